From an optimization exercise on the open Yosys and OpenROAD flow, aimed at small area; shortcuts taken in it are not production practice. RTL that was checked went through simulation tests only; none was proved equivalent to the original. The runs stand in the order in which they began. Some may have run side by side, so a run need not build on the results above it, and the first need not be the original design. Some runs may be left out. An edit can pass the tests and still lose a function that they never use. For runs 1 to 6, only the layout was checked, not whether the RTL still works. The clock cells of run 7 come from the design's own scripts or RTL, not from TritonCTS. No driver is modelled on the clock port, so clock power and skew are understated where the tree is cut down; a real chip needs a root buffer or a tree.

<file path="design/flow/run.sh">
#!/bin/bash
# synth_recipe.tcl (not shown) runs the flow's synth.tcl, then flattens the netlist and writes it again
# the make line also repeats each setting of config.mk as NAME=value (left out here)
make -C /OpenROAD-flow-scripts/flow DESIGN_CONFIG=/design/flow/config.mk WORK_HOME=/design/flow/orfs CLKGATE_MAP_FILE= SYNTH_SCRIPT=/design/flow/synth_recipe.tcl finish
</file>
<file path="design/flow/design.v">
module motor_driver_wrapper (  
input PCLK,  
input PRESERN,  
input PSEL,  
input PENABLE,  
output wire PREADY,  
output wire PSLVERR,  
input PWRITE,  
input [31:0] PADDR,  
input wire [31:0] PWDATA,  
output wire [31:0] PRDATA,  
output wire [3:0] pulseX,
output wire [3:0] pulseY,
output reg [3:0] LED,
output wire [1:0] motionstateY
);
reg [1:0] DIRX;
reg [1:0] DIRY;
assign PREADY = 1;
assign PSLVERR = 0;
assign PRDATA = 32'b0;
wire WRITE_EN;
assign WRITE_EN = (PSEL && PENABLE && PWRITE);
always@(posedge PCLK) begin
if(~PRESERN) begin
	DIRX = 2'b11;
	DIRY = 2'b11;
	LED = 4'b1111;
end
if (WRITE_EN && PADDR[3:2] == 2'b00) begin
	DIRX = PWDATA[1:0];
	if (PWDATA[1:0] == 2'b01)
		LED[1:0] = 2'b10;
	else if (PWDATA[1:0] == 2'b10)
		LED[1:0] = 2'b01;
	else if (PWDATA[1:0] == 2'b11)
		LED[1:0] = 2'b11;
	else
		LED[1:0] = 2'b00;
end
if (WRITE_EN && PADDR[3:2] == 2'b01) begin
	DIRY = PWDATA[1:0];
	if (PWDATA[1:0] == 2'b01)
		LED[3:2] = 2'b10;
	else if (PWDATA[1:0] == 2'b10)
		LED[3:2] = 2'b01;
	else if (PWDATA[1:0] == 2'b11)
		LED[3:2] = 2'b11;
	else
		LED[3:2] = 2'b00;
end
end
motors_driver d1(.clock(PCLK), .reset(PRESERN), .dirX(DIRX), .dirY(DIRY), .pulseX(pulseX), .pulseY(pulseY), .motionstateY(motionstateY));
endmodule
module motors_driver(clock, reset, dirX, dirY, pulseX, pulseY,motionstateY);
input clock, reset;
input [1:0] dirX, dirY;
wire [1:0] dirXtest;
assign dirXtest = dirX;
parameter STOP = 2'b00;
parameter ACCEL = 2'b01;
parameter RUN = 2'b10;
parameter DECEL = 2'b11;
output reg[3:0] pulseX;
output reg [3:0] pulseY;
reg pulseEnX;
reg pulseEnY;
reg pulseClkX;
reg pulseClkY;
reg [1:0] motionstateX;
output reg [1:0] motionstateY;
reg [1:0] nextmotionstateX, nextmotionstateY;
reg [1:0] prevdirX, prevdirY;
reg [25:0] speedX;
reg [25:0] speedY;
parameter OFF = 3'b000;			 
parameter STEP1 = 3'b001;		 
parameter STEP2 = 3'b010;		 
parameter STEP3 = 3'b011;		 
parameter STEP4 = 3'b100;		 
reg [28:0] countX, countY;
wire riseX = (countX >= speedX) && ~pulseClkX;
wire riseY = (countY >= speedY) && ~pulseClkY;
always @(posedge clock)
begin
	if(~reset) begin
		pulseClkX <= 0;
		countX <= 0;
	end
	else if(countX >= speedX) begin
		pulseClkX <= ~pulseClkX;
		countX <= 0;
	end
	else begin
		countX <= countX + 2;
	end		
end
always @(posedge clock)
begin
	if(~reset) begin
		pulseClkY <= 0;
		countY <= 0;
	end
	else if(countY >= speedY) begin
		pulseClkY <= ~pulseClkY;
		countY <= 0;
	end
	else begin
		countY <= countY + 2;
	end
end
reg [2:0] stateX;
reg [2:0] stateY;
reg [2:0] nextstateX, nextstateY;
always@ *
begin
	nextstateX = stateX;
	nextstateY = stateY;
	case (stateX)
	OFF:	begin
			nextstateX = STEP1;
			end
	STEP1: 	begin
			if(dirX == 2'b10 || ((dirX == 2'b01 || dirX == 2'b00) && motionstateX == DECEL)) begin
			nextstateX = STEP2;
			end
			if(dirX == 2'b01 || ((dirX == 2'b10 || dirX == 2'b00) && motionstateX == DECEL)) begin
			nextstateX = STEP4;
			end
		end
	STEP2: 	begin
			if(dirX == 2'b10 || ((dirX == 2'b01 || dirX == 2'b00) && motionstateX == DECEL)) begin
			nextstateX = STEP3;
			end
			if(dirX == 2'b01 || ((dirX == 2'b10 || dirX == 2'b00) && motionstateX == DECEL)) begin
			nextstateX = STEP1;
			end
		end
	STEP3: 	begin
			if(dirX == 2'b10 || ((dirX == 2'b01 || dirX == 2'b00) && motionstateX == DECEL)) begin
			nextstateX = STEP4;
			end
			if(dirX == 2'b01 || ((dirX == 2'b10 || dirX == 2'b00) && motionstateX == DECEL))begin
			nextstateX = STEP2;
			end
		end
	STEP4: 	begin
			if(dirX == 2'b10 || ((dirX == 2'b01 || dirX == 2'b00) && motionstateX == DECEL)) begin
			nextstateX = STEP1;
			end
			if(dirX == 2'b01 || ((dirX == 2'b10 || dirX == 2'b00) && motionstateX == DECEL)) begin
			nextstateX = STEP3;
			end
		end
	default: nextstateX = OFF;
	endcase
	case (stateY)
	OFF:	begin
			nextstateY = STEP1;
			end
	STEP1: 	begin
			if(dirY == 2'b10 || ((dirY == 2'b01 || dirY == 2'b00) && motionstateY == DECEL)) begin
			nextstateY = STEP2;
			end
			if(dirY == 2'b01 || ((dirY == 2'b10 || dirY == 2'b00) && motionstateY == DECEL)) begin
			nextstateY = STEP4;
			end
		end
	STEP2: 	begin
			if(dirY == 2'b10 || ((dirY == 2'b01 || dirY == 2'b00) && motionstateY == DECEL)) begin
			nextstateY = STEP3;
			end
			if(dirY == 2'b01 || ((dirY == 2'b10 || dirY == 2'b00) && motionstateY == DECEL)) begin
			nextstateY = STEP1;
			end
		end
	STEP3: 	begin
			if(dirY == 2'b10 || ((dirY == 2'b01 || dirY == 2'b00) && motionstateY == DECEL)) begin
			nextstateY = STEP4;
			end
			if(dirY == 2'b01 || ((dirY == 2'b10 || dirY == 2'b00) && motionstateY == DECEL)) begin
			nextstateY = STEP2;
			end
		end
	STEP4: 	begin
			if(dirY == 2'b10 || ((dirY == 2'b01 || dirY == 2'b00) && motionstateY == DECEL)) begin
			nextstateY = STEP1;
			end
			if(dirY == 2'b01 || ((dirY == 2'b10 || dirY == 2'b00) && motionstateY == DECEL)) begin
			nextstateY = STEP3;
			end
		end
	default: nextstateY = OFF;
	endcase
end
always@ (posedge clock)
begin
	if(~reset) begin
		stateX <= OFF;
	end
	else if(~riseX) begin
	end
	else if(~pulseEnX) begin			 
		stateX <= OFF;
	end
	else begin
		stateX <= nextstateX;
	end
end
always@ (posedge clock)
begin
	if(~reset) begin
		stateY <= OFF;
	end
	else if(~riseY) begin
	end
	else if(~pulseEnY) begin			 
		stateY <= OFF;
	end
	else begin
		stateY <= nextstateY;
	end
end
always@ *
begin
	case(stateX)
	OFF: 	begin
			pulseX = 4'b0000;
			end
	STEP1:	begin
			pulseX = 4'b1001;
			end
	STEP2:	begin
			pulseX = 4'b0101;
			end
	STEP3:	begin
			pulseX = 4'b0110;
			end
	STEP4:	begin
			pulseX = 4'b1010;
			end
	default: pulseX = 4'b0000;
	endcase
	case(stateY)
	OFF: 	begin
			pulseY = 4'b0000;
			end
	STEP1:	begin
			pulseY = 4'b1001;
			end
	STEP2:	begin
			pulseY = 4'b0101;
			end
	STEP3:	begin
			pulseY = 4'b0110;
			end
	STEP4:	begin
			pulseY = 4'b1010;
			end
	default: pulseY = 4'b0000;
	endcase
end
always @*
begin
	case(motionstateX)
	STOP:	if(dirX == 2'b10 || dirX == 2'b01) begin
				nextmotionstateX = ACCEL;
			end
			else begin
				nextmotionstateX = STOP;
			end
	ACCEL:	if(speedX <= 15'b101110111000000 ) begin
				nextmotionstateX = RUN;
			end
			else if(prevdirX != dirX) begin
				nextmotionstateX = DECEL;
			end
			else begin
				nextmotionstateX = ACCEL;
			end
	RUN:	if(prevdirX != dirX) begin
				nextmotionstateX = DECEL;
			end
			else begin
				nextmotionstateX = RUN;
			end
	DECEL:	if((speedX >= 17'b11000011010100000) ) begin
				nextmotionstateX = STOP;
			end
			else begin
				nextmotionstateX = DECEL;
			end
	default: nextmotionstateX = STOP;
	endcase
	case(motionstateY)
	STOP:	if(dirY == 2'b10 || dirY == 2'b01) begin
				nextmotionstateY = ACCEL;
			end
			else begin
				nextmotionstateY = STOP;
			end
	ACCEL:	if(speedY <= 16'b1000010011010000) begin
				nextmotionstateY = RUN;
			end
			else if(prevdirY != dirY) begin
				nextmotionstateY = DECEL;
			end
			else begin
				nextmotionstateY = ACCEL;
			end
	RUN:	if(prevdirY != dirY) begin
				nextmotionstateY = DECEL;
			end
			else begin
				nextmotionstateY = RUN;
			end
	DECEL:	if((speedY >= 17'b11000011010100000) ) begin
				nextmotionstateY = STOP;
			end
			else begin
				nextmotionstateY = DECEL;
			end
	default: nextmotionstateY = STOP;
	endcase
end
always @(posedge clock)
begin
	if(~reset) begin
		motionstateX <= STOP;
		speedX <= 17'b11000011010100000;
		prevdirX <= 2'b11;
	end
	else if(riseX) begin
	motionstateX <= nextmotionstateX;
	case(motionstateX)
	STOP: 	speedX <= 17'b11000011010100000;
	ACCEL: 	speedX <= speedX - 9'b111110100;
	DECEL: 	speedX <= speedX + 9'b111110100;
	RUN:	speedX <= 15'b101110111000000;
	endcase
	prevdirX <= dirX;
	end
end
always @(posedge clock)
begin
	if(~reset) begin
		motionstateY <= STOP;
		speedY <= 17'b11000011010100000;
		prevdirY <= 2'b11;
	end
	else if(riseY) begin
	motionstateY <= nextmotionstateY;
	case(motionstateY)
	STOP: 	speedY <= 17'b11000011010100000;
	ACCEL: 	speedY <= speedY - 8'b11111010;
	DECEL: 	speedY <= speedY + 8'b11111010;
	RUN:	speedY <= 16'b1000010011010000;
	endcase
	prevdirY <= dirY;
	end
end
always @ (posedge clock)
begin
	if(~reset) begin
		pulseEnX <= 0;
		pulseEnY <= 0;
	end
	else begin
	case(motionstateX)
	STOP:	begin
			pulseEnX <= 0;
			end
	ACCEL:	begin
			pulseEnX <= 1;
			end
	RUN:	begin
			pulseEnX <= 1;
			end
	DECEL:	begin
			pulseEnX <= 1;
			end
	endcase
	case(motionstateY)
	STOP:	begin
			pulseEnY <= 0;
			end
	ACCEL:	begin
			pulseEnY <= 1;
			end
	RUN:	begin
			pulseEnY <= 1;
			end
	DECEL:	begin
			pulseEnY <= 1;
			end
	endcase
	end
end
endmodule
</file>
<file path="design/flow/config.mk">
export PLATFORM = sky130hd
export DESIGN_NAME = motor_driver_wrapper
export DESIGN_NICKNAME = motor_driver_wrapper
export VERILOG_FILES = /design/flow/design.v
export SDC_FILE = /design/flow/constraint.sdc
export NUM_CORES = 4
export LEC_CHECK = 0
export CAP_MARGIN = 20
export CORE_MARGIN = 2
export CORE_UTILIZATION = 40
export SLEW_MARGIN = 20
</file>
<file path="design/flow/constraint.sdc">
create_clock -name core_clock -period 10.0 [get_ports {PCLK}]
set_input_delay 2.0000 -clock core_clock [delete_from_list [all_inputs] [get_ports {PCLK}]]
set_output_delay 2.0000 -clock core_clock [all_outputs]
set_load 0.01 [all_outputs]
</file>
==> results.toml, run 1 <==
[yosys]
yosys.area_share.simple_pct = 22.5
synth_warnings = 2
synth_compound_area_share_pct = 21.7
synth_cell_type_count = 77
synth_edf_count = 8
netlist_top_cells_area = "dfxtp_1, ha_1, a21oi_1"
synth_xor_xnor_area_share_pct = 7.36
ys_seq_elements = 131
synth_top_cell_area_share_pct = 25.9
synth_cells = 1227
synth-seq-area-share_pct = 28.4
synth_top_cell_by_area = "dfxtp_1"
syn_area_per_cell_um2 = 7.76
synth_fa_ha_area_share_pct = 11.7
ys.flop_type = "dfxtp_1"
synth_area_mm2 = 0.00952
muxShareOfSynthArea_pct = 0.736
async_reset_ff_share_pct = 0
synth_top_family_by_area = "simple AND/OR/NAND/NOR gates"

[sta]
slew_violations = 0
min_period_over_period_pct = 41.1
slew_headroom_pct = 30.7
worst_pin_slew_ns = 1.04
rsz0062_at_grt = "false"
setup_viol = 0
fin_skew_ns = 0.0113
period_needed_ns = 4.11
finalSetupTns_ns = 0
hold_viol = 0
fmax_ghz = 0.243

[global_routing]
gr-total-overflow = 0
antenna_found_initial = 1
grt_pass1_wl_um = 39300
grt_max_degree = 40
grt_pass1_vias = 7908
gr-usage-all-layers_pct = 19.4

[clock_tree]
worst_skew_pair.late_latency_ns = 0.43
cts_tree = "yes"
cts-root-buf = "clkbuf_16"
clk_path_buf_depth = 2
cts.htree.levels = 4
cts_hold_buf = 0
post_cts_buffers = 0
ctsResizeCount = 0
cts_sinks = 131
clk_pin_slew_ns = 0.06
cts_buffers = 17

[min_path]
hold_end = "d1.countX[1]"
hp-class = "reg -> reg"
worstHoldStart = "d1.countX[1]"
hold_path_depth = 1

[layout]
final_nets = 1379
diodes = 0
fillers = 2366
syn2layout_area_growth_pct = 10.2
drive_above_1_share_pct = 4.21

[critical_path]
required_ns = 10.33
cp-start-kind = "primary input"
r2r_end = "d1.speedX[22]"
critPathMaxStageDelay_ns = 0.50
cp_slowest_cell = "clkinv_1"
crit_fanout = 38
criticalPathCategory = "in -> reg"
crit_path_cell_trace = "clkdlybuf4s50_1 -> buf_4 -> clkinv_1 -> buf_4 -> or3_1 -> o311ai_1"
cp_common_cell = "buf_4"
reg2reg_from = "d1.motionstateX[1]"
crit_arrival_ns = 4.44
r2r_cells = 11
crit_path_end_kind = "flop"
r2r_slack_ns = 6.38

[die]
io_pins = 117
die_w_um = 158
start_util_pct = 40.7
rows = 56
die_area_mm2 = 0.0251
fp.dieH_um = 158
core_mm2 = 0.0234

[detailed_routing]
postRouteAntennaNets = 0
drt_pass1_iterations = 5
drtIter0Drc = 494
drc = 0
num_vias = 8420
wl_per_cell_um = 14.9
wl_um = 23100
avgViaCountPerCell = 5.42

[place]
gp_congestion = 0.897
port_buffers = 22
hpwl_um = 16400

[flow_run]
drv_cap = 0

[status]
status = "timing/DRC/antenna clean"
[registers in the layout (all words and copies together), names as in the netlist, 2 cells and up]
register         cells
d1.stateY            3
d1.countY           28
d1.stateX            3
d1.speedX           24
d1.prevdirY          2
DIRY                 2
DIRX                 2
LED                  4
d1.motionstateX      2
d1.speedY           25
d1.countX           28
d1.prevdirX          2
d1.motionstateY      2
[layer usage]
layer,up-vias,wire length (um),track usage (%)
met5,-,8,0
met4,2,427,7.04
met3,31,823,3.27
met2,138,10100,30.4
met1,3921,11700,26.9
li1,4328,-,-
[final cells by class]
| class | instances | area, um^2 | area share [%] |
|---|---|---|---|
| Multi-Input combinational cell | 976 | 6230 | 59.4 |
| Sequential cell | 131 | 2700 | 25.7 |
| Clock buffer | 20 | 457 | 4.35 |
| Tap cell | 319 | 399 | 3.80 |
| Timing Repair Buffer | 29 | 273 | 2.60 |
| Inverter | 67 | 256 | 2.44 |
| Clock inverter | 12 | 178 | 1.69 |
[kinds of logic (layout without fill, tap and decap cells)]
family / after synthesis / in the layout
and+or+nand+nor: 448 / 448
DFF: 131 / 131
buffers and inverters: 156 / 128
AOI/OAI and AO/OA: 314 / 314
adders and majority gates: 89 / 89
muxes: 7 / 7
xor gates and xnor gates: 80 / 80
other: 2 / 38
[cells in the final DEF, fill, tap and decap left out, types with 20 or more instances in the layout]
master and n:
a21o_1 39, a21oi_1 90, and3_1 22, clkdlybuf4s50_1 22
conb_1 38, dfxtp_1 123, ha_1 88, inv_1 64
nand2_1 118, nand3_1 68, nand4_1 24, nor2_1 117
nor3_1 25, o21ai_0 37, o21ai_1 20, xnor2_1 33
xor2_1 47
[worst max-delay path, delay by kind of cell]
kind | cells | cell delay (ns)
and+or+nand+nor | 1 | 0.35
AOI/OAI and AO/OA | 1 | 0.23
buffers and inverters | 4 | 1.80
[through the flow]
| step | hold slack (ns) | instance area (um^2) | instances | util [%] | worst slack, ns |
|---|---|---|---|---|---|
| after CTS | 0.472 | 10500 | 1554 | 44.9 | 5.91 |
| after global placement | 0.448 | 9860 | 1522 | 42.1 | 5.51 |
| final | 0.470 | 10500 | 1554 | 44.9 | 5.89 |
| after detailed placement | 0.457 | 9860 | 1522 | 42.1 | 5.48 |
| after global routing | 0.502 | 10500 | 1554 | 44.9 | 5.79 |
| after floorplan | 0.430 | 9660 | 1263 | - | 6.70 |
[synth_stat cells (10+ instances only)]
cell	n
o21ai_0	37
nand4_1	24
a21oi_1	90
buf_4	34
dfxtp_1	123
inv_1	64
xor2_1	47
a21o_1	39
o211ai_1	10
o21a_1	14
or3_1	13
and3_1	22
o21ai_1	21
clkbuf_1	50
nor3_1	25
nand3_1	68
nand2_1	119
ha_1	88
a31oi_1	15
xnor2_1	33
nor2_1	117
a211oi_1	17
[worst max path at each step]
stage | from | endpoint | slack [ns] | depth (start not counted)
after CTS | PRESERN | d1.speedY[22] | 5.91 | 6
after detailed placement | PRESERN | d1.speedY[22] | 5.48 | 6
after global placement | PRESERN | d1.speedY[23] | 5.51 | 6
after global routing | PRESERN | d1.speedY[22] | 5.79 | 6
final | PRESERN | d1.speedY[22] | 5.89 | 6
after floorplan | d1.motionstateY[0] | d1.speedY[25] | 6.70 | 13
Power of run 1 is not shown: the default activity estimate is doubtful for this run.
==> inputs of run 2 (changes only) <==
==> design/flow/design.v (replaced) <==
module motor_driver_wrapper (
input PCLK,
input PRESERN,
input PSEL,
input PENABLE,
output wire PREADY,
output wire PSLVERR,
input PWRITE,
input [31:0] PADDR,
input wire [31:0] PWDATA,
output wire [31:0] PRDATA,
output wire [3:0] pulseX,
output wire [3:0] pulseY,
output wire [3:0] LED,
output wire [1:0] motionstateY
);
reg [1:0] DIRX;
reg [1:0] DIRY;
assign PREADY = 1'b1;
assign PSLVERR = 1'b0;
assign PRDATA = 32'b0;
wire WRITE_EN = PSEL & PENABLE & PWRITE;
always @(posedge PCLK) begin
	if (WRITE_EN && PADDR[3:2] == 2'b00) DIRX <= PWDATA[1:0];
	else if (~PRESERN) DIRX <= 2'b11;
	if (WRITE_EN && PADDR[3:2] == 2'b01) DIRY <= PWDATA[1:0];
	else if (~PRESERN) DIRY <= 2'b11;
end
assign LED = {DIRY[0], DIRY[1], DIRX[0], DIRX[1]};
wire [1:0] msX;
motor_axis #(.PW(8), .PRE(250), .KW(8), .KSTART(200), .KMAX(48)) ax (
	.clock(PCLK), .reset(PRESERN), .dir(DIRX), .pulse(pulseX), .ms(msX));
motor_axis #(.PW(7), .PRE(125), .KW(9), .KSTART(400), .KMAX(136)) ay (
	.clock(PCLK), .reset(PRESERN), .dir(DIRY), .pulse(pulseY), .ms(motionstateY));
endmodule
module motor_axis #(parameter PW = 8, PRE = 250, KW = 8, KSTART = 200, KMAX = 48) (
	input clock,
	input reset,
	input [1:0] dir,
	output wire [3:0] pulse,
	output reg [1:0] ms
);
localparam STOP = 2'b00, ACCEL = 2'b01, RUN = 2'b10, DECEL = 2'b11;
reg [PW-1:0] b;
reg [KW-1:0] a;
reg [KW-1:0] k;
reg pclk;
reg [1:0] prevdir;
reg on, x, y;
wire bz = (b == 0);
wire bw = (b == PRE-1);
wire trig = bz && (a == k);
wire rise = trig && ~pclk;
wire clr = trig | ~reset;
always @(posedge clock) begin
	if (clr) begin
		b <= 0;
		a <= 0;
	end else if (bw) begin
		b <= 0;
		a <= a + 1'b1;
	end else begin
		b <= b + 1'b1;
	end
	if (~reset) pclk <= 1'b0;
	else if (trig) pclk <= ~pclk;
end
reg [1:0] nms;
always @* begin
	case (ms)
	STOP:  nms = (dir[0] ^ dir[1]) ? ACCEL : STOP;
	ACCEL: nms = (k == KMAX) ? RUN : (prevdir != dir) ? DECEL : ACCEL;
	RUN:   nms = (prevdir != dir) ? DECEL : RUN;
	default: nms = (k == KSTART) ? STOP : DECEL;
	endcase
end
wire decel = (ms == DECEL);
wire back = (dir == 2'b01) | (decel & (dir != 2'b11));
wire fwd = (dir == 2'b10) & ~decel;
always @(posedge clock) begin
	if (~reset) begin
		ms <= STOP;
		k <= KSTART;
		prevdir <= 2'b11;
		on <= 1'b0;
	end else if (rise) begin
		ms <= nms;
		case (ms)
		STOP:  k <= KSTART;
		ACCEL: k <= k - 1'b1;
		RUN:   k <= KMAX;
		default: k <= k + 1'b1;
		endcase
		prevdir <= dir;
		on <= (ms != STOP);
	end
end
always @(posedge clock) begin
	if (reset && rise) begin
		if (~on) begin
			x <= 1'b1;
			y <= 1'b1;
		end else if (back) begin
			x <= y;
			y <= ~x;
		end else if (fwd) begin
			x <= ~y;
			y <= x;
		end
	end
end
assign pulse = on ? {x, ~x, ~y, y} : 4'b0000;
endmodule
==> run 2 against run 1 <==
Die area decreased by 53%. Still clean. Synthesized cell count is 56% lower. Sequential share of layout area rose by 5.2 points. Via count decreased by 57%.
==> results.toml, run 2 <==
[status]
status = "timing/DRC/antenna clean"

[critical_path]
critPathBufInv = 1
cp-start-kind = "flop"
crit_fanout = 19
crit_family = "flip-flops"
crit_path_end_kind = "output pin"
criticalPathCategory = "reg -> out"
cp_slowest_cell = "dfxtp_1"
critPathMaxStageDelay_ns = 0.72
crit_path_cell_trace = "clkdlybuf4s50_1"
reg2reg_from = "ay.ms[1]"
crit_path_start = "ay.ms[1]"
required_ns = 8.00
crit_arrival_ns = 1.72

[clock_tree]
worst_skew_pair.late_latency_ns = 0.35
cts_buffers = 9
cts_tree = "yes"
cts.htree.levels = 3
clk_path_buf_depth = 2
clk_pin_slew_ns = 0.07
cts-root-buf = "clkbuf_8"
ctsResizeCount = 0
cts_hold_buf = 0
post_cts_buffers = 0
cts_sinks = 69

[place]
hpwl_um = 6350
gp_congestion = 0.835
port_buffers = 22
dp.cells = 673
place_ws_ns = 6.04

[layout]
top_regs = "ay.a: 9 flops, ay.k: 9 flops"
fin_cells = 689
diodes = 0
final_cell_mix = "nor2_1, dfxtp_1, nand2_1, xnor2_1, conb_1"
syn2layout_area_growth_pct = 7.54
drive_above_1_share_pct = 6.92
final_nets = 626
fillers = 1065

[detailed_routing]
wl_um = 8820
drtIter0Drc = 182
num_vias = 3599
avgViaCountPerCell = 5.22
postRouteAntennaNets = 0
drc = 0
wl_per_cell_um = 12.8
drt_pass1_iterations = 4

[yosys]
synth_top_cell_by_area = "dfxtp_1"
synth_compound_area_share_pct = 13.3
yosys.area_share.simple_pct = 25.3
synth_warnings = 3
synth_top_cell_area_share_pct = 27.8
synth_edf_count = 8
synth_area_mm2 = 0.00440
ys.flop_type = "dfxtp_1"
netlist_top_cells_area = "dfxtp_1, xnor2_1, buf_4"
muxShareOfSynthArea_pct = 2.13
synth-seq-area-share_pct = 33.2
synth_fa_ha_area_share_pct = 3.70
synth_xor_xnor_area_share_pct = 11.2
async_reset_ff_share_pct = 0
ys_seq_elements = 69
synth_common_cells = "dfxtp_1, nor2_1, nand2_1"
synth_top_family_by_area = "simple AND/OR/NAND/NOR gates"
syn_area_per_cell_um2 = 8.11
synth_cell_type_count = 64
synth_cells = 542

[sta]
fin_skew_ns = 0.00959
hold_viol = 0
slew_headroom_pct = 57.9
min_period_over_period_pct = 37.2
finalSetupTns_ns = 0
slew_violations = 0
setup_ws_ns = 6.28
setup_viol = 0
fmax_ghz = 0.269
period_needed_ns = 3.72
worst_pin_slew_ns = 0.626
rsz0062_at_grt = "false"

[global_routing]
gr-usage-all-layers_pct = 16.0
antenna_found_initial = 0
gr-total-overflow = 0
grt_max_degree = 24
grt_pass1_wl_um = 15100
grt_pass1_vias = 3270

[die]
die_w_um = 109
rows = 38
core_mm2 = 0.0108
start_util_pct = 40.7
die_area_mm2 = 0.0118
fp.dieH_um = 109
io_pins = 117

[min_path]
hp-class = "reg -> reg"
worstHoldStart = "ay.b[0]"

[flow_run]
drv_cap = 0
run 2: changes by cell type after synthesis, moves of 48 or more:
cell | before | now
ha_1 | 88 | 13
nand2_1 | 119 | 54
dfxtp_1 | 123 | 61
a21oi_1 | 90 | 29
nor2_1 | 117 | 61
inv_1 | 64 | 14
nand3_1 | 68 | 20
run 2: cell type report:
cell class | count | area, um^2 | area share [%]
clock buffers | 12 | 145 | 3.07
clock inverters | 4 | 71.3 | 1.51
inverters | 16 | 60.1 | 1.27
multi-input cells | 423 | 2570 | 54.4
flip-flops and latches | 69 | 1460 | 30.9
well taps | 140 | 175 | 3.70
repair buffers | 25 | 243 | 5.13
run 2: worst paths after layout:
kind                endpoint  slack (ns)  depth (start not counted)
max          motionstateY[1]        6.28                          1
min                  ay.b[0]        0.47                          1
max reg2reg          ay.k[6]        7.35                          9
min reg2reg          ay.b[0]        0.47                          1
run 2: metrics by stage:
stage,hold slack (ns),instance area (um^2),utilization [%]
6_report,0.467,4730,43.8
5_1_grt,0.520,4730,43.8
4_1_cts,0.468,4730,43.8
3_5_place_dp,0.450,4510,41.8
3_3_place_gp,0.439,4510,41.8
2_1_floorplan,0.426,4520,-
run 2: kinds of logic after synthesis:
logic type | Yosys count
adder cells (fa/ha/maj) | 13
XOR/XNOR | 53
AND/OR/NAND/NOR | 221
multiplexers | 9
buffers and inverters | 82
flip-flops | 69
other | 2
AO/OA/AOI/OAI | 93
run 2: layer usage:
layer,up-vias,routed length [um],track usage [%]
met5,-,0,0
met4,0,134,7.42
met3,10,630,3.95
met2,122,3880,24.8
met1,1651,4180,20.9
li1,1816,-,-
Power of run 2 is not shown: the default activity estimate is doubtful for this run.
==> inputs of run 3 (changes only) <==
==> design/flow/design.v (replaced) <==
module motor_driver_wrapper (
input PCLK,
input PRESERN,
input PSEL,
input PENABLE,
output wire PREADY,
output wire PSLVERR,
input PWRITE,
input [31:0] PADDR,
input wire [31:0] PWDATA,
output wire [31:0] PRDATA,
output wire [3:0] pulseX,
output wire [3:0] pulseY,
output wire [3:0] LED,
output wire [1:0] motionstateY
);
reg [1:0] DIRX;
reg [1:0] DIRY;
assign PREADY = 1'b1;
assign PSLVERR = 1'b0;
assign PRDATA = 32'b0;
wire WRITE_EN = PSEL & PENABLE & PWRITE;
always @(posedge PCLK) begin
	if (WRITE_EN && PADDR[3:2] == 2'b00) DIRX <= PWDATA[1:0];
	else if (~PRESERN) DIRX <= 2'b11;
	if (WRITE_EN && PADDR[3:2] == 2'b01) DIRY <= PWDATA[1:0];
	else if (~PRESERN) DIRY <= 2'b11;
end
assign LED = {DIRY[0], DIRY[1], DIRX[0], DIRX[1]};
wire [1:0] msX;
motor_axis_X ax (.clock(PCLK), .reset(PRESERN), .dir(DIRX), .pulse(pulseX), .ms(msX));
motor_axis_Y ay (.clock(PCLK), .reset(PRESERN), .dir(DIRY), .pulse(pulseY), .ms(motionstateY));
endmodule
module motor_axis_X (
	input clock,
	input reset,
	input [1:0] dir,
	output wire [3:0] pulse,
	output reg [1:0] ms
);
localparam STOP = 2'b00, ACCEL = 2'b01, RUN = 2'b10, DECEL = 2'b11;
localparam [8-1:0] BTAPS = 8'b10001110, S0 = 8'b11001111;
localparam [8-1:0] KTAPS = 8'b10001110, A0 = 8'b11010010, KSTART = 8'b00001101, KRUN = 8'b10010000;
reg [8-1:0] b;
reg [8-1:0] a;
reg [8-1:0] k;
reg pclk;
reg [1:0] prevdir;
reg on, x, y;
wire bz = (b[1] & b[2] & b[3] & ~b[4] & ~b[5] & b[6] & b[7]);           
wire bw = (b[0] & b[1] & b[2] & ~b[3] & ~b[4] & b[5] & b[6]);           
wire az = (~a[0] & a[1] & ~a[2] & a[4] & ~a[5] & a[7]);      
wire trig = bz & az;
wire rise = trig & ~pclk;
wire clr = trig | ~reset;
wire [8-1:0] kup = {k[8-2:0], ^(k & KTAPS)};
wire [8-1:0] kdn = {k[0] ^ ^(k[8-1:1] & KTAPS[8-2:0]), k[8-1:1]};
reg [8-1:0] knext;
always @* begin
	case (ms)
	STOP:  knext = KSTART;
	ACCEL: knext = kdn;
	RUN:   knext = KRUN;
	default: knext = kup;
	endcase
end
always @(posedge clock) begin
	if (clr) b <= S0;
	else b <= {b[8-2:0], ^(b & BTAPS) ^ bw};
	if (~reset) a <= KSTART;
	else if (trig) a <= rise ? knext : k;
	else if (bw) a <= {a[0] ^ ^(a[7:1] & KTAPS[6:0]), a[7:1]};
	if (~reset) pclk <= 1'b0;
	else if (trig) pclk <= ~pclk;
end
reg [1:0] nms;
always @* begin
	case (ms)
	STOP:  nms = (dir[0] ^ dir[1]) ? ACCEL : STOP;
	ACCEL: nms = (~k[0] & ~k[1] & ~k[2] & ~k[3] & ~k[5]) ? RUN : (prevdir != dir) ? DECEL : ACCEL;
	RUN:   nms = (prevdir != dir) ? DECEL : RUN;
	default: nms = (k[0] & ~k[4] & ~k[5] & ~k[6] & ~k[7]) ? STOP : DECEL;
	endcase
end
wire decel = (ms == DECEL);
wire back = (dir == 2'b01) | (decel & (dir != 2'b11));
wire fwd = (dir == 2'b10) & ~decel;
always @(posedge clock) begin
	if (~reset) begin
		ms <= STOP;
		k <= KSTART;
		prevdir <= 2'b11;
		on <= 1'b0;
	end else if (rise) begin
		ms <= nms;
		k <= knext;
		prevdir <= dir;
		on <= (ms != STOP);
	end
end
always @(posedge clock) begin
	if (reset & rise) begin
		if (~on) begin
			x <= 1'b1;
			y <= 1'b1;
		end else if (back) begin
			x <= y;
			y <= ~x;
		end else if (fwd) begin
			x <= ~y;
			y <= x;
		end
	end
end
assign pulse = on ? {x, ~x, ~y, y} : 4'b0000;
endmodule
module motor_axis_Y (
	input clock,
	input reset,
	input [1:0] dir,
	output wire [3:0] pulse,
	output reg [1:0] ms
);
localparam STOP = 2'b00, ACCEL = 2'b01, RUN = 2'b10, DECEL = 2'b11;
localparam [7-1:0] BTAPS = 7'b1000001, S0 = 7'b1010100;
localparam [9-1:0] KTAPS = 9'b100001000, A0 = 9'b000000011, KSTART = 9'b101011010, KRUN = 9'b010001000;
reg [7-1:0] b;
reg [9-1:0] a;
reg [9-1:0] k;
reg pclk;
reg [1:0] prevdir;
reg on, x, y;
wire bz = (~b[1] & b[2] & ~b[3] & b[4] & ~b[5] & b[6]);           
wire bw = (~b[0] & b[1] & ~b[2] & b[3] & ~b[4] & b[5]);           
wire az = (a[0] & a[1] & ~a[2] & ~a[4] & ~a[5] & ~a[6] & ~a[8]);      
wire trig = bz & az;
wire rise = trig & ~pclk;
wire clr = trig | ~reset;
wire [9-1:0] kup = {k[9-2:0], ^(k & KTAPS)};
wire [9-1:0] kdn = {k[0] ^ ^(k[9-1:1] & KTAPS[9-2:0]), k[9-1:1]};
reg [9-1:0] knext;
always @* begin
	case (ms)
	STOP:  knext = KSTART;
	ACCEL: knext = kdn;
	RUN:   knext = KRUN;
	default: knext = kup;
	endcase
end
always @(posedge clock) begin
	if (clr) b <= S0;
	else b <= {b[7-2:0], ^(b & BTAPS) ^ bw};
	if (~reset) a <= KSTART;
	else if (trig) a <= rise ? knext : k;
	else if (bw) a <= {a[0] ^ ^(a[8:1] & KTAPS[7:0]), a[8:1]};
	if (~reset) pclk <= 1'b0;
	else if (trig) pclk <= ~pclk;
end
reg [1:0] nms;
always @* begin
	case (ms)
	STOP:  nms = (dir[0] ^ dir[1]) ? ACCEL : STOP;
	ACCEL: nms = (~k[0] & ~k[1] & ~k[2] & ~k[4] & ~k[5] & ~k[6]) ? RUN : (prevdir != dir) ? DECEL : ACCEL;
	RUN:   nms = (prevdir != dir) ? DECEL : RUN;
	default: nms = (~k[0] & k[1] & ~k[2] & k[3] & k[4] & ~k[5]) ? STOP : DECEL;
	endcase
end
wire decel = (ms == DECEL);
wire back = (dir == 2'b01) | (decel & (dir != 2'b11));
wire fwd = (dir == 2'b10) & ~decel;
always @(posedge clock) begin
	if (~reset) begin
		ms <= STOP;
		k <= KSTART;
		prevdir <= 2'b11;
		on <= 1'b0;
	end else if (rise) begin
		ms <= nms;
		k <= knext;
		prevdir <= dir;
		on <= (ms != STOP);
	end
end
always @(posedge clock) begin
	if (reset & rise) begin
		if (~on) begin
			x <= 1'b1;
			y <= 1'b1;
		end else if (back) begin
			x <= y;
			y <= ~x;
		end else if (fwd) begin
			x <= ~y;
			y <= x;
		end
	end
end
assign pulse = on ? {x, ~x, ~y, y} : 4'b0000;
endmodule
==> run 3 against run 2 <==
Clock-buffer cell count grew 1. Flip-flop and latch count unchanged. Sequential share of layout area up 3.8 points. Still clean on timing, DRC and antenna. Final area is 11% lower. Highest routed layer unchanged. Critical path type unchanged. Synthesized area fell by 13%. Register-to-register slack better by 0.26 ns. Non-clock buffer count grew 1.
==> results.toml, run 3 <==
[sta]
hold_viol = 0
setup_viol = 0
setup_ws_ns = 6.22
fmax_ghz = 0.264
worst_pin_slew_ns = 0.978
min_period_over_period_pct = 37.8
slew_violations = 0
period_needed_ns = 3.78
slew_headroom_pct = 34.8
rsz0062_at_grt = "false"
fin_skew_ns = 0.0106
finalSetupTns_ns = 0
hold_slack_ns = 0.469

[place]
port_buffers = 22
place_ws_ns = 5.91
gp_congestion = 0.763
hpwl_um = 5310

[die]
start_util_pct = 41.3
io_pins = 117
fp.dieH_um = 102
core_mm2 = 0.00928
die_area_mm2 = 0.0104
rows = 35
die_w_um = 102

[flow_run]
drv_cap = 0

[detailed_routing]
drc = 0
postRouteAntennaNets = 0
wl_um = 7890
drtIter0Drc = 151
wl_per_cell_um = 13.6
drt_pass1_iterations = 4
avgViaCountPerCell = 5.14
num_vias = 2991

[critical_path]
crit_family = "flip-flops"
crit_path_end_kind = "output pin"
r2r_cells = 4
r2r_slack_ns = 7.61
cp_slowest_cell = "dfxtp_1"
crit_fanout = 21
crit_path_cell_trace = "clkdlybuf4s50_1"
critPathBufInv = 1
worst-path-stages = 1
required_ns = 8.00
critPathMaxStageDelay_ns = 0.77
crit_arrival_ns = 1.78
cp-start-kind = "flop"
r2r_end = "ay.ms[1]"
reg2reg_from = "ay.a[4]"
criticalPathCategory = "reg -> out"

[min_path]
hold_end = "ax.b[7]"
hold_path_depth = 1
worstHoldStart = "ax.b[6]"
hp-class = "reg -> reg"

[clock_tree]
cts_hold_buf = 0
cts.htree.levels = 3
cts_tree = "yes"
clk_path_buf_depth = 2
cts_buffers = 9
worst_skew_pair.late_latency_ns = 0.34
clk_pin_slew_ns = 0.07
post_cts_buffers = 0
cts-root-buf = "clkbuf_8"
ctsResizeCount = 0
cts_sinks = 69

[status]
status = "timing/DRC/antenna clean"

[layout]
top_regs = "ay.a: 9 flops, ay.k: 9 flops"
syn2layout_area_growth_pct = 10.0
drive_above_1_share_pct = 6.18
utilization_pct = 45.4
final_cell_mix = "dfxtp_1, nand2_1, conb_1, nor2_1, mux2i_1"
final_nets = 520
final_common_cell = "dfxtp_1"
diodes = 0

[yosys]
synth_top_cell_by_area = "dfxtp_1"
ys.flop_type = "dfxtp_1"
syn_area_per_cell_um2 = 8.75
synth_common_cells = "dfxtp_1, nand2_1, buf_4"
yosysMostFrequentCell = "dfxtp_1"
synth_area_mm2 = 0.00383
synth_top_cell_area_share_pct = 31.9
async_reset_ff_share_pct = 0
synth_edf_count = 8
ys_seq_elements = 69
synth_cell_type_count = 60
synth_cells = 438
netlist_top_cells_area = "dfxtp_1, buf_4, mux2i_1"
synth_warnings = 3
synth-seq-area-share_pct = 38.1

[global_routing]
gr-usage-all-layers_pct = 16.1
grt_pass1_vias = 2767
grt_pass1_wl_um = 13400
gr-total-overflow = 0
grt_max_degree = 42
antenna_found_initial = 0
-- run 3: logic make-up (layout without fill, tap and decap cells) --
group | count (synthesis) | in the layout | share of synthesized area, %
adders and majority gates | 2 | 2 | 0.653
AOI/OAI and AO/OA | 84 | 84 | 14.4
other | 2 | 34 | 0.196
buffers and inverters | 72 | 55 | 10.5
and+or+nand+nor | 160 | 160 | 23.4
muxes | 27 | 27 | 7.41
xor gates and xnor gates | 22 | 22 | 5.39
DFF | 69 | 69 | 38.1
-- run 3: how the worst max path moves through the flow --
stage                         from               to  slack (ns)
after floorplan           PADDR[3]          DIRY[0]        7.17
after global placement     PRESERN          ay.b[6]        5.89
after detailed placement   PRESERN          ay.a[3]        5.91
after CTS                 ay.ms[1]  motionstateY[1]        6.21
after global routing       PRESERN          ay.a[3]        6.08
final                     ay.ms[1]  motionstateY[1]        6.22
-- run 3: area by class of cell --
cell class                      count  area, um^2
Timing Repair Buffer               26         250
Inverter                           14        52.6
Clock inverter                      2        35.0
Tap cell                          129         161
Multi-Input combinational cell    329        2100
Sequential cell                    69        1460
Clock buffer                       13         159
Fill cell                         943        5070
-- run 3: per-layer routing --
metal | wire [um] | part of all wire (%) | global-route usage [%] | up-vias
li1 | - | - | - | 1512
met5 | 0 | 0 | 0 | -
met2 | 3580 | 45 | 25.5 | 59
met4 | 108 | 1.4 | 5.33 | 0
met1 | 3910 | 50 | 22.3 | 1409
met3 | 294 | 3.7 | 3.21 | 11
-- run 3: stage by stage --
stage / cell area [um^2] / cells
CTS: 4220 / 582
floorplan: 3950 / 470
global route: 4220 / 582
global placement: 4020 / 567
detailed placement: 4020 / 567
finish: 4220 / 582
Power of run 3 is not shown: the default activity estimate is doubtful for this run.
==> inputs of run 4 (changes only) <==
--- a/design/flow/design.v
+++ b/design/flow/design.v
@@ -41,5 +41,5 @@
 localparam STOP = 2'b00, ACCEL = 2'b01, RUN = 2'b10, DECEL = 2'b11;
 localparam [8-1:0] BTAPS = 8'b10001110, S0 = 8'b11001111;
-localparam [8-1:0] KTAPS = 8'b10001110, A0 = 8'b11010010, KSTART = 8'b00001101, KRUN = 8'b10010000;
+localparam [8-1:0] KTAPS = 8'b10001110, A0 = 8'b00010011, KSTART = 8'b00001000, KRUN = 8'b00000101;
 reg [8-1:0] b;
 reg [8-1:0] a;
@@ -50,6 +50,5 @@
 wire bz = (b[1] & b[2] & b[3] & ~b[4] & ~b[5] & b[6] & b[7]);           
 wire bw = (b[0] & b[1] & b[2] & ~b[3] & ~b[4] & b[5] & b[6]);           
-wire az = (~a[0] & a[1] & ~a[2] & a[4] & ~a[5] & a[7]);      
-wire trig = bz & az;
+wire trig = bz & (a == k);
 wire rise = trig & ~pclk;
 wire clr = trig | ~reset;
@@ -68,7 +67,6 @@
 	if (clr) b <= S0;
 	else b <= {b[8-2:0], ^(b & BTAPS) ^ bw};
-	if (~reset) a <= KSTART;
-	else if (trig) a <= rise ? knext : k;
-	else if (bw) a <= {a[0] ^ ^(a[7:1] & KTAPS[6:0]), a[7:1]};
+	if (clr) a <= A0;
+	else if (bw) a <= {a[6:0], ^(a & KTAPS)};
 	if (~reset) pclk <= 1'b0;
 	else if (trig) pclk <= ~pclk;
@@ -78,7 +76,7 @@
 	case (ms)
 	STOP:  nms = (dir[0] ^ dir[1]) ? ACCEL : STOP;
-	ACCEL: nms = (~k[0] & ~k[1] & ~k[2] & ~k[3] & ~k[5]) ? RUN : (prevdir != dir) ? DECEL : ACCEL;
+	ACCEL: nms = (k[0] & ~k[1] & ~k[4] & ~k[5] & ~k[7]) ? RUN : (prevdir != dir) ? DECEL : ACCEL;
 	RUN:   nms = (prevdir != dir) ? DECEL : RUN;
-	default: nms = (k[0] & ~k[4] & ~k[5] & ~k[6] & ~k[7]) ? STOP : DECEL;
+	default: nms = (~k[1] & ~k[2] & ~k[4] & ~k[5] & ~k[7]) ? STOP : DECEL;
 	endcase
 end
@@ -133,6 +131,5 @@
 wire bz = (~b[1] & b[2] & ~b[3] & b[4] & ~b[5] & b[6]);           
 wire bw = (~b[0] & b[1] & ~b[2] & b[3] & ~b[4] & b[5]);           
-wire az = (a[0] & a[1] & ~a[2] & ~a[4] & ~a[5] & ~a[6] & ~a[8]);      
-wire trig = bz & az;
+wire trig = bz & (a == k);
 wire rise = trig & ~pclk;
 wire clr = trig | ~reset;
@@ -151,7 +148,6 @@
 	if (clr) b <= S0;
 	else b <= {b[7-2:0], ^(b & BTAPS) ^ bw};
-	if (~reset) a <= KSTART;
-	else if (trig) a <= rise ? knext : k;
-	else if (bw) a <= {a[0] ^ ^(a[8:1] & KTAPS[7:0]), a[8:1]};
+	if (clr) a <= A0;
+	else if (bw) a <= {a[7:0], ^(a & KTAPS)};
 	if (~reset) pclk <= 1'b0;
 	else if (trig) pclk <= ~pclk;
==> run 4 against run 3 <==
Global-route usage down 2.2 points. Worst hold slack worse by 0.024 ns. Still clean. Clock-buffer cell count is 1 higher. Worst setup slack worse by 0.014 ns. Non-clock buffer count is 1 lower. Sequential share of layout area grew 1.7 points. Synthesized cell count down 6.6%. Maximum frequency shrank 0.37%. Highest routed layer unchanged. Wire length shrank 18%. Critical path depth unchanged. Flip-flop and latch count unchanged. Critical endpoint unchanged. Core utilization is 1.3 points lower.
==> results.toml, run 4 <==
[clock_tree]
post_cts_buffers = 0
cts_sinks = 69
clk_path_buf_depth = 2
worst_skew_pair.late_latency_ns = 0.34
cts_tree = "yes"
cts.htree.levels = 3
cts_buffers = 9
ctsResizeCount = 0
cts_hold_buf = 0
cts-root-buf = "clkbuf_8"
clk_pin_slew_ns = 0.07

[sta]
setup_ws_ns = 6.20
fmax_ghz = 0.263
period_needed_ns = 3.80
fin_skew_ns = 0.00847
slew_violations = 0
finalSetupTns_ns = 0
slew_headroom_pct = 39.1
hold_viol = 0
min_period_over_period_pct = 38.0
worst_pin_slew_ns = 0.908
setup_viol = 0
rsz0062_at_grt = "false"

[yosys]
synth_cell_type_count = 51
synth_area_mm2 = 0.00370
synth_top_cell_area_share_pct = 33.0
synth_warnings = 3
synth_edf_count = 8
netlist_top_cells_area = "dfxtp_1, mux2i_1, buf_4"
syn_area_per_cell_um2 = 9.05
synth_cells = 409
async_reset_ff_share_pct = 0
ys.flop_type = "dfxtp_1"
synth_top_cell_by_area = "dfxtp_1"
ys_seq_elements = 69
synth_common_cells = "dfxtp_1, nand2_1, buf_4, mux2i_1, xnor2_1"
synth-seq-area-share_pct = 39.5
yosysMostFrequentCell = "dfxtp_1"

[critical_path]
crit_family = "flip-flops"
cp-start-kind = "flop"
critPathMaxStageDelay_ns = 0.79
required_ns = 8.00
crit_path_start = "ay.ms[1]"
r2r_end = "ax.ms[1]"
critPathBufInv = 1
criticalPathCategory = "reg -> out"
crit_path_cell_trace = "clkdlybuf4s50_1"
crit_path_end_kind = "output pin"
r2r_cells = 5
r2r_slack_ns = 7.40
crit_arrival_ns = 1.80
cp_slowest_cell = "dfxtp_1"
reg2reg_from = "ax.k[1]"
crit_fanout = 22

[global_routing]
gr-usage-all-layers_pct = 14.0
antenna_found_initial = 0
grt_pass1_wl_um = 11400
grt_pass1_vias = 2442
gr-total-overflow = 0
grt_max_degree = 45

[die]
start_util_pct = 40.6
die_w_um = 100
core_mm2 = 0.00911
io_pins = 117
fp.dieH_um = 100
rows = 35
die_area_mm2 = 0.0100

[detailed_routing]
avgViaCountPerCell = 4.86
drc = 0
wl_um = 6460
wl_per_cell_um = 12.1
postRouteAntennaNets = 0
num_vias = 2593
drt_pass1_iterations = 4
drtIter0Drc = 70

[layout]
final_cell_mix = "dfxtp_1, nand2_1, mux2i_1, conb_1, xnor2_1"
drive_above_1_share_pct = 5.92
top_regs = "ay.a: 9 flops, ay.k: 9 flops"
fillers = 901
final_nets = 489
utilization_pct = 44.1
final_common_cell = "dfxtp_1"
diodes = 0
syn2layout_area_growth_pct = 8.45

[min_path]
hp-class = "reg -> reg"
hold_path_depth = 1
worstHoldStart = "ax.b[0]"
hold_end = "ax.b[1]"

[place]
gp_congestion = 0.763
port_buffers = 22
hpwl_um = 4430
place_ws_ns = 6.34

[status]
status = "timing/DRC/antenna clean"

[flow_run]
drv_cap = 0
## run 4: cell count changes in the layout (fill, tap and decap cells not counted), sizes merged, moves of 8 or more
cell / delta
o21ai: -9
xnor2: +17
nand2: +18
mux2i: +10
a21oi: -8
## run 4: logic make-up (layout without fill, tap and decap cells)
family	count (synthesis)	count (layout)	share of synthesized area (%)
AO/OA/AOI/OAI	49	49	9.13
XOR/XNOR	41	41	9.91
adder cells (fa/ha/maj)	2	2	0.676
buffers and inverters	66	47	11.0
flip-flops	69	69	39.5
multiplexers	36	36	9.77
other	2	34	0.203
AND/OR/NAND/NOR	144	144	19.8
## run 4: through the flow
step,area (um^2),std cells,hold slack [ns]
4_1_cts,4010,533,0.450
6_report,4010,533,0.445
3_3_place_gp,3820,518,0.425
2_1_floorplan,3820,441,0.411
5_1_grt,4010,533,0.467
3_5_place_dp,3820,518,0.429
## run 4: metal layers
| metal | wire length [um] | share of wire [%] | global-route usage [%] | vias to the layer above |
|---|---|---|---|---|
| met5 | 0 | 0 | 0 | - |
| met4 | 72 | 1.1 | 3.69 | 0 |
| met3 | 217 | 3.4 | 4.39 | 8 |
| met2 | 3020 | 47 | 22.1 | 41 |
| met1 | 3150 | 49 | 18.6 | 1218 |
| li1 | - | - | - | 1326 |
## run 4: final cells by class
class / instances / area (um^2) / share of cell area, %
Multi-Input combinational cell: 306 / 1950 / 48.6
Clock buffer: 14 / 163 / 4.05
Timing Repair Buffer: 25 / 243 / 6.05
Inverter: 7 / 26.3 / 0.655
Clock inverter: 1 / 30.0 / 0.748
Sequential cell: 69 / 1460 / 36.4
Tap cell: 111 / 139 / 3.46
## run 4: worst max path at each step
stage | depth (start not counted) | slack (ns) | to
floorplan | 4 | 6.92 | ax.x
global placement | 4 | 6.32 | ay.b[4]
CTS | 1 | 6.20 | motionstateY[1]
finish | 1 | 6.20 | motionstateY[1]
detailed placement | 4 | 6.34 | ay.b[4]
global route | 1 | 6.10 | motionstateY[1]
Power of run 4 is not shown: the default activity estimate is doubtful for this run.
==> inputs of run 5 (changes only) <==
--- a/design/flow/config.mk
+++ b/design/flow/config.mk
@@ -9,3 +9,6 @@
 export CORE_MARGIN = 2
 export CORE_UTILIZATION = 40
+export CTS_BUF_LIST = sky130_fd_sc_hd__clkbuf_16
+export CTS_CLUSTER_DIAMETER = 500
+export CTS_CLUSTER_SIZE = 100
 export SLEW_MARGIN = 20
==> run 5 against run 4 <==
Worst setup slack improved by 0.015 ns. Register-to-register slack about the same. Synthesized cell count unchanged. Synthesized area unchanged. Worst hold slack about the same. Die area unchanged. Maximum frequency increased by 0.39%. Sequential share of layout area decreased by 0.72 points. Via count increased by 0.15%.
==> results.toml, run 5 <==
[status]
status = "timing/DRC/antenna clean"

[yosys]
yosysMostFrequentCell = "dfxtp_1"
synth_warnings = 3
synth_area_mm2 = 0.00370
netlist_top_cells_area = "dfxtp_1, mux2i_1, buf_4"
synth_top_cell_by_area = "dfxtp_1"
async_reset_ff_share_pct = 0
muxShareOfSynthArea_pct = 9.77
synth_top_cell_area_share_pct = 33.0
synth_compound_area_share_pct = 9.13
syn_area_per_cell_um2 = 9.05
synth_xor_xnor_area_share_pct = 9.91
synth_cells = 409
synth-seq-area-share_pct = 39.5
synth_top_family_by_area = "simple AND/OR/NAND/NOR gates"
synth_cell_type_count = 51
synth_fa_ha_area_share_pct = 0.676
yosys.area_share.simple_pct = 19.8
synth_edf_count = 8
ys.flop_type = "dfxtp_1"
synth_common_cells = "dfxtp_1, nand2_1, buf_4, mux2i_1, xnor2_1"
ys_seq_elements = 69

[die]
fp.dieH_um = 100
start_util_pct = 40.6
rows = 35
io_pins = 117
die_w_um = 100
core_mm2 = 0.00911
die_area_mm2 = 0.0100

[min_path]
worstHoldStart = "ax.b[0]"
hp-class = "reg -> reg"

[critical_path]
reg2reg_from = "ax.k[1]"
critPathBufInv = 1
required_ns = 8.00
crit_arrival_ns = 1.78
criticalPathCategory = "reg -> out"
cp-start-kind = "flop"
crit_path_cell_trace = "clkdlybuf4s50_1"
crit_path_start = "ay.ms[1]"
critPathMaxStageDelay_ns = 0.79
crit_fanout = 22
crit_path_end_kind = "output pin"
crit_family = "flip-flops"
cp_slowest_cell = "dfxtp_1"

[sta]
slew_violations = 0
period_needed_ns = 3.78
min_period_over_period_pct = 37.8
hold_slack_ns = 0.445
slew_headroom_pct = 39.4
finalSetupTns_ns = 0
worst_pin_slew_ns = 0.905
rsz0062_at_grt = "false"
fmax_ghz = 0.264
fin_skew_ns = 0.00533
setup_viol = 0
hold_viol = 0

[clock_tree]
clk_pin_slew_ns = 0.05
worst_skew_pair.late_latency_ns = 0.32
cts_buffers = 9
cts_sinks = 69
cts-root-buf = "clkbuf_16"
ctsResizeCount = 0
cts.htree.levels = 3
cts_tree = "yes"
cts_hold_buf = 0
post_cts_buffers = 0
clk_path_buf_depth = 2

[layout]
drive_above_1_share_pct = 5.45
top_regs = "ay.a: 9 flops, ay.k: 9 flops"
final_common_cell = "dfxtp_1"
final_cell_mix = "dfxtp_1, nand2_1, mux2i_1, conb_1, xnor2_1"
diodes = 0
fillers = 896
syn2layout_area_growth_pct = 10.6
final_nets = 489

[place]
hpwl_um = 4430
port_buffers = 22
gp_congestion = 0.763

[flow_run]
drv_cap = 0

[detailed_routing]
drt_pass1_iterations = 4
postRouteAntennaNets = 0
wl_um = 6420
drc = 0
num_vias = 2597
wl_per_cell_um = 12.0
drtIter0Drc = 74
avgViaCountPerCell = 4.87

[global_routing]
grt_pass1_vias = 2476
grt_max_degree = 45
gr-total-overflow = 0
gr-usage-all-layers_pct = 14.0
grt_pass1_wl_um = 11400
antenna_found_initial = 0
==> run 5: final cells by class <==
type                    count  area [um^2]  share of cell area [%]
flip-flops and latches     69         1460                    35.7
clock buffers               9          225                    5.50
multi-input cells         306         1950                    47.7
clock inverters             6         48.8                    1.19
inverters                   7         26.3                   0.642
well taps                 111          139                    3.39
repair buffers             25          243                    5.93
==> run 5: routing by layer <==
| metal | vias to the layer above | GRT usage, % | part of all wire [%] | wire length [um] |
|---|---|---|---|---|
| li1 | 1328 | - | - | - |
| met1 | 1215 | 18.4 | 49 | 3120 |
| met2 | 48 | 22.3 | 48 | 3050 |
| met3 | 6 | 3.62 | 2.8 | 181 |
| met4 | 0 | 4.95 | 1.0 | 66 |
| met5 | - | 0 | 0 | 0 |
==> run 5: per-stage QoR <==
stage / cell area, um^2 / setup slack, ns / cells / util, %
floorplan: 3820 / 6.92 / 441 / -
global placement: 3820 / 6.32 / 518 / 42.0
detailed placement: 3820 / 6.34 / 518 / 42.0
CTS: 4100 / 6.23 / 533 / 45.0
global route: 4100 / 6.13 / 533 / 45.0
finish: 4100 / 6.22 / 533 / 45.0
==> run 5: path summary, 6_finish.rpt <==
kind	cells after the start	slack, ns	to
max	1	6.22	motionstateY[1]
max reg2reg	5	7.41	ax.ms[1]
min	1	0.44	ax.b[1]
min reg2reg	1	0.44	ax.b[1]
==> run 5: kinds of logic after synthesis <==
group / Yosys count
adder cells (fa/ha/maj): 2
XOR/XNOR: 41
flip-flops: 69
AO/OA/AOI/OAI: 49
multiplexers: 36
buffers and inverters: 66
AND/OR/NAND/NOR: 144
other: 2
Power of run 5 is not shown: the default activity estimate is doubtful for this run.
==> inputs of run 6 (changes only) <==
--- a/design/flow/design.v
+++ b/design/flow/design.v
@@ -55,13 +55,7 @@
 wire [8-1:0] kup = {k[8-2:0], ^(k & KTAPS)};
 wire [8-1:0] kdn = {k[0] ^ ^(k[8-1:1] & KTAPS[8-2:0]), k[8-1:1]};
-reg [8-1:0] knext;
-always @* begin
-	case (ms)
-	STOP:  knext = KSTART;
-	ACCEL: knext = kdn;
-	RUN:   knext = KRUN;
-	default: knext = kup;
-	endcase
-end
+wire k_is_krun = (k[0]);   
+wire kstep = ms[0] | (ms[1] ? ~k_is_krun : on);
+wire [7:0] knext = kstep ? (ms[1] ? kup : kdn) : k;
 always @(posedge clock) begin
 	if (clr) b <= S0;
@@ -136,13 +130,7 @@
 wire [9-1:0] kup = {k[9-2:0], ^(k & KTAPS)};
 wire [9-1:0] kdn = {k[0] ^ ^(k[9-1:1] & KTAPS[9-2:0]), k[9-1:1]};
-reg [9-1:0] knext;
-always @* begin
-	case (ms)
-	STOP:  knext = KSTART;
-	ACCEL: knext = kdn;
-	RUN:   knext = KRUN;
-	default: knext = kup;
-	endcase
-end
+wire k_is_krun = (~k[2]);   
+wire kstep = ms[0] | (ms[1] ? ~k_is_krun : on);
+wire [8:0] knext = kstep ? (ms[1] ? kup : kdn) : k;
 always @(posedge clock) begin
 	if (clr) b <= S0;
--- a/design/flow/config.mk
+++ b/design/flow/config.mk
@@ -9,6 +9,3 @@
 export CORE_MARGIN = 2
 export CORE_UTILIZATION = 40
-export CTS_BUF_LIST = sky130_fd_sc_hd__clkbuf_16
-export CTS_CLUSTER_DIAMETER = 500
-export CTS_CLUSTER_SIZE = 100
 export SLEW_MARGIN = 20
==> run 6 against run 5 <==
Still clean. First-iteration DRC count is 65% higher. Flip-flop and latch count stayed put. Clock skew is 0.0028 ns higher. Register-to-register slack better by 0.21 ns. Die area is 1.3% higher. Worst setup slack better by 0.00095 ns. Clock-buffer cell count is 2 higher. Sequential share of layout area is 0.065 points lower. Synthesized area is 1.4% higher. Final area is 0.18% higher. Core utilization is 0.13 points lower. Maximum frequency hardly changed. Critical path type unchanged. Largest cell class unchanged.
==> results.toml, run 6 <==
[clock_tree]
cts-root-buf = "clkbuf_8"
clk_path_buf_depth = 2
cts.htree.levels = 3
cts_hold_buf = 0
cts_sinks = 69
cts_buffers = 9
ctsResizeCount = 0
clk_pin_slew_ns = 0.08
worst_skew_pair.late_latency_ns = 0.35
cts_tree = "yes"
post_cts_buffers = 0

[sta]
worst_pin_slew_ns = 1.04
hold_viol = 0
slew_violations = 0
min_period_over_period_pct = 37.8
rsz0062_at_grt = "false"
slew_headroom_pct = 30.4
fin_skew_ns = 0.00813
hold_slack_ns = 0.453
setup_viol = 0
fmax_ghz = 0.264
period_needed_ns = 3.78
finalSetupTns_ns = 0

[yosys]
yosysMostFrequentCell = "dfxtp_1"
async_reset_ff_share_pct = 0
synth_xor_xnor_area_share_pct = 9.57
synth_fa_ha_area_share_pct = 0.667
synth_area_mm2 = 0.00375
yosys.area_share.simple_pct = 21.2
synth_top_family_by_area = "simple AND/OR/NAND/NOR gates"
synth_top_cell_area_share_pct = 32.5
ys_seq_elements = 69
netlist_top_cells_area = "dfxtp_1, mux2i_1, buf_4"
synth_common_cells = "dfxtp_1, nand2_1, buf_4"
ys.flop_type = "dfxtp_1"
synth_edf_count = 8
synth-seq-area-share_pct = 38.9
syn_area_per_cell_um2 = 9.02
muxShareOfSynthArea_pct = 7.24
synth_cell_type_count = 57
synth_compound_area_share_pct = 12.0
synth_top_cell_by_area = "dfxtp_1"
synth_cells = 416
synth_warnings = 3

[detailed_routing]
avgViaCountPerCell = 5.08
wl_um = 7170
postRouteAntennaNets = 0
drt_pass1_iterations = 4
wl_per_cell_um = 13.1
num_vias = 2778
drc = 0
drtIter0Drc = 122

[critical_path]
critPathMaxStageDelay_ns = 0.77
crit_fanout = 20
cp-start-kind = "flop"
crit_arrival_ns = 1.78
crit_family = "flip-flops"
crit_path_end_kind = "output pin"
critPathBufInv = 1
required_ns = 8.00
cp_slowest_cell = "dfxtp_1"
criticalPathCategory = "reg -> out"
crit_path_cell_trace = "clkdlybuf4s50_1"

[global_routing]
gr-total-overflow = 0
grt_pass1_wl_um = 12400
gr-usage-all-layers_pct = 15.2
grt_pass1_vias = 2571
antenna_found_initial = 0
grt_max_degree = 26

[place]
gp_congestion = 0.788
dp.cells = 531
port_buffers = 22
detailed_place.area_mm2 = 0.00391
hpwl_um = 5090

[layout]
syn2layout_area_growth_pct = 9.34
top_regs = "ay.a: 9 flops, ay.k: 9 flops"
fin_cells = 547
final_common_cell = "dfxtp_1"
final_cell_mix = "dfxtp_1, nand2_1, conb_1, nor2_1, mux2i_1"
diodes = 0
fillers = 907
drive_above_1_share_pct = 7.80
multi_input_area_mm2 = 0.00203
regArea_mm2 = 0.00146
fin_area_mm2 = 0.00410
final_nets = 502

[flow_run]
drv_cap = 0

[min_path]
hp-class = "reg -> reg"

[die]
start_util_pct = 41.0
die_area_mm2 = 0.0102
io_pins = 117
rows = 35
core_mm2 = 0.00915
fp.dieH_um = 101
die_w_um = 101

[status]
status = "timing/DRC/antenna clean"
-- run 6: changes by cell type after synthesis, moves of 7 or more --
cell / before / now
nand2_1: 54 / 36
xor2_1: 10 / 24
xnor2_1: 30 / 17
a21oi_1: 11 / 21
mux2i_1: 35 / 26
a21boi_1: 8 / 0
nor2b_1: 10 / 2
nor2_1: 23 / 30
o21ai_0: 9 / 16
-- run 6: layout make-up --
cell class | count | share of cell area, %
multi-input combinational | 316 | 49.5
sequential | 69 | 35.6
timing repair buffer | 24 | 5.73
clock buffer | 11 | 3.96
tap | 111 | 3.39
inverter | 11 | 1.01
clock inverter | 5 | 0.793
-- run 6: kinds of logic after synthesis --
logic type | after synthesis
fa+ha+maj | 2
simple gates | 143
mux | 27
compound gates | 69
flops | 69
xor+xnor | 41
buf+inv | 63
other cells | 2
-- run 6: worst paths after layout --
path                 start         endpoint  slack (ns)  cells after the start
setup / recovery  ay.ms[1]  motionstateY[1]        6.22                      1
hold / removal     ax.b[0]          ax.b[1]        0.45                      1
setup reg to reg   ay.k[4]          ay.k[6]        7.62                      5
hold reg to reg    ax.b[0]          ax.b[1]        0.45                      1
-- run 6: per-stage QoR --
stage	utilization [%]	worst slack, ns
floorplan	-	7.17
global placement	42.7	6.20
detailed placement	42.7	6.17
CTS	44.8	6.22
global route	44.8	6.15
finish	44.8	6.22
-- run 6: per-layer routing --
metal	part of all wire (%)	routed length, um	global-route usage, %	vias up
li1	-	-	-	1403
met4	1.5	106	5.69	0
met3	4.4	315	4.02	12
met2	42	3030	22.8	60
met1	52	3720	20.9	1303
met5	0	0	0	-
Power of run 6 is not shown: the default activity estimate is doubtful for this run.
==> inputs of run 7 (changes only) <==
--- a/design/flow/design.v
+++ b/design/flow/design.v
@@ -53,16 +53,21 @@
 wire rise = trig & ~pclk;
 wire clr = trig | ~reset;
+wire [8-1:0] bnext = {b[8-2:0], ^(b & BTAPS) ^ bw};
+wire [8-1:0] anext = {a[8-2:0], ^(a & KTAPS)};
 wire [8-1:0] kup = {k[8-2:0], ^(k & KTAPS)};
 wire [8-1:0] kdn = {k[0] ^ ^(k[8-1:1] & KTAPS[8-2:0]), k[8-1:1]};
-wire k_is_krun = (k[0]);   
-wire kstep = ms[0] | (ms[1] ? ~k_is_krun : on);
-wire [7:0] knext = kstep ? (ms[1] ? kup : kdn) : k;
+wire kld = ~reset | (rise & (ms == STOP));      
+wire kr = reset & rise & (ms == RUN);           
+wire ku = reset & rise & (ms == DECEL);         
+wire kd = reset & rise & (ms == ACCEL);         
+wire kh = reset & ~rise;                        
+wire aadv = ~clr & bw;
+wire ahold = ~clr & ~bw;
 always @(posedge clock) begin
-	if (clr) b <= S0;
-	else b <= {b[8-2:0], ^(b & BTAPS) ^ bw};
-	if (clr) a <= A0;
-	else if (bw) a <= {a[6:0], ^(a & KTAPS)};
-	if (~reset) pclk <= 1'b0;
-	else if (trig) pclk <= ~pclk;
+	b <= ({8{~clr}} & bnext) | ({8{clr}} & S0);
+	a <= ({8{aadv}} & anext) | ({8{ahold}} & a) | ({8{clr}} & A0);
+	k <= ({8{kld}} & KSTART) | ({8{kr}} & KRUN) | ({8{ku}} & kup) |
+	     ({8{kd}} & kdn) | ({8{kh}} & k);
+	pclk <= reset & (pclk ^ trig);
 end
 reg [1:0] nms;
@@ -81,10 +86,8 @@
 	if (~reset) begin
 		ms <= STOP;
-		k <= KSTART;
 		prevdir <= 2'b11;
 		on <= 1'b0;
 	end else if (rise) begin
 		ms <= nms;
-		k <= knext;
 		prevdir <= dir;
 		on <= (ms != STOP);
@@ -128,16 +131,21 @@
 wire rise = trig & ~pclk;
 wire clr = trig | ~reset;
+wire [7-1:0] bnext = {b[7-2:0], ^(b & BTAPS) ^ bw};
+wire [9-1:0] anext = {a[9-2:0], ^(a & KTAPS)};
 wire [9-1:0] kup = {k[9-2:0], ^(k & KTAPS)};
 wire [9-1:0] kdn = {k[0] ^ ^(k[9-1:1] & KTAPS[9-2:0]), k[9-1:1]};
-wire k_is_krun = (~k[2]);   
-wire kstep = ms[0] | (ms[1] ? ~k_is_krun : on);
-wire [8:0] knext = kstep ? (ms[1] ? kup : kdn) : k;
+wire kld = ~reset | (rise & (ms == STOP));      
+wire kr = reset & rise & (ms == RUN);           
+wire ku = reset & rise & (ms == DECEL);         
+wire kd = reset & rise & (ms == ACCEL);         
+wire kh = reset & ~rise;                        
+wire aadv = ~clr & bw;
+wire ahold = ~clr & ~bw;
 always @(posedge clock) begin
-	if (clr) b <= S0;
-	else b <= {b[7-2:0], ^(b & BTAPS) ^ bw};
-	if (clr) a <= A0;
-	else if (bw) a <= {a[7:0], ^(a & KTAPS)};
-	if (~reset) pclk <= 1'b0;
-	else if (trig) pclk <= ~pclk;
+	b <= ({7{~clr}} & bnext) | ({7{clr}} & S0);
+	a <= ({9{aadv}} & anext) | ({9{ahold}} & a) | ({9{clr}} & A0);
+	k <= ({9{kld}} & KSTART) | ({9{kr}} & KRUN) | ({9{ku}} & kup) |
+	     ({9{kd}} & kdn) | ({9{kh}} & k);
+	pclk <= reset & (pclk ^ trig);
 end
 reg [1:0] nms;
@@ -156,10 +164,8 @@
 	if (~reset) begin
 		ms <= STOP;
-		k <= KSTART;
 		prevdir <= 2'b11;
 		on <= 1'b0;
 	end else if (rise) begin
 		ms <= nms;
-		k <= knext;
 		prevdir <= dir;
 		on <= (ms != STOP);
==> design/flow/flow/run.sh (new file) <==
#!/bin/bash
# Own layout flow: the standard ORFS flow (standard.sh) with two changes:
#  - port buffers are buf_1 (buffer_ports' default pick is a 10 um2 delay cell)
#  - the clock tree is a small two-level tree built by cts_tree.tcl instead of TritonCTS
# Every tool's output is in orfs/logs/ (one log per step) and standard.log.
set -euo pipefail
HERE=$(pwd)
export BUFFER_PORTS_ARGS="-buffer_cell sky130_fd_sc_hd__buf_1"
export PRE_CTS_TCL=$HERE/flow/cts_tree.tcl
export CTS_ROOT_BUF=${CTS_ROOT_BUF:-sky130_fd_sc_hd__clkbuf_4}
export CTS_LEAF_BUF=${CTS_LEAF_BUF:-sky130_fd_sc_hd__clkbuf_8}
export CTS_LEAF_SINKS=${CTS_LEAF_SINKS:-18}
bash standard.sh > standard.log 2>&1
==> design/flow/flow/cts_tree.tcl (new file) <==
# Replace TritonCTS's H-tree with a small two-level tree: the clock sinks are
# split into a few groups by location (k-means), each group is driven by one
# leaf buffer at its centroid, and one root buffer on the clock port drives
# the leaf buffers.
rename clock_tree_synthesis tritoncts_clock_tree_synthesis
proc clock_tree_synthesis { args } {
  set block [ord::get_db_block]
  set db [ord::get_db]
  set port_net [[$block findBTerm PCLK] getNet]
  set leaf_master [$db findMaster $::env(CTS_LEAF_BUF)]
  set root_master [$db findMaster $::env(CTS_ROOT_BUF)]
  set sinks {}
  foreach it [$port_net getITerms] {
    set bb [[$it getInst] getBBox]
    lappend sinks [list $it [expr {([$bb xMin] + [$bb xMax]) / 2.0}] [expr {([$bb yMin] + [$bb yMax]) / 2.0}]]
  }
  set n [llength $sinks]
  set k [expr {max(1, int(ceil(double($n) / $::env(CTS_LEAF_SINKS))))}]
  # k-means, seeded with sinks spread through the list sorted by x
  set sorted [lsort -real -index 1 $sinks]
  set cx {}
  set cy {}
  for {set c 0} {$c < $k} {incr c} {
    set s [lindex $sorted [expr {int(($c + 0.5) * $n / $k)}]]
    lappend cx [lindex $s 1]
    lappend cy [lindex $s 2]
  }
  for {set iter 0} {$iter < 50} {incr iter} {
    set sumx [lrepeat $k 0.0]
    set sumy [lrepeat $k 0.0]
    set cnt [lrepeat $k 0]
    set assign {}
    foreach s $sinks {
      set best 0
      set bd 1e30
      for {set c 0} {$c < $k} {incr c} {
        set d [expr {abs([lindex $s 1] - [lindex $cx $c]) + abs([lindex $s 2] - [lindex $cy $c])}]
        if {$d < $bd} { set bd $d; set best $c }
      }
      lappend assign $best
      lset sumx $best [expr {[lindex $sumx $best] + [lindex $s 1]}]
      lset sumy $best [expr {[lindex $sumy $best] + [lindex $s 2]}]
      lset cnt $best [expr {[lindex $cnt $best] + 1}]
    }
    for {set c 0} {$c < $k} {incr c} {
      if {[lindex $cnt $c] > 0} {
        lset cx $c [expr {[lindex $sumx $c] / [lindex $cnt $c]}]
        lset cy $c [expr {[lindex $sumy $c] / [lindex $cnt $c]}]
      }
    }
  }
  set root [odb::dbInst_create $block $root_master clkbuf_root]
  set trunk [odb::dbNet_create $block clknet_trunk]
  $trunk setSigType CLOCK
  set rx 0.0
  set ry 0.0
  set used 0
  for {set c 0} {$c < $k} {incr c} {
    if {[lindex $cnt $c] == 0} { continue }
    set buf [odb::dbInst_create $block $leaf_master clkbuf_leaf_$c]
    set net [odb::dbNet_create $block clknet_leaf_$c]
    $net setSigType CLOCK
    [$buf findITerm A] connect $trunk
    [$buf findITerm X] connect $net
    $buf setLocation [expr {int([lindex $cx $c])}] [expr {int([lindex $cy $c])}]
    $buf setPlacementStatus PLACED
    set rx [expr {$rx + [lindex $cx $c]}]
    set ry [expr {$ry + [lindex $cy $c]}]
    incr used
    set nets($c) $net
  }
  foreach s $sinks c $assign {
    set it [lindex $s 0]
    $it disconnect
    $it connect $nets($c)
  }
  [$root findITerm A] connect $port_net
  [$root findITerm X] connect $trunk
  $root setLocation [expr {int($rx / $used)}] [expr {int($ry / $used)}]
  $root setPlacementStatus PLACED
  puts "cts: $n sinks on $used $::env(CTS_LEAF_BUF) leaves (sizes $cnt) under one $::env(CTS_ROOT_BUF)"
  set_propagated_clock [all_clocks]
}
==> design/flow/standard.sh (new file) <==
#!/bin/bash
# synth_recipe.tcl (not shown) runs the flow's synth.tcl, then flattens the netlist and writes it again
# the make line also repeats each setting of config.mk as NAME=value (left out here)
make -C /OpenROAD-flow-scripts/flow DESIGN_CONFIG=/design/flow/config.mk WORK_HOME=/design/flow/orfs CLKGATE_MAP_FILE= SYNTH_SCRIPT=/design/flow/synth_recipe.tcl "${@:-finish}"
removed: design/flow/run.sh
==> run 7 against run 6 <==
Via count fell by 10%. Core utilization fell by 2.9 points. Final area down 11%. Largest cell class unchanged. Synthesized cell count is 6.3% lower. First-iteration DRC count up 0.82%. Critical path type unchanged. Sequential share of layout area is 4.4 points higher. Wire length fell by 18%. Maximum frequency rose by 19%. Worst setup slack improved by 0.61 ns.
==> results.toml, run 7 <==
[status]
status = "timing/DRC/antenna clean"

[yosys]
async_reset_ff_share_pct = 0
ys_seq_elements = 69
ys.flop_type = "dfxtp_1"
synth_cell_type_count = 52
netlist_top_cells_area = "dfxtp_1, buf_4, xnor2_1"
synth_top_cell_by_area = "dfxtp_1"
synth-seq-area-share_pct = 40.6
syn_area_per_cell_um2 = 9.22
synth_common_cells = "dfxtp_1, buf_4, nand2_1"
synth_warnings = 3
synth_cells = 390
yosysMostFrequentCell = "dfxtp_1"
synth_top_cell_area_share_pct = 33.9
synth_edf_count = 8
synth_area_mm2 = 0.00360

[layout]
utilization_pct = 41.9
top_regs = "ay.a: 9 flops, ay.k: 9 flops"
syn2layout_area_growth_pct = 1.57
multi_input_area_mm2 = 0.00183
fin_cells = 508
final_nets = 475
fillers = 866
drive_above_1_share_pct = 6.00
final_cell_mix = "dfxtp_1, nand2_1, conb_1, xnor2_1, nor2_1"
final_common_cell = "dfxtp_1"
diodes = 0
regArea_mm2 = 0.00146

[sta]
hold_viol = 0
period_needed_ns = 3.18
min_period_over_period_pct = 31.8
rsz0062_at_grt = "false"
slew_violations = 0
setup_viol = 0
fin_skew_ns = 0.0191
slew_headroom_pct = 56.2
fmax_ghz = 0.315
worst_pin_slew_ns = 0.658
finalSetupTns_ns = 0

[min_path]
hold_path_depth = 2
hp-class = "reg -> reg"
hold_end = "ax.b[5]"
worstHoldStart = "ax.b[4]"

[place]
gp_congestion = 0.736
port_buffers = 22
dp.cells = 503
hpwl_um = 4180

[critical_path]
required_ns = 8.00
crit_fanout = 13
crit_path_end_kind = "output pin"
criticalPathCategory = "reg -> out"
critPathMaxStageDelay_ns = 0.62
reg2reg_from = "ay.k[5]"
crit_family = "flip-flops"
crit_path_cell_trace = "buf_1"
critPathBufInv = 1
crit_arrival_ns = 1.18
cp-start-kind = "flop"
r2r_end = "ay.k[5]"
crit_path_start = "ay.ms[1]"
r2r_slack_ns = 7.18
r2r_cells = 8
cp_slowest_cell = "dfxtp_1"

[global_routing]
gr-total-overflow = 0
grt_pass1_vias = 2194
grt_pass1_wl_um = 10200
grt_max_degree = 31
gr-usage-all-layers_pct = 11.8
antenna_found_initial = 0

[detailed_routing]
wl_per_cell_um = 11.5
drc = 0
drt_pass1_iterations = 5
postRouteAntennaNets = 0
avgViaCountPerCell = 4.92
num_vias = 2497
wl_um = 5860
drtIter0Drc = 123

[clock_tree]
worst_skew_pair.late_latency_ns = 0.38
ctsResizeCount = 0
clk_pin_slew_ns = 0.11
post_cts_buffers = 0
cts_hold_buf = 0

[die]
rows = 34
start_util_pct = 41.2
die_w_um = 98.8
die_area_mm2 = 0.00977
core_mm2 = 0.00872
fp.dieH_um = 98.8
io_pins = 117

[flow_run]
drv_cap = 0
run 7: per-stage QoR:
stage                     hold WS, ns  worst slack, ns  cell area, um^2
after floorplan                 0.403             7.06             3720
after detailed placement        0.426             6.56             3590
after global placement          0.420             6.56             3590
after CTS                       0.443             6.80             3650
final                           0.439             6.82             3650
after global routing            0.466             6.72             3650
run 7: logic make-up (layout without fill, tap and decap cells):
group                      Yosys count  after routing  synth area share [%]
other                                2             34                 0.209
xor gates and xnor gates            41             41                  10.2
and+or+nand+nor                    137            137                  19.8
adders and majority gates            4              4                  1.39
muxes                               19             19                  5.29
buffers and inverters               70             48                  12.0
DFF                                 69             69                  40.6
AOI/OAI and AO/OA                   48             48                  10.5
run 7: area by class of cell:
class	count	area share, %
sequential	69	40.0
multi-input combinational	283	50.0
timing repair buffer	24	2.67
buffer	5	1.71
inverter	19	1.95
tap	108	3.70
run 7: how the worst max path moves through the flow:
stage                 endpoint  depth (start not counted)
2_1_floorplan             ax.x                          3
3_3_place_gp           ay.k[5]                          6
3_5_place_dp           ay.k[5]                          6
4_1_cts        motionstateY[1]                          1
5_1_grt        motionstateY[1]                          1
6_report       motionstateY[1]                          1
run 7: per-layer routing:
metal / track usage [%] / share of wire, % / routed length [um] / vias up
li1: - / - / - / 1273
met1: 16.9 / 49 / 2860 / 1163
met2: 20.2 / 46 / 2700 / 55
met3: 0.709 / 3.6 / 208 / 6
met4: 1.58 / 1.5 / 87 / 0
met5: 0 / 0 / 0 / -
Power of run 7 is not shown: the default activity estimate is doubtful for this run.

-- port drivers added, routing unchanged --
The results above use ideal ports. As a check the final layouts listed here were re-extracted and re-timed, cells and wires unchanged. Step 1 sets driving cells, clkbuf_16 on the clock port and buf_2 on the other inputs (assumed; they add their load-dependent delay and slew). Step 2 adds t to the input delays and takes it off the output delays; t is the mean of the earliest and latest rising clock arrival at the registers after step 1. Input paths then give back, and output paths get back, about the clock's delay inside the block. Three values: ideal, step 1, step 2; two values: the first two.
run | t, ns | setup slack, ns | hold WS [ns] | worst setup path after step 2
run 1 | 0.471 | 5.891 / 5.919 / 5.448 | 0.470 / 0.470 / 0.470 | input to register
run 2 | 0.373 | 6.280 / 6.248 / 6.024 | 0.467 / 0.467 / 0.467 | input to register
run 3 | 0.367 | 6.217 / 6.185 / 5.914 | 0.469 / 0.469 / 0.469 | input to register
run 4 | 0.365 | 6.203 / 6.173 / 6.326 | 0.445 / 0.445 / 0.445 | input to register
run 5 | 0.354 | 6.218 / 6.183 / 6.337 | 0.445 / 0.445 / 0.445 | input to register
run 6 | 0.377 | 6.219 / 6.188 / 6.158 | 0.453 / 0.453 / 0.453 | input to register
run 7 | 0.395 | 6.825 / 6.798 / 6.553 | 0.439 / 0.439 / 0.439 | input to register
After both steps every run listed still meets setup and hold. For run 1, which loses most, drivers alone change the setup slack by +0.028 ns; drivers and shift together by -0.443 ns.
